This design comes from an exercise in tuning for small area on the open sky130 flow, not from production work. The RTL was checked by simulation tests, not by an equivalence proof against the original design. The runs stand in the order in which they began. Some may have run side by side, so a run need not build on the results above it, and the first need not be the original design. Not every run is shown, and edits may drop behaviour that the tests do not exercise. Power figures rest on the tool's default switching activity, not on a simulated workload. No driver is modelled on the clock port, so clocking that relies on it looks cheaper here than on a real chip.

<file path="flow/config.mk">
export PLATFORM = sky130hd
export DESIGN_NAME = sd_encr_device
export DESIGN_NICKNAME = sd_encr_device
export VERILOG_FILES = /design/flow/design.v
export SDC_FILE = /design/flow/constraint.sdc
export NUM_CORES = 4
export LEC_CHECK = 0
export CAP_MARGIN = 20
export CORE_MARGIN = 2
export CORE_UTILIZATION = 45
export PLACE_DENSITY_LB_ADDON = 0.2
export SLEW_MARGIN = 20
</file>
<file path="flow/constraint.sdc">
create_clock -name core_clock -period 10.0 [get_ports {clk}]
set_input_delay 2.0000 -clock core_clock [delete_from_list [all_inputs] [get_ports {clk}]]
set_output_delay 2.0000 -clock core_clock [all_outputs]
set_load 0.01 [all_outputs]
</file>
<file path="flow/design.v">
module spi_transactor (
    input  wire       clk,
    input  wire       rst,
    input  wire       load,
    input  wire [7:0] load_data,
    output reg  [7:0] rx_byte,      
    output reg        done,
    output wire       active,       
    output reg        spi_clk,
    output wire       spi_mosi,
    input  wire       spi_miso
);
    reg       start;
    reg       busy;
    reg [2:0] div;
    reg       rise, fall;
    reg [3:0] bit_cnt;
    reg [7:0] tx_shift;
    reg [7:0] rx_shift;
    assign active   = start | busy | done;
    assign spi_mosi = ~busy | tx_shift[7];
    wire last = busy & fall & (bit_cnt == 4'd8);
    always @(posedge clk or posedge rst) begin
        if (rst) begin
            start   <= 1'b0;
            busy    <= 1'b0;
            done    <= 1'b0;
            spi_clk <= 1'b0;
        end else begin
            start <= load;
            done  <= last;
            if (!busy)
                spi_clk <= 1'b0;
            else if (div == 3'd4)
                spi_clk <= ~spi_clk;
            if (start && !busy)
                busy <= 1'b1;
            else if (last)
                busy <= 1'b0;
        end
    end
    always @(posedge clk) begin
        rise <= 1'b0;
        fall <= 1'b0;
        if (!busy)
            div <= 3'd0;
        else if (div == 3'd4) begin
            div  <= 3'd0;
            rise <= ~spi_clk;
            fall <= spi_clk;
        end else
            div <= div + 1'd1;
        if (start && !busy)
            bit_cnt <= 4'd0;
        else if (busy && rise) begin
            bit_cnt  <= bit_cnt + 1'd1;
            rx_shift <= {rx_shift[6:0], spi_miso};
        end
        if (load)
            tx_shift <= load_data;
        else if (busy && fall)
            tx_shift <= {tx_shift[6:0], 1'b0};
        if (done)
            rx_byte <= rx_shift;
    end
endmodule
module SD_Controller (
    input  wire         clk,
    input  wire         rst,
    input  wire         start,
    input  wire [511:0] key,
    output wire         done,
    output wire         spi_clk,
    output wire         spi_cs_n,
    output wire         spi_mosi,
    input  wire         spi_miso
);
localparam P_SETUP = 2'd0, P_SEND = 2'd1, P_WAIT = 2'd2, P_MISC = 2'd3;
localparam C_CMD0 = 4'd0, C_CMD8 = 4'd1, C_CMD59 = 4'd2, C_CMD55 = 4'd3,
           C_ACMD41 = 4'd4, C_CMD58 = 4'd5, C_CMD16 = 4'd6, C_READ = 4'd7,
           C_WRITE = 4'd8;
localparam M_IDLE = 4'd0, M_POWERUP = 4'd1, M_RTOKEN = 4'd2, M_RDATA = 4'd3,
           M_WWAIT = 4'd4, M_WTOKEN = 4'd5, M_WDATA = 4'd6, M_WRESP = 4'd7,
           M_WBUSY = 4'd8, M_ERROR = 4'd9;
reg  [3:0]  idx;
reg  [1:0]  ph;
reg         cs_n;
reg  [5:0]  cnt;        
reg  [10:0] tcnt;       
reg  [10:0] retry;
reg  [3:0]  rr;         
reg  [17:0] addr;       
wire       active;
wire       tx_done;
wire [7:0] rx_byte;
reg        load;
reg  [7:0] load_data;
assign spi_cs_n = cs_n;
assign done     = (ph == P_SETUP) && (idx == C_WRITE);
spi_transactor u_spi (
    .clk       (clk),
    .rst       (rst),
    .load      (load),
    .load_data (load_data),
    .rx_byte   (rx_byte),
    .done      (tx_done),
    .active    (active),
    .spi_clk   (spi_clk),
    .spi_mosi  (spi_mosi),
    .spi_miso  (spi_miso)
);
wire       in_misc = (ph == P_MISC);
wire       shift   = in_misc && ((idx == M_RDATA && tx_done) || (idx == M_WDATA && !active));
wire       xen     = in_misc && (idx == M_WWAIT) && (cnt == 6'd5);
wire [7:0] blk_byte;
xorEncr u_buf (
    .clk      (clk),
    .shift    (shift),
    .xen      (xen),
    .in_byte  (rx_byte),
    .key      (key),
    .out_byte (blk_byte)
);
reg [7:0] cmd_byte;
wire rw_cmd = (idx == C_READ) || (idx == C_WRITE);
always @(*) begin
    cmd_byte = 8'h00;
    case (cnt[2:0])
        3'd0: case (idx)
                C_CMD0:   cmd_byte = 8'h40;
                C_CMD8:   cmd_byte = 8'h48;
                C_CMD59:  cmd_byte = 8'h7B;
                C_CMD55:  cmd_byte = 8'h77;
                C_ACMD41: cmd_byte = 8'h69;
                C_CMD58:  cmd_byte = 8'h7A;
                C_CMD16:  cmd_byte = 8'h50;
                C_READ:   cmd_byte = 8'h51;
                default:  cmd_byte = 8'h58;
              endcase
        3'd1: cmd_byte = rw_cmd ? addr[17:10] : 8'h00;
        3'd2: cmd_byte = rw_cmd ? addr[9:2] : 8'h00;
        3'd3: cmd_byte = rw_cmd ? {addr[1:0], 6'd0} : (idx == C_CMD8) ? 8'h01 : 8'h00;
        3'd4: cmd_byte = (idx == C_CMD8) ? 8'hAA : (idx == C_CMD16) ? 8'h40 : 8'h00;
        default: case (idx)
                C_CMD0:   cmd_byte = 8'h95;
                C_CMD8:   cmd_byte = 8'h87;
                C_CMD59:  cmd_byte = 8'h01;
                C_CMD55:  cmd_byte = 8'h65;
                C_ACMD41: cmd_byte = 8'h01;
                C_CMD58:  cmd_byte = 8'hFF;
                C_CMD16:  cmd_byte = 8'hFF;
                default:  cmd_byte = 8'h01;
              endcase
    endcase
end
wire rx_ff  = (rx_byte == 8'hFF);
wire exp01  = (idx == C_CMD0) || (idx == C_CMD8) || (idx == C_CMD55);
wire rx_ok  = (rx_byte == {7'd0, exp01});
wire multi  = (idx == C_CMD8) || (idx == C_CMD58);
always @(*) begin
    load      = 1'b0;
    load_data = 8'hFF;
    if (!active) begin
        case (ph)
            P_SEND: begin load = 1'b1; load_data = cmd_byte; end
            P_WAIT: load = 1'b1;
            P_SETUP: ;
            default: case (idx)
                M_POWERUP: load = (tcnt < 11'd80);
                M_RTOKEN, M_RDATA, M_WRESP, M_WBUSY: load = 1'b1;
                M_WTOKEN: begin load = 1'b1; load_data = 8'hFE; end
                M_WDATA:  begin load = 1'b1; load_data = blk_byte; end
                default: ;
            endcase
        endcase
    end
end
always @(posedge clk or posedge rst) begin
    if (rst) begin
        ph    <= P_MISC;
        idx   <= M_IDLE;
        cs_n  <= 1'b1;
        retry <= 11'd0;
        addr  <= 18'd0;
    end else begin
        case (ph)
            P_SETUP: begin
                cs_n <= 1'b0;
                ph   <= P_SEND;
                if (idx == C_ACMD41) begin
                    retry <= retry + 1'd1;
                    if (retry > 11'd2000) begin ph <= P_MISC; idx <= M_ERROR; end
                end
            end
            P_SEND: begin
                if (tx_done && cnt == 6'd6) ph <= P_WAIT;
            end
            P_WAIT: begin
                if (tx_done) begin
                    if (!rx_ff && rx_ok && !(multi && cnt != 6'd4)) begin
                        if (idx == C_READ) begin
                            ph <= P_MISC; idx <= M_RTOKEN;
                        end else if (idx == C_WRITE) begin
                            ph <= P_MISC; idx <= M_WTOKEN;
                        end else begin
                            ph <= P_SETUP; idx <= idx + 1'd1;
                        end
                    end
                    if (rr >= 4'd10) begin
                        retry <= retry + 1'd1;
                        if (retry > 11'd2000) begin ph <= P_MISC; idx <= M_ERROR; end
                        else begin ph <= P_SETUP; idx <= C_CMD0; end
                    end
                end
            end
            default: case (idx)
                M_IDLE: begin
                    cs_n <= 1'b1;
                    idx  <= M_POWERUP;
                end
                M_POWERUP: begin
                    if (tcnt >= 11'd80) begin ph <= P_SETUP; idx <= C_CMD0; end
                end
                M_RTOKEN: begin
                    if (tx_done) begin
                        if (rx_byte == 8'hFE) idx <= M_RDATA;
                        else if (tcnt > 11'd1024) idx <= M_ERROR;
                    end
                end
                M_RDATA: begin
                    if (tx_done && cnt == 6'd63) idx <= M_WWAIT;
                end
                M_WWAIT: begin
                    if (cnt == 6'd9) begin ph <= P_SETUP; idx <= C_WRITE; end
                end
                M_WTOKEN: begin
                    if (tx_done) idx <= M_WDATA;
                end
                M_WDATA: begin
                    if (tx_done && cnt == 6'd63) idx <= M_WRESP;
                end
                M_WRESP: begin
                    if (tx_done && rx_byte[4:0] == 5'h05) idx <= M_WBUSY;
                end
                M_WBUSY: begin
                    if (tx_done && rx_ff) begin
                        addr <= addr + 1'd1;
                        cs_n <= 1'b1;
                        ph   <= P_SETUP;
                        idx  <= C_READ;
                    end
                end
                M_ERROR: begin
                    cs_n <= 1'b1;
                end
                default: ;
            endcase
        endcase
    end
end
always @(posedge clk) begin
    case (ph)
        P_SETUP: begin
            cnt <= 6'd0;
            if (idx == C_CMD0 || idx == C_CMD8) begin
                rr   <= 4'd0;
                tcnt <= 11'd0;
            end
        end
        P_SEND: begin
            if (!active) cnt <= cnt + 1'd1;
            else if (tx_done && cnt == 6'd6) cnt <= 6'd0;
        end
        P_WAIT: begin
            if (!active) tcnt <= tcnt + 1'd1;
            else if (tx_done) begin
                if (!rx_ff) begin
                    tcnt <= 11'd0;
                    if (rx_ok) begin
                        if (multi && cnt != 6'd4) cnt <= cnt + 1'd1;
                    end else
                        rr <= rr + 1'd1;
                end else if (tcnt > 11'd1000)
                    rr <= rr + 1'd1;
            end
        end
        default: case (idx)
            M_IDLE: tcnt <= 11'd0;
            M_POWERUP: if (tx_done) tcnt <= tcnt + 1'd1;
            M_RTOKEN: begin
                if (tx_done) begin
                    if (rx_byte == 8'hFE) begin cnt <= 6'd0; tcnt <= 11'd0; end
                    else tcnt <= tcnt + 1'd1;
                end
            end
            M_RDATA: if (tx_done && cnt != 6'd63) cnt <= cnt + 1'd1;
            M_WWAIT: begin
                if (cnt == 6'd63) cnt <= 6'd0;
                else if (cnt != 6'd0 || start) cnt <= cnt + 1'd1;
            end
            M_WDATA: if (tx_done && cnt != 6'd63) cnt <= cnt + 1'd1;
            default: ;
        endcase
    endcase
end
endmodule
module regfile_1024bit (
    input  wire         clk,        
    input  wire         rw,         
    input  wire         sel,        
    input  wire [511:0] data_in,    
    output reg  [511:0] data_out    
);
    reg [511:0] lo;
    reg [511:0] hi;
    always @(posedge clk) begin
        if (rw) begin
            if (sel) hi <= data_in;
            else     lo <= data_in;
        end else begin
            data_out <= sel ? hi : lo;
        end
    end
endmodule
module xorEncr (
    input  wire         clk,
    input  wire         shift,      
    input  wire         xen,        
    input  wire [7:0]   in_byte,
    input  wire [511:0] key,
    output wire [7:0]   out_byte
);
    reg [511:0] d;
    always @(posedge clk) begin
        if (shift)
            d <= {d[503:0], in_byte};
        else if (xen)
            d <= d ^ key;
    end
    assign out_byte = d[511:504];
endmodule
module sd_encr_device (
    input wire clk,                     
    input wire rst,                     
    input wire start,                   
    input wire rw_flag,                 
    output wire done,                   
    output wire sd_clk,
    output wire sd_cs_n,
    output wire sd_mosi,
    input  wire sd_miso,
    input wire key_rw,                  
    input wire key_sel,                 
    input wire [511:0] key_data_in,     
    output wire [511:0] key_data_out    
);
    regfile_1024bit u_regfile (
        .clk      (clk),
        .rw       (key_rw),
        .sel      (key_sel),
        .data_in  (key_data_in),
        .data_out (key_data_out)
    );
    SD_Controller u_sd_controller (
        .clk      (clk),
        .rst      (rst),
        .start    (start),
        .key      (key_data_out),
        .done     (done),
        .spi_clk  (sd_clk),
        .spi_cs_n (sd_cs_n),
        .spi_mosi (sd_mosi),
        .spi_miso (sd_miso)
    );
endmodule
</file>
<file path="flow/run.sh">
#!/bin/bash
# synth_recipe.tcl (not shown) runs the flow's synth.tcl, then flattens the netlist and writes it again
# the make line also repeats each setting of config.mk as NAME=value (left out here)
make -C /OpenROAD-flow-scripts/flow DESIGN_CONFIG=/design/flow/config.mk WORK_HOME=/design/flow/orfs CLKGATE_MAP_FILE= SYNTH_SCRIPT=/design/flow/synth_recipe.tcl finish
</file>
==> results of run 1 <==
==> power by group through the flow <==
stage | registers, mW | clock network, mW | logic [mW]
after floorplan | 10.9 | 0 | 0.499
after global placement | 10.8 | 0 | 1.33
after detailed placement | 10.8 | 0 | 1.35
after CTS | 10.6 | 8.21 | 1.36
after global routing | 10.6 | 8.53 | 1.43
final | 10.6 | 8.04 | 1.34
==> final cells by class <==
cell class | instances | area, µm²
Inverter | 32 | 124
Tap cell | 2385 | 2980
Fill cell | 14366 | 79900
Clock inverter | 121 | 1270
Timing Repair Buffer | 1076 | 10900
Antenna cell | 38 | 95.1
Multi-Input combinational cell | 2481 | 17700
Clock buffer | 271 | 5710
Sequential cell | 2142 | 64000
==> through the flow <==
step | cell area [µm²] | setup WS (ps)
after global routing | 103000 | 4540
after floorplan | 82600 | -33770
after detailed placement | 95700 | 4410
final | 103000 | 4830
after CTS | 103000 | 4740
after global placement | 95700 | 4430
==> kinds of logic (layout without fill, tap and decap cells) <==
family	after synthesis	in the layout	share of synthesized area
other cells	0	38	0
compound gates	643	643	0.0424
fa+ha+maj	26	26	0.00394
mux	524	524	0.0714
simple gates	732	732	0.0371
xor+xnor	556	556	0.0589
buf+inv	229	1500	0.0111
flops	2142	2142	0.775
==> metal layers <==
layer  GRT usage  up-vias  share of wire
met5           0        -         0.0013
met4       0.110       44          0.047
met3      0.0613      462          0.065
met2       0.397     1306           0.51
met1       0.278    22781           0.38
li1            -    20439              -
==> flip-flops by register name, indices dropped and copies added, names as in the netlist, 11 cells and up <==
name / flops
u_regfile.data_out: 512
u_regfile.hi: 512
u_regfile.lo: 512
u_sd_controller.u_buf.d: 512
u_sd_controller.addr: 18
u_sd_controller.retry: 11
u_sd_controller.tcnt: 11
==> worst max-delay path by stage <==
stage	from	end	slack (ps)	depth (start not counted)
2_1_floorplan	key_rw	u_regfile.lo[0]	-33770	2
3_3_place_gp	key_rw	u_regfile.data_out[150]	4430	5
3_5_place_dp	key_rw	u_regfile.data_out[150]	4410	5
4_1_cts	u_sd_controller.idx[1]	done	4740	5
5_1_grt	u_sd_controller.u_spi.done	u_sd_controller.u_buf.d[360]	4540	9
6_report	u_sd_controller.idx[1]	done	4830	5
==> worst max-delay path, delay by kind of cell, from the launching register on <==
| family | cells | cell delay (ps) |
|---|---|---|
| buf+inv | 2 | 740 |
| simple gates | 2 | 580 |
| flops | 1 | 490 |
| fa+ha+maj | 1 | 520 |
==> synth_stat cells (all sizes together), types with 12 or more instances <==
| library cell | count |
|---|---|
| ha | 26 |
| nand3 | 21 |
| nand4 | 12 |
| and3 | 14 |
| inv | 32 |
| nor2 | 575 |
| dfrtp | 37 |
| clkbuf | 147 |
| xor2 | 15 |
| buf | 50 |
| mux2 | 517 |
| edfxtp | 2093 |
| a21oi | 535 |
| o21ai | 27 |
| nor3 | 13 |
| nand2 | 50 |
| xnor2 | 541 |
==> flow_summary.json, run 1 <==
{
  "drv_slew": 0,
  "rsz0062_at_grt": "no",
  "cts_tree": "yes",
  "hold_violations": 0,
  "antenna_found_initial": 90,
  "synth_area_per_cell_um2": 17.0,
  "placed_cells": 8116,
  "ys_top_cells_by_area": "edfxtp_1 (76%), mux2_2 (7.0%), xnor2_1 (5.7%), a21oi_1 (3.2%), nor2_1 (2.6%)",
  "power.switching_mw": 4.25,
  "crit_arrival_ps": 3170,
  "internal-power_mw": 15.7,
  "combPwrFrac": 0.067,
  "fin_util": 0.563,
  "yosysUniqueCellTypes": 81,
  "leakage_nw": 34.2,
  "finalSetupTns_ps": 0,
  "setup_viol": 0,
  "cp_data_required_time_ps": 8000,
  "worstSkewPairLatency_ps": 860,
  "synth_top_flop_cell": "edfxtp_1",
  "finalCriticalPeriod_ps": 5170,
  "core.rowCount": 157,
  "gp_congestion": 0.858,
  "grt_max_degree": 209,
  "finClkSkew_ps": 25.9,
  "die_x_um": 432,
  "ir_worst_vdd_mv": 0.176,
  "synth-seq-cells": 2142,
  "routed_via_density": 5.27,
  "ys_async_sr_fraction": 0.0187,
  "clk_pin_slew_ps": 60,
  "yosysTopAreaCell": "edfxtp_1",
  "min_path_type": "reg -> reg",
  "drc": 0,
  "reg2reg_slack_ps": 5060,
  "holdPathStages": 0,
  "grt_pass1_vias": 45580,
  "most-common-layout-cells": "edfxtp_1 (2,093), clkdlybuf4s50_1 (1,032), nor2_1 (573), xnor2_1 (541), a21oi_1 (535)",
  "numCtsBuffers": 218,
  "antenna_left": 0,
  "holdPathEnd": "u_sd_controller.u_spi.rx_byte[7]",
  "outcome": "no timing/DRC/antenna violations",
  "dr.pass1.iters": 7,
  "synth_edf_count": 2093,
  "via_count": 45032,
  "gr-usage-all-layers": 0.234,
  "io_pins": 1035,
  "drt-initial-drc-count": 3674,
  "rr_startpoint": "u_sd_controller.u_spi.done",
  "yosysWarnings": 4,
  "postCtsResizedCells": 0,
  "start_util": 0.452,
  "synth_top_area_share": 0.761,
  "port_buffers": 1033,
  "cp_slowest_stage_delay_ps": 610,
  "whs_ps": 443,
  "crit_fanout": 13,
  "dp_hpwl_um": 153000,
  "crit_path_end_kind": "output pin",
  "worst_pin_slew_ps": 1110,
  "power.total_mw": 20.0,
  "syn_inst": 4852,
  "max_cap_viol_count": 0,
  "drive_gt1_frac": 0.144,
  "cts_setup_buffers": 0,
  "cts_max_level": 4,
  "die_y_um": 432,
  "start_kind": "flop",
  "reg2reg_depth": 8,
  "clk_path_buf_depth": 3,
  "max-slew-margin-rel": 0.263,
  "seq_area_frac_synth": 0.775,
  "clockRootBuffer": "clkbuf_16",
  "path_cells": "inv_1 > ha_1 > and3b_1 > and2_1 > clkdlybuf4s50_1",
  "overflow": 0,
  "grt_pass1_wl_um": 314000,
  "syn2layout_area_growth_pct": 24.4,
  "p_per_area_mw_per_mm2": 194,
  "p_seq_frac": 0.531,
  "switching_share": 0.213,
  "cp_slowest_cell": "clkdlybuf4s50_1",
  "clock-sinks": 2142,
  "crit_type": "reg -> out",
  "ctsHoldBuffers": 0,
  "layout_commonest_cell": "edfxtp_1",
  "avgRoutedWirePerCell_um": 26.2,
  "layout.nets": 6496,
  "p_clk_frac": 0.402,
  "synth_nets": 5397,
  "syn_area_mm2": 0.0826,
  "timing.final.crit_share": 0.517,
  "drt-total-wl_um": 224000,
  "r2r_end": "u_sd_controller.u_buf.d[336]",
  "dieArea_mm2": 0.187,
  "clock.fmax_mhz": 194,
  "instances_no_fill": 8546,
  "core_mm2": 0.183,
  "hold_start": "u_sd_controller.u_spi.rx_shift[7]"
}
==> inputs of run 2 (changes only) <==
--- a/flow/design.v
+++ b/flow/design.v
@@ -331,12 +331,8 @@
     output wire [7:0]   out_byte
 );
     reg [511:0] d;
-    always @(posedge clk) begin
-        if (shift)
-            d <= {d[503:0], in_byte};
-        else if (xen)
-            d <= d ^ key;
-    end
+    always @(posedge clk)
+        d <= shift ? {d[503:0], in_byte} : (d ^ (key & {512{xen}}));
     assign out_byte = d[511:504];
 endmodule
 module sd_encr_device (
==> run 2 against run 1 <==
- register-to-register slack better by 470 ps
- critical path depth stayed put
- critical path type unchanged
- via count is 2.8% higher
- clock skew is 15 ps higher
- non-clock buffer count is 1 higher
- first-iteration DRC count is 8.7% lower
==> flow_summary.json, run 2 <==
{
  "outcome": "no timing/DRC/antenna violations",
  "ys_async_sr_fraction": 0.0187,
  "synth_edf_count": 1581,
  "clk_path_buf_depth": 3,
  "drv_slew": 0,
  "grt_pass1_vias": 45759,
  "cp_data_required_time_ps": 8000,
  "hold_start": "u_sd_controller.u_spi.rx_shift[7]",
  "power.total_mw": 19.2,
  "gp_congestion": 0.854,
  "routed_via_density": 5.13,
  "synth_nets": 5957,
  "start_kind": "flop",
  "holdPathEnd": "u_sd_controller.u_spi.rx_byte[7]",
  "crit_type": "reg -> out",
  "grt_pass1_wl_um": 310000,
  "via_count": 46308,
  "avgRoutedWirePerCell_um": 24.3,
  "layout_commonest_cell": "edfxtp_1",
  "crit_arrival_ps": 3310,
  "overflow": 0,
  "setup_viol": 0,
  "ir_worst_vdd_mv": 0.165,
  "layout.nets": 6999,
  "p_per_area_mw_per_mm2": 194,
  "reg2reg_depth": 8,
  "grt_max_degree": 205,
  "ctsHoldBuffers": 0,
  "io_pins": 1035,
  "clock-sinks": 2142,
  "timing.final.crit_share": 0.531,
  "max_cap_viol_count": 0,
  "leakage_nw": 36.0,
  "clk_pin_slew_ps": 60,
  "dieArea_mm2": 0.180,
  "min_path_type": "reg -> reg",
  "synth_commonest_cells": "edfxtp_1 (1,581), nand2_1 (567), nor2_1 (565), a21oi_1 (534), xor2_1 (528)",
  "drt-total-wl_um": 219000,
  "cts_setup_buffers": 0,
  "finalCriticalPeriod_ps": 5310,
  "dp_hpwl_um": 149000,
  "die_x_um": 424,
  "fill_cells": 14216,
  "drt-initial-drc-count": 3353,
  "clock.fmax_mhz": 188,
  "rr_startpoint": "u_sd_controller.idx[3]",
  "fin_area_mm2": 0.0993,
  "crit_fanout": 13,
  "finClkSkew_ps": 40.7,
  "placed_area_mm2": 0.0923,
  "port_buffers": 1033,
  "synth_area_per_cell_um2": 14.7,
  "most-common-layout-cells": "edfxtp_1 (1,581), clkdlybuf4s50_1 (1,032), nand2_1 (566), nor2_1 (564), a21oi_1 (534)",
  "worstSkewPairLatency_ps": 870,
  "syn_inst": 5412,
  "synth_top_area_share": 0.597,
  "r2r_end": "u_sd_controller.u_buf.d[114]",
  "die_y_um": 424,
  "yosysTopAreaCell": "edfxtp_1",
  "drive_gt1_frac": 0.133,
  "holdPathStages": 0,
  "antenna_found_initial": 77,
  "finalSetupTns_ps": 0,
  "core_mm2": 0.176,
  "yosysUniqueCellTypes": 68,
  "clockRootBuffer": "clkbuf_16",
  "crit_path_end_kind": "output pin",
  "start_util": 0.452,
  "core.rowCount": 154,
  "synth_top_flop_cell": "edfxtp_1",
  "cts_tree": "yes",
  "numCtsBuffers": 214,
  "yosysWarnings": 4,
  "synth-seq-cells": 2142,
  "max-slew-margin-rel": 0.176,
  "cts_max_level": 4,
  "rsz0062_at_grt": "no",
  "ys_top_cells_by_area": "edfxtp_1 (60%), dfxtp_1 (13%), mux2_2 (7.3%), xor2_1 (5.8%), a21oi_1 (3.4%)",
  "drc": 0,
  "reg2reg_slack_ps": 5530,
  "hold_violations": 0,
  "syn_area_mm2": 0.0795,
  "seq_area_frac_synth": 0.741,
  "syn2layout_area_growth_pct": 24.9,
  "gr-usage-all-layers": 0.236,
  "worst_pin_slew_ps": 1240,
  "synth_most_common_cell": "edfxtp_1",
  "postCtsResizedCells": 0,
  "dr.pass1.iters": 5,
  "antenna_left": 0
}
run 2: cell type report:
class                           instances  area, µm²  area share
Antenna cell                           36       90.1    0.000907
Clock buffer                          298       5920      0.0596
Clock inverter                        110        995      0.0100
Inverter                               28        109     0.00110
Multi-Input combinational cell       2991      19500       0.196
Sequential cell                      2142      58900       0.593
Tap cell                             2340       2930      0.0295
Timing Repair Buffer                 1077      10900       0.109
run 2: critical path: stages (launching register included):
cell,delay (ps)
dfrtp_1,490
inv_1,130
ha_1,530
nand3b_1,460
nor2_1,270
clkdlybuf4s50_1,570
run 2: how the worst max path moves through the flow:
stage,depth (start not counted),to,start,slack [ps]
2_1_floorplan,2,u_regfile.lo[0],key_rw,-33770
3_3_place_gp,5,u_regfile.data_out[104],key_sel,4280
3_5_place_dp,5,u_regfile.data_out[112],key_sel,4260
4_1_cts,5,done,u_sd_controller.idx[1],4640
5_1_grt,5,done,u_sd_controller.idx[1],4460
6_report,5,done,u_sd_controller.idx[1],4690
run 2: per-stage QoR:
| stage | hold slack, ps | setup slack [ps] | util | instances |
|---|---|---|---|---|
| 5_1_grt | 437 | 4460 | 0.564 | 9016 |
| 6_report | 420 | 4690 | 0.565 | 9022 |
| 2_1_floorplan | 400 | -33770 | - | 5412 |
| 3_3_place_gp | 405 | 4280 | 0.525 | 8578 |
| 4_1_cts | 423 | 4640 | 0.564 | 8986 |
| 3_5_place_dp | 408 | 4260 | 0.525 | 8578 |
run 2: layer usage:
metal / up-vias / part of all wire / global-route usage
met4: 24 / 0.043 / 0.109
met5: - / 0.00083 / 0
met1: 23065 / 0.39 / 0.283
met3: 413 / 0.057 / 0.0509
met2: 1327 / 0.51 / 0.407
li1: 21479 / - / -
run 2: kinds of logic after synthesis:
logic type / synth area share
DFF: 0.741
muxes: 0.0737
AOI/OAI and AO/OA: 0.0432
xor gates and xnor gates: 0.0614
buffers and inverters: 0.0140
and+or+nand+nor: 0.0625
adders and majority gates: 0.00409
run 2: power by group:
part           internal (mW)  switching [mW]  leakage [nW]  total, mW
Clock                   4.40            3.46          3.37       7.86
Combinational          0.596           0.524          12.9       1.12
Sequential              10.1           0.186          19.7       10.3
Total                   15.1            4.17          36.0       19.2
==> inputs of run 3 (changes only) <==
==> flow/flow/run.sh (new file) <==
#!/bin/bash
# The standard layout (standard.sh: standard synthesis, floorplan, place,
# CTS, route, finish) with one change: the buffer on every input and output
# port is sky130_fd_sc_hd__buf_1 instead of the cell buffer_ports picks itself.
set -euo pipefail
cd "$(dirname "${BASH_SOURCE[0]}")/.."
bash standard.sh "BUFFER_PORTS_ARGS=-buffer_cell sky130_fd_sc_hd__buf_1" finish > standard_finish.log 2>&1
==> flow/standard.sh (new file) <==
#!/bin/bash
# synth_recipe.tcl (not shown) runs the flow's synth.tcl, then flattens the netlist and writes it again
# the make line also repeats each setting of config.mk as NAME=value (left out here)
make -C /OpenROAD-flow-scripts/flow DESIGN_CONFIG=/design/flow/config.mk WORK_HOME=/design/flow/orfs CLKGATE_MAP_FILE= SYNTH_SCRIPT=/design/flow/synth_recipe.tcl "${@:-finish}"
--- a/flow/config.mk
+++ b/flow/config.mk
@@ -8,5 +8,6 @@
 export CAP_MARGIN = 20
 export CORE_MARGIN = 2
 export CORE_UTILIZATION = 45
+export CTS_BUF_LIST = sky130_fd_sc_hd__clkbuf_4 sky130_fd_sc_hd__clkbuf_8
 export PLACE_DENSITY_LB_ADDON = 0.2
 export SLEW_MARGIN = 20
removed: flow/run.sh
==> run 3 against run 2 <==
- worst hold slack lost 4.7 ps
- synthesized cell count is the same
- non-clock buffer count increased by 4
- clock skew grew 65 ps
- maximum frequency is 5.7% higher
- design area fell by 6.2%
- largest cell class unchanged
==> flow_summary.json, run 3 <==
{
  "outcome": "no timing/DRC/antenna violations",
  "seq_area_mm2": 0.0589,
  "rsz0062_at_grt": "no",
  "synth_edf_count": 1581,
  "postCtsResizedCells": 0,
  "synth_area_per_cell_um2": 14.7,
  "whs_ps": 416,
  "multi_input_area_mm2": 0.0195,
  "finalCriticalPeriod_ps": 5030,
  "drt-total-wl_um": 218000,
  "grt_pass1_wl_um": 309000,
  "port_buffers": 1033,
  "clock.fmax_mhz": 199,
  "syn_area_mm2": 0.0795,
  "min_path_type": "reg -> reg",
  "clock-sinks": 2142,
  "most-common-layout-cells": "edfxtp_1 (1,581), buf_1 (1,032), nand2_1 (566), nor2_1 (564), a21oi_1 (534)",
  "timing.final.crit_share": 0.503,
  "die_x_um": 424,
  "max_cap_viol_count": 0,
  "hold_start": "u_sd_controller.u_spi.rx_shift[7]",
  "via_count": 47204,
  "drv_slew": 0,
  "dp_hpwl_um": 147000,
  "synth_fa_ha_area_frac": 0.00409,
  "layout.nets": 7153,
  "p_per_area_mw_per_mm2": 202,
  "antenna_left": 0,
  "core_mm2": 0.176,
  "fill_cells": 15160,
  "wl_met2_um": 110000,
  "worstSkewPairLatency_ps": 1110,
  "synthMuxAreaShare": 0.0737,
  "ys_top_cells_by_area": "edfxtp_1 (60%), dfxtp_1 (13%), mux2_2 (7.3%), xor2_1 (5.8%), a21oi_1 (3.4%)",
  "layout_commonest_cell": "edfxtp_1",
  "leakage_nw": 33.7,
  "rr_startpoint": "u_sd_controller.u_spi.done",
  "die_y_um": 424,
  "dr.pass1.iters": 5,
  "start_util": 0.452,
  "placed_area_mm2": 0.0859,
  "drc": 0,
  "synth-seq-cells": 2142,
  "finClkSkew_ps": 106,
  "crit_arrival_ps": 3030,
  "syn_inst": 5412,
  "drive_gt1_frac": 0.171,
  "io_pins": 1035,
  "routed_via_density": 5.09,
  "synth_commonest_cells": "edfxtp_1 (1,581), nand2_1 (567), nor2_1 (565), a21oi_1 (534), xor2_1 (528)",
  "ys_async_sr_fraction": 0.0187,
  "hold_violations": 0,
  "setup_viol": 0,
  "synth_top_family_by_area": "multiplexers",
  "start_kind": "flop",
  "grt_max_degree": 180,
  "synth_most_common_cell": "edfxtp_1",
  "yosysUniqueCellTypes": 68,
  "cp_data_required_time_ps": 8000,
  "drt-initial-drc-count": 3309,
  "crit_fanout": 13,
  "antenna_found_initial": 78,
  "dr.max_layer_used": "met5",
  "gp_congestion": 0.852,
  "crit_path_end_kind": "output pin",
  "cts_max_level": 5,
  "clk_pin_slew_ps": 60,
  "cts_setup_buffers": 0,
  "synth_top_area_share": 0.597,
  "clockRootBuffer": "clkbuf_8",
  "avgRoutedWirePerCell_um": 23.5,
  "overflow": 0,
  "synth-xor-area-share": 0.0614,
  "synth_compound_area_frac": 0.0432,
  "yosysTopAreaCell": "edfxtp_1",
  "power.total_mw": 18.8,
  "wl_met1_um": 83800,
  "ctsHoldBuffers": 0,
  "finalSetupTns_ps": 0,
  "worst_pin_slew_ps": 1060,
  "routed-wl-met3_um": 13400,
  "cts_tree": "yes",
  "dieArea_mm2": 0.180,
  "synth_top_flop_cell": "edfxtp_1",
  "fin_area_mm2": 0.0932,
  "synth_nets": 5957,
  "clk_path_buf_depth": 4,
  "max-slew-margin-rel": 0.295,
  "numCtsBuffers": 364,
  "crit_type": "reg -> out",
  "crit_start": "u_sd_controller.idx[1]",
  "grt_pass1_vias": 47356,
  "syn2layout_area_growth_pct": 17.2,
  "synth_simple_gate_area_frac": 0.0625,
  "ir_worst_vdd_mv": 0.201,
  "gr-usage-all-layers": 0.234,
  "yosysWarnings": 4,
  "seq_area_frac_synth": 0.741,
  "core.rowCount": 154
}
run 3: cell count changes in the layout (fill, tap and decap cells not counted), sizes merged:
cell           change
clkinv             -1
inv                -7
clkdlybuf4s50   -1032
diode             +10
buf             +1035
clkbuf           +262
bufinv             -8
run 3: kinds of logic after synthesis:
logic type | count (synthesis)
AOI/OAI and AO/OA | 640
DFF | 2142
adders and majority gates | 26
buffers and inverters | 279
xor gates and xnor gates | 557
muxes | 520
and+or+nand+nor | 1248
run 3: final cells by class:
| class | instances | share of cell area |
|---|---|---|
| Multi-Input combinational cell | 2991 | 0.209 |
| Antenna cell | 46 | 0.00124 |
| Inverter | 28 | 0.00117 |
| Timing Repair Buffer | 1081 | 0.0475 |
| Clock inverter | 94 | 0.00481 |
| Sequential cell | 2142 | 0.632 |
| Tap cell | 2340 | 0.0314 |
| Clock buffer | 559 | 0.0724 |
run 3: layer usage:
layer	vias up	track usage
met5	-	0
met1	23484	0.274
met2	1400	0.396
met4	24	0.126
li1	21822	-
met3	474	0.0590
run 3: per-stage QoR:
step	worst slack, ps	std cells	utilization
final	4970	9281	0.530
after global routing	4720	9277	0.530
after CTS	4910	9235	0.529
after detailed placement	4060	8582	0.488
after global placement	4080	8582	0.488
after floorplan	-33770	5412	-
run 3: worst paths after layout:
check                                                   endpoint  slack, ps  cells after the start
worst max-delay path                                        done       4970                      5
worst min-delay path            u_sd_controller.u_spi.rx_byte[7]        420                      0
worst max register to register      u_sd_controller.u_buf.d[262]       5970                      8
worst min register to register  u_sd_controller.u_spi.rx_byte[7]        420                      0
max in group asynchronous                  u_sd_controller.ph[1]       8550                      3
min in group asynchronous                u_sd_controller.addr[1]       1090                      3
run 3: power breakdown:
part / leakage, nW / internal, mW / switching (mW)
sequential: 19.7 / 10.1 / 0.190
combinational: 10.1 / 0.281 / 0.514
clock: 3.86 / 4.30 / 3.44
run 3: worst max-delay path: stages, from the launching register on:
cell and delay [ps]:
dfrtp_1 480, inv_1 120, ha_1 530, nand3b_1 450, nor2_1 250, buf_1 180
==> inputs of run 4 (changes only) <==
--- a/flow/design.v
+++ b/flow/design.v
@@ -304,6 +304,18 @@
     endcase
 end
 endmodule
+module rf_a2bb2oi (
+    input  wire a1_n, a2_n, b1, b2,
+    output wire y
+);
+    assign y = ~((~a1_n & ~a2_n) | (b1 & b2));
+endmodule
+module rf_a222oi (
+    input  wire a1, a2, b1, b2, c1, c2,
+    output wire y
+);
+    assign y = ~((a1 & a2) | (b1 & b2) | (c1 & c2));
+endmodule
 module regfile_1024bit (
     input  wire         clk,        
     input  wire         rw,         
@@ -311,17 +323,41 @@
     input  wire [511:0] data_in,    
     output reg  [511:0] data_out    
 );
-    reg [511:0] lo;
-    reg [511:0] hi;
-    always @(posedge clk) begin
-        if (rw) begin
-            if (sel) hi <= data_in;
-            else     lo <= data_in;
-        end else begin
-            data_out <= sel ? hi : lo;
+    reg  [511:0] lo_n;
+    reg  [511:0] hi_n;
+    wire [511:0] lo_n_next, hi_n_next, out_next;
+    wire [511:0] out_n = ~data_out;
+    wire we_lo = rw & ~sel;         
+    wire we_hi = rw & sel;          
+    wire rd_lo = ~rw & ~sel;        
+    wire rd_hi = ~rw & sel;         
+    genvar i;
+    generate
+        for (i = 0; i < 512; i = i + 1) begin : g_bit
+            rf_a2bb2oi u_lo (.a1_n(we_lo), .a2_n(lo_n[i]), .b1(we_lo), .b2(data_in[i]), .y(lo_n_next[i]));
+            rf_a2bb2oi u_hi (.a1_n(we_hi), .a2_n(hi_n[i]), .b1(we_hi), .b2(data_in[i]), .y(hi_n_next[i]));
+            rf_a222oi  u_out (.a1(rw), .a2(out_n[i]), .b1(rd_hi), .b2(hi_n[i]), .c1(rd_lo), .c2(lo_n[i]),
+                              .y(out_next[i]));
         end
+    endgenerate
+    always @(posedge clk) begin
+        lo_n     <= lo_n_next;
+        hi_n     <= hi_n_next;
+        data_out <= out_next;
     end
 endmodule
+module xe_nand2 (input wire a, b, output wire y);
+    assign y = ~(a & b);
+endmodule
+module xe_nor2 (input wire a, b, output wire y);
+    assign y = ~(a | b);
+endmodule
+module xe_xnor2 (input wire a, b, output wire y);
+    assign y = ~(a ^ b);
+endmodule
+module xe_a21oi (input wire a1, a2, b1, output wire y);
+    assign y = ~((a1 & a2) | b1);
+endmodule
 module xorEncr (
     input  wire         clk,
     input  wire         shift,      
@@ -330,10 +366,22 @@
     input  wire [511:0] key,
     output wire [7:0]   out_byte
 );
-    reg [511:0] d;
+    reg  [511:0] s;
+    wire [511:0] s_next;
+    wire [511:0] below = {s[503:0], in_byte};
+    genvar i;
+    generate
+        for (i = 0; i < 512; i = i + 1) begin : g_bit
+            wire g_n, x, h;
+            xe_nand2 u_g (.a(xen), .b(key[i]), .y(g_n));         
+            xe_xnor2 u_x (.a(s[i]), .b(g_n), .y(x));             
+            xe_nor2  u_h (.a(shift), .b(x), .y(h));
+            xe_a21oi u_y (.a1(shift), .a2(below[i]), .b1(h), .y(s_next[i]));   
+        end
+    endgenerate
     always @(posedge clk)
-        d <= shift ? {d[503:0], in_byte} : (d ^ (key & {512{xen}}));
-    assign out_byte = d[511:504];
+        s <= s_next;
+    assign out_byte = s[511:504];
 endmodule
 module sd_encr_device (
     input wire clk,                     
==> flow/flow/run.sh (replaced) <==
#!/bin/bash
# The standard layout (standard.sh) with two changes:
#  - flow/downsize.tcl runs before floorplanning (PRE_FLOORPLAN_TCL): each
#    combinational cell of the synthesized netlist gets the smallest drive
#    strength of its type; repair_design/repair_timing size up what needs it.
#  - the buffer on every input and output port is sky130_fd_sc_hd__buf_1
#    instead of the cell buffer_ports picks itself.
# Synthesis is standard.sh's, unchanged. make's full output goes to
# standard_finish.log here; ORFS's per-step logs are under orfs/logs.
set -euo pipefail
cd "$(dirname "${BASH_SOURCE[0]}")/.."
bash standard.sh \
  "PRE_FLOORPLAN_TCL=$PWD/flow/downsize.tcl" \
  "BUFFER_PORTS_ARGS=-buffer_cell sky130_fd_sc_hd__buf_1" \
  finish > standard_finish.log 2>&1
==> flow/flow/downsize.tcl (new file) <==
# PRE_FLOORPLAN hook: give every combinational cell of the synthesized
# netlist the smallest-area drive strength of its own type (same function and
# pins). Registers, clock cells and anything else are left as they are.
# repair_design and repair_timing later size up whatever needs it.
set db [ord::get_db]
set block [ord::get_db_block]
set skip {^(df|edf|sdf|sedf|dl|sdl|clk|tap|fill|decap|conb|lpflow|probe|diode|ebuf|einv)}
set swapped 0
foreach inst [$block getInsts] {
  set m [$inst getMaster]
  set name [$m getName]
  if {![regexp {^sky130_fd_sc_hd__([a-z0-9]+)_([0-9]+)$} $name -> base size]} { continue }
  if {[regexp $skip $base]} { continue }
  set best $m
  set best_area [expr {[$m getWidth] * [$m getHeight]}]
  foreach s {0 1 2 4} {
    set c [$db findMaster sky130_fd_sc_hd__${base}_$s]
    if {$c == "NULL" || $c == ""} { continue }
    set a [expr {[$c getWidth] * [$c getHeight]}]
    if {$a < $best_area} { set best $c; set best_area $a }
  }
  if {$best != $m} {
    $inst swapMaster $best
    incr swapped
  }
}
puts "downsize.tcl: swapped $swapped instances to smaller drive strengths"
--- a/flow/config.mk
+++ b/flow/config.mk
@@ -11,3 +11,5 @@
 export CTS_BUF_LIST = sky130_fd_sc_hd__clkbuf_4 sky130_fd_sc_hd__clkbuf_8
 export PLACE_DENSITY_LB_ADDON = 0.2
 export SLEW_MARGIN = 20
+export SYNTH_HIERARCHICAL = 1
+export SYNTH_MINIMUM_KEEP_SIZE = 0
==> run 4 against run 3 <==
- worst hold slack got worse by 34 ps
- routed wire length is 4.1% higher
- non-clock buffer count increased by 12
- critical endpoint unchanged
- highest routed layer unchanged
- global-route usage increased by 2.7 points
==> flow_summary.json, run 4 <==
{
  "outcome": "no timing/DRC/antenna violations",
  "fin_area_mm2": 0.0882,
  "synth_nets": 7263,
  "numCtsBuffers": 359,
  "die_x_um": 408,
  "core_mm2": 0.162,
  "reg2reg_slack_ps": 6130,
  "crit_arrival_ps": 2710,
  "ir_worst_vdd_mv": 0.196,
  "worstSetupEndpoint": "done",
  "antenna_found_initial": 82,
  "setup_viol": 0,
  "yosysWarnings": 10,
  "grt_pass1_wl_um": 340000,
  "clockRootBuffer": "clkbuf_8",
  "max-slew-margin-rel": 0.223,
  "io_pins": 1035,
  "rsz0062_at_grt": "no",
  "placed_cells": 9963,
  "drive_gt1_frac": 0.0833,
  "die_y_um": 408,
  "rr_startpoint": "u_sd_controller.idx[2]",
  "gr-usage-all-layers": 0.261,
  "port_buffers": 1033,
  "start_kind": "flop",
  "gp_congestion": 0.860,
  "core.rowCount": 148,
  "ctsHoldBuffers": 0,
  "drt-total-wl_um": 227000,
  "clk_path_buf_depth": 4,
  "fin_util": 0.543,
  "r2r_end": "u_sd_controller.u_buf.s[117]",
  "grt_max_degree": 235,
  "hold_violations": 0,
  "worstSkewPairLatency_ps": 1060,
  "whs_ps": 382,
  "routed_via_density": 5.47,
  "clock-sinks": 2142,
  "crit_start": "u_sd_controller.ph[0]",
  "reg2reg_depth": 8,
  "start_util": 0.452,
  "drt-initial-drc-count": 5665,
  "finClkSkew_ps": 95.6,
  "avgRoutedWirePerCell_um": 21.4,
  "dieArea_mm2": 0.166,
  "max_cap_viol_count": 0,
  "finalCriticalPeriod_ps": 4710,
  "dr.pass1.iters": 9,
  "syn_inst": 6718,
  "postCtsResizedCells": 0,
  "crit_fanout": 15,
  "via_count": 58011,
  "cts_tree": "yes",
  "layout_commonest_cell": "dfxtp_1",
  "fill_cells": 14694,
  "crit_path_end_kind": "output pin",
  "timing.final.crit_share": 0.471,
  "grt_pass1_vias": 55640,
  "clk_pin_slew_ps": 70,
  "overflow": 0,
  "cts_max_level": 5,
  "most-common-layout-cells": "dfxtp_1 (2,057), buf_1 (1,032), a2bb2oi_1 (1,025), nor2_1 (573), nand2_1 (559)",
  "cts_setup_buffers": 0,
  "drv_slew": 0,
  "clock.fmax_mhz": 212,
  "dp_hpwl_um": 150000,
  "drc": 0,
  "layout.nets": 8695,
  "placed_area_mm2": 0.0807,
  "crit_type": "reg -> out",
  "cp_data_required_time_ps": 8000,
  "min_path_type": "reg -> reg",
  "antenna_left": 0,
  "worst_pin_slew_ps": 1160,
  "leakage_nw": 35.3,
  "instances_no_fill": 10613,
  "p_per_area_mw_per_mm2": 227
}
-- run 4: cell type report --
type / instances / area (µm²) / area share
Sequential cell: 2142 / 43500 / 0.494
Clock buffer: 569 / 7010 / 0.0795
Multi-Input combinational cell: 4010 / 27800 / 0.316
Inverter: 544 / 2040 / 0.0232
Clock inverter: 42 / 355 / 0.00403
Antenna cell: 38 / 95.1 / 0.00108
Tap cell: 2175 / 2720 / 0.0309
Timing Repair Buffer: 1093 / 4580 / 0.0519
-- run 4: power breakdown --
group | internal (mW) | switching, mW | leakage, nW
registers | 9.48 | 0.632 | 18.0
logic | 0.926 | 1.07 | 13.3
clock network | 4.55 | 3.40 | 3.95
total | 14.9 | 5.10 | 35.3
-- run 4: worst min-delay path by stage --
stage	start	end	slack [ps]	depth (start not counted)
2_1_floorplan	u_sd_controller.u_spi.rx_shift[7]	u_sd_controller.u_spi.rx_byte[7]	400	0
3_3_place_gp	u_sd_controller.u_spi.rx_shift[7]	u_sd_controller.u_spi.rx_byte[7]	410	0
3_5_place_dp	u_sd_controller.u_spi.rx_shift[7]	u_sd_controller.u_spi.rx_byte[7]	410	0
4_1_cts	u_sd_controller.u_buf.s[153]	u_sd_controller.u_buf.s[161]	390	1
5_1_grt	u_sd_controller.u_buf.s[395]	u_sd_controller.u_buf.s[403]	410	1
6_report	u_sd_controller.u_buf.s[153]	u_sd_controller.u_buf.s[161]	380	1
-- run 4: critical path, cell delays in order (launching register included) --
cell and delay (ps):
dfstp_2 390, inv_1 80, ha_1 560, inv_1 270, nor2_1 170, buf_1 260
-- run 4: stage by stage --
step / setup TNS (ps) / worst slack [ps] / total power [mW]
6_report: 0 / 5290 / 20.0
5_1_grt: 0 / 5140 / 20.8
4_1_cts: 0 / 5210 / 20.2
3_5_place_dp: 0 / 4430 / 12.2
3_3_place_gp: 0 / 4450 / 12.2
2_1_floorplan: -4410960 / -3630 / 11.6
-- run 4: metal layers --
layer	GRT usage	up-vias	part of all wire
met5	0	-	0.0024
met4	0.129	84	0.046
met3	0.0786	509	0.080
met2	0.411	2004	0.46
met1	0.324	27438	0.41
li1	-	27976	-
==> inputs of run 5 (changes only) <==
--- a/flow/design.v
+++ b/flow/design.v
@@ -3,7 +3,7 @@
     input  wire       rst,
     input  wire       load,
     input  wire [7:0] load_data,
-    output reg  [7:0] rx_byte,      
+    output reg  [7:0] sr,           
     output reg        done,
     output wire       active,       
     output reg        spi_clk,
@@ -13,13 +13,14 @@
     reg       start;
     reg       busy;
     reg [2:0] div;
-    reg       rise, fall;
     reg [3:0] bit_cnt;
-    reg [7:0] tx_shift;
-    reg [7:0] rx_shift;
+    reg       sbit;
     assign active   = start | busy | done;
-    assign spi_mosi = ~busy | tx_shift[7];
-    wire last = busy & fall & (bit_cnt == 4'd8);
+    assign spi_mosi = ~busy | sr[7];
+    wire div0 = (div == 3'd0);
+    wire rise = spi_clk & div0;
+    wire fall = busy & ~spi_clk & div0 & (bit_cnt != 4'd0);
+    wire last = fall & (bit_cnt == 4'd8);
     always @(posedge clk or posedge rst) begin
         if (rst) begin
             start   <= 1'b0;
@@ -33,35 +34,27 @@
                 spi_clk <= 1'b0;
             else if (div == 3'd4)
                 spi_clk <= ~spi_clk;
-            if (start && !busy)
+            if (start)
                 busy <= 1'b1;
             else if (last)
                 busy <= 1'b0;
         end
     end
     always @(posedge clk) begin
-        rise <= 1'b0;
-        fall <= 1'b0;
-        if (!busy)
+        if (!busy || div == 3'd4)
             div <= 3'd0;
-        else if (div == 3'd4) begin
-            div  <= 3'd0;
-            rise <= ~spi_clk;
-            fall <= spi_clk;
-        end else
+        else
             div <= div + 1'd1;
-        if (start && !busy)
+        if (start)
             bit_cnt <= 4'd0;
-        else if (busy && rise) begin
-            bit_cnt  <= bit_cnt + 1'd1;
-            rx_shift <= {rx_shift[6:0], spi_miso};
-        end
+        else if (rise)
+            bit_cnt <= bit_cnt + 1'd1;
+        if (rise)
+            sbit <= spi_miso;
         if (load)
-            tx_shift <= load_data;
-        else if (busy && fall)
-            tx_shift <= {tx_shift[6:0], 1'b0};
-        if (done)
-            rx_byte <= rx_shift;
+            sr <= load_data;
+        else if (fall)
+            sr <= {sr[6:0], sbit};
     end
 endmodule
 module SD_Controller (
@@ -92,7 +85,7 @@
 reg  [17:0] addr;       
 wire       active;
 wire       tx_done;
-wire [7:0] rx_byte;
+wire [7:0] rx_cur;     
 reg        load;
 reg  [7:0] load_data;
 assign spi_cs_n = cs_n;
@@ -102,7 +95,7 @@
     .rst       (rst),
     .load      (load),
     .load_data (load_data),
-    .rx_byte   (rx_byte),
+    .sr        (rx_cur),
     .done      (tx_done),
     .active    (active),
     .spi_clk   (spi_clk),
@@ -110,14 +103,15 @@
     .spi_miso  (spi_miso)
 );
 wire       in_misc = (ph == P_MISC);
-wire       shift   = in_misc && ((idx == M_RDATA && tx_done) || (idx == M_WDATA && !active));
+wire       shift   = in_misc && (((idx == M_RTOKEN || (idx == M_RDATA && cnt != 6'd63)) && tx_done) ||
+                                 (idx == M_WDATA && !active));
 wire       xen     = in_misc && (idx == M_WWAIT) && (cnt == 6'd5);
 wire [7:0] blk_byte;
 xorEncr u_buf (
     .clk      (clk),
     .shift    (shift),
     .xen      (xen),
-    .in_byte  (rx_byte),
+    .in_byte  (rx_cur),
     .key      (key),
     .out_byte (blk_byte)
 );
@@ -153,9 +147,18 @@
               endcase
     endcase
 end
-wire rx_ff  = (rx_byte == 8'hFF);
+reg rx_ff, rx_00, rx_01, rx_fe, rx_x5;
+always @(posedge clk) begin
+    if (tx_done) begin
+        rx_ff <= (rx_cur == 8'hFF);
+        rx_00 <= (rx_cur == 8'h00);
+        rx_01 <= (rx_cur == 8'h01);
+        rx_fe <= (rx_cur == 8'hFE);
+        rx_x5 <= (rx_cur[4:0] == 5'h05);
+    end
+end
 wire exp01  = (idx == C_CMD0) || (idx == C_CMD8) || (idx == C_CMD55);
-wire rx_ok  = (rx_byte == {7'd0, exp01});
+wire rx_ok  = exp01 ? rx_01 : rx_00;
 wire multi  = (idx == C_CMD8) || (idx == C_CMD58);
 always @(*) begin
     load      = 1'b0;
@@ -223,7 +226,7 @@
                 end
                 M_RTOKEN: begin
                     if (tx_done) begin
-                        if (rx_byte == 8'hFE) idx <= M_RDATA;
+                        if (rx_fe) idx <= M_RDATA;
                         else if (tcnt > 11'd1024) idx <= M_ERROR;
                     end
                 end
@@ -240,7 +243,7 @@
                     if (tx_done && cnt == 6'd63) idx <= M_WRESP;
                 end
                 M_WRESP: begin
-                    if (tx_done && rx_byte[4:0] == 5'h05) idx <= M_WBUSY;
+                    if (tx_done && rx_x5) idx <= M_WBUSY;
                 end
                 M_WBUSY: begin
                     if (tx_done && rx_ff) begin
@@ -289,7 +292,7 @@
             M_POWERUP: if (tx_done) tcnt <= tcnt + 1'd1;
             M_RTOKEN: begin
                 if (tx_done) begin
-                    if (rx_byte == 8'hFE) begin cnt <= 6'd0; tcnt <= 11'd0; end
+                    if (rx_fe) begin cnt <= 6'd0; tcnt <= 11'd0; end
                     else tcnt <= tcnt + 1'd1;
                 end
             end
--- a/flow/config.mk
+++ b/flow/config.mk
@@ -8,7 +8,9 @@
 export CAP_MARGIN = 20
 export CORE_MARGIN = 2
 export CORE_UTILIZATION = 45
-export CTS_BUF_LIST = sky130_fd_sc_hd__clkbuf_4 sky130_fd_sc_hd__clkbuf_8
+export CTS_BUF_LIST = sky130_fd_sc_hd__clkbuf_16
+export CTS_CLUSTER_DIAMETER = 100
+export CTS_CLUSTER_SIZE = 30
 export PLACE_DENSITY_LB_ADDON = 0.2
 export SLEW_MARGIN = 20
 export SYNTH_HIERARCHICAL = 1
==> run 5 against run 4 <==
- still clean on timing, DRC and antenna
- die area is 0.31% lower
- global-route usage is 1.4 points lower
- sequential share of layout area grew 2.8 points
- clock power is 47% lower
- worst hold slack gained 50 ps
- register-to-register slack worse by 810 ps
- non-clock buffer count is 6 lower
- combinational power about the same
- sequential power hardly changed
- first-iteration DRC count is 8.0% higher
- total power is 19% lower
- largest power group unchanged
- highest routed layer unchanged
==> flow_summary.json, run 5 <==
{
  "overflow": 0,
  "min_path_type": "reg -> reg",
  "crit_fanout": 164,
  "cts_tree": "yes",
  "power.total_mw": 16.2,
  "clock-sinks": 2130,
  "drc": 0,
  "drv_slew": 0,
  "antenna_left": 0,
  "numCtsBuffers": 83,
  "leakage_nw": 32.4,
  "crit_arrival_ps": 5340,
  "setup_viol": 0,
  "gp_congestion": 0.852,
  "p_clk_frac": 0.260,
  "clk_pin_slew_ps": 110,
  "antenna_found_initial": 79,
  "clockRootBuffer": "clkbuf_16",
  "grt_pass1_wl_um": 324000,
  "synth_nets": 7269,
  "grt_max_degree": 231,
  "port_buffers": 1033,
  "cp_data_required_time_ps": 10660,
  "grt_pass1_vias": 52531,
  "finalCriticalPeriod_ps": 4680,
  "via_count": 55919,
  "syn_inst": 6724,
  "drt-total-wl_um": 216000,
  "dieArea_mm2": 0.166,
  "ir_worst_vdd_mv": 0.160,
  "yosysWarnings": 10,
  "dp_hpwl_um": 143000,
  "start_kind": "flop",
  "postCtsResizedCells": 0,
  "die_y_um": 407,
  "crit_path_end_kind": "flop",
  "max_cap_viol_count": 0,
  "avgRoutedWirePerCell_um": 21.3,
  "outcome": "no timing/DRC/antenna violations",
  "reg2reg_slack_ps": 5320,
  "most-common-layout-cells": "dfxtp_1 (2,055), buf_1 (1,032), a2bb2oi_1 (1,024), nor2_1 (575), nand2_1 (555)",
  "p_per_area_mw_per_mm2": 196,
  "crit_type": "reg -> reg",
  "timing.final.crit_share": 0.468,
  "combPwrFrac": 0.121,
  "drt-initial-drc-count": 6119,
  "fill_cells": 15059,
  "worstSkewPairLatency_ps": 740,
  "layout.nets": 8415,
  "clk_path_buf_depth": 3,
  "core.rowCount": 148,
  "gr-usage-all-layers": 0.246,
  "ctsHoldBuffers": 0,
  "io_pins": 1035,
  "fin_util": 0.511,
  "max-slew-margin-rel": 0.146,
  "die_x_um": 407,
  "drive_gt1_frac": 0.0231,
  "clock.fmax_mhz": 214,
  "finClkSkew_ps": 49.8,
  "cts_max_level": 3,
  "start_util": 0.451,
  "hold_violations": 0,
  "layout_commonest_cell": "dfxtp_1",
  "internal-power_mw": 11.9,
  "path_cells": "inv_1 > ha_1 > nand2_1 > nor2_1 > and4_4 > buf_12 > buf_12 > nand2_1 > xnor2_1 > nor2_1 > a21oi_1",
  "cts_setup_buffers": 0,
  "cp_slowest_stage_delay_ps": 730,
  "switching_share": 0.267,
  "worst_pin_slew_ps": 1280,
  "routed_via_density": 5.53,
  "p_seq_frac": 0.619,
  "core_mm2": 0.162,
  "dr.pass1.iters": 7,
  "power.switching_mw": 4.33,
  "cp_slowest_cell": "and4_4",
  "rsz0062_at_grt": "no"
}
-- run 5: final timing paths --
| check | from | endpoint | cells past startpoint |
|---|---|---|---|
| setup / recovery | u_sd_controller.idx[1] | u_sd_controller.u_buf.s[158] | 11 |
| hold / removal | u_regfile.hi_n[511] | u_regfile.data_out[511] | 1 |
| setup reg to reg | u_sd_controller.idx[1] | u_sd_controller.u_buf.s[158] | 11 |
| hold reg to reg | u_regfile.hi_n[511] | u_regfile.data_out[511] | 1 |
| max in group asynchronous | rst | u_sd_controller.addr[2] | 3 |
| min in group asynchronous | rst | u_sd_controller.u_spi.spi_clk | 2 |
-- run 5: power groups by stage --
stage / combinational, mW / sequential [mW] / clock [mW]
floorplan: 1.26 / 10.2 / 0
detailed placement: 1.96 / 10.2 / 0
global route: 2.12 / 10.1 / 4.61
CTS: 1.97 / 10.0 / 4.33
finish: 1.97 / 10.0 / 4.21
global placement: 1.92 / 10.2 / 0
-- run 5: final cells by class --
cell class / instances / area (µm²) / share of cell area
Sequential cell: 2130 / 43200 / 0.522
Inverter: 547 / 2050 / 0.0248
Multi-Input combinational cell: 4021 / 27900 / 0.337
Clock inverter: 16 / 186 / 0.00225
Clock buffer: 84 / 2100 / 0.0254
Tap cell: 2175 / 2720 / 0.0329
Antenna cell: 45 / 113 / 0.00136
Timing Repair Buffer: 1087 / 4570 / 0.0552
-- run 5: routing by layer --
layer,vias to the layer above,part of all wire,wire (µm),global-route usage
met5,-,0.0019,419,0
met4,60,0.043,9300,0.103
met3,368,0.067,14400,0.0539
met2,1634,0.46,99600,0.395
met1,26642,0.43,91900,0.321
li1,27215,-,-,-
-- run 5: critical path: cells and delay by family (launching register included) --
| kind | cells | cell delay [ps] |
|---|---|---|
| adders and majority gates | 1 | 480 |
| xor gates and xnor gates | 1 | 190 |
| and+or+nand+nor | 5 | 1670 |
| AOI/OAI and AO/OA | 1 | 190 |
| buffers and inverters | 3 | 1150 |
| DFF | 1 | 470 |
-- run 5: per-stage QoR --
| stage | area (µm²) | setup WS, ps | instances | hold WS [ps] | TNS (ps) |
|---|---|---|---|---|---|
| 2_1_floorplan | 73200 | -3630 | 6724 | 418 | -3690760 |
| 3_3_place_gp | 80400 | 5010 | 9959 | 421 | 0 |
| 3_5_place_dp | 80400 | 4990 | 9959 | 426 | 0 |
| 4_1_cts | 82700 | 5310 | 10059 | 433 | 0 |
| 5_1_grt | 82800 | 5020 | 10096 | 445 | 0 |
| 6_report | 82800 | 5320 | 10105 | 432 | 0 |
==> inputs of run 6 (changes only) <==
--- a/flow/design.v
+++ b/flow/design.v
@@ -82,6 +82,14 @@
 reg  [10:0] tcnt;       
 reg  [10:0] retry;
 reg  [3:0]  rr;         
+wire [10:0] tcnt_inc  = {tcnt[9:0], ~(tcnt[10] ^ tcnt[8])};
+wire [10:0] retry_inc = {retry[9:0], ~(retry[10] ^ retry[8])};
+wire [3:0]  rr_inc    = {rr[2:0], ~(rr[3] ^ rr[2])};
+wire t80    = (tcnt  == 11'd1688);    
+wire t1001  = (tcnt  == 11'd433);     
+wire t1025  = (tcnt  == 11'd1407);    
+wire r2001  = (retry == 11'd1870);    
+wire rr10   = (rr    == 4'd2);        
 reg  [17:0] addr;       
 wire       active;
 wire       tx_done;
@@ -115,38 +123,34 @@
     .key      (key),
     .out_byte (blk_byte)
 );
-reg [7:0] cmd_byte;
 wire rw_cmd = (idx == C_READ) || (idx == C_WRITE);
-always @(*) begin
-    cmd_byte = 8'h00;
-    case (cnt[2:0])
-        3'd0: case (idx)
-                C_CMD0:   cmd_byte = 8'h40;
-                C_CMD8:   cmd_byte = 8'h48;
-                C_CMD59:  cmd_byte = 8'h7B;
-                C_CMD55:  cmd_byte = 8'h77;
-                C_ACMD41: cmd_byte = 8'h69;
-                C_CMD58:  cmd_byte = 8'h7A;
-                C_CMD16:  cmd_byte = 8'h50;
-                C_READ:   cmd_byte = 8'h51;
-                default:  cmd_byte = 8'h58;
-              endcase
-        3'd1: cmd_byte = rw_cmd ? addr[17:10] : 8'h00;
-        3'd2: cmd_byte = rw_cmd ? addr[9:2] : 8'h00;
-        3'd3: cmd_byte = rw_cmd ? {addr[1:0], 6'd0} : (idx == C_CMD8) ? 8'h01 : 8'h00;
-        3'd4: cmd_byte = (idx == C_CMD8) ? 8'hAA : (idx == C_CMD16) ? 8'h40 : 8'h00;
-        default: case (idx)
-                C_CMD0:   cmd_byte = 8'h95;
-                C_CMD8:   cmd_byte = 8'h87;
-                C_CMD59:  cmd_byte = 8'h01;
-                C_CMD55:  cmd_byte = 8'h65;
-                C_ACMD41: cmd_byte = 8'h01;
-                C_CMD58:  cmd_byte = 8'hFF;
-                C_CMD16:  cmd_byte = 8'hFF;
-                default:  cmd_byte = 8'h01;
-              endcase
-    endcase
-end
+wire i0 = (idx == C_CMD0),   i1 = (idx == C_CMD8),  i2 = (idx == C_CMD59), i3 = (idx == C_CMD55);
+wire i4 = (idx == C_ACMD41), i5 = (idx == C_CMD58), i6 = (idx == C_CMD16), i7 = (idx == C_READ);
+wire i8 = (idx == C_WRITE);
+wire c0 = (cnt[2:0] == 3'd0), c1 = (cnt[2:0] == 3'd1), c2 = (cnt[2:0] == 3'd2);
+wire c3 = (cnt[2:0] == 3'd3), c4 = (cnt[2:0] == 3'd4), c5 = (cnt[2:0] == 3'd5);
+wire [7:0] b0 = {1'b0, 1'b1,
+                 i2 | i3 | i4 | i5,                
+                 i2 | i3 | i5 | i6 | i7 | i8,      
+                 i1 | i2 | i4 | i5 | i8,           
+                 i3,                               
+                 i2 | i3 | i5,                     
+                 i2 | i3 | i4 | i7};               
+wire [7:0] b5 = {i0 | i1 | i5 | i6,                
+                 i3 | i5 | i6,                     
+                 i3 | i5 | i6,                     
+                 i0 | i5 | i6,                     
+                 i5 | i6,
+                 i0 | i1 | i3 | i5 | i6,           
+                 i1 | i5 | i6,                     
+                 1'b1};
+wire [7:0] cmd_byte = ({8{c0}} & b0) | ({8{c5}} & b5) |
+                      ({8{c1 & rw_cmd}} & addr[17:10]) |
+                      ({8{c2 & rw_cmd}} & addr[9:2]) |
+                      ({8{c3 & rw_cmd}} & {addr[1:0], 6'd0}) |
+                      ({8{c3 & i1}} & 8'h01) |
+                      ({8{c4 & i1}} & 8'hAA) |
+                      ({8{c4 & i6}} & 8'h40);
 reg rx_ff, rx_00, rx_01, rx_fe, rx_x5;
 always @(posedge clk) begin
     if (tx_done) begin
@@ -169,7 +173,7 @@
             P_WAIT: load = 1'b1;
             P_SETUP: ;
             default: case (idx)
-                M_POWERUP: load = (tcnt < 11'd80);
+                M_POWERUP: load = !t80;
                 M_RTOKEN, M_RDATA, M_WRESP, M_WBUSY: load = 1'b1;
                 M_WTOKEN: begin load = 1'b1; load_data = 8'hFE; end
                 M_WDATA:  begin load = 1'b1; load_data = blk_byte; end
@@ -191,8 +195,8 @@
                 cs_n <= 1'b0;
                 ph   <= P_SEND;
                 if (idx == C_ACMD41) begin
-                    retry <= retry + 1'd1;
-                    if (retry > 11'd2000) begin ph <= P_MISC; idx <= M_ERROR; end
+                    retry <= retry_inc;
+                    if (r2001) begin ph <= P_MISC; idx <= M_ERROR; end
                 end
             end
             P_SEND: begin
@@ -209,9 +213,9 @@
                             ph <= P_SETUP; idx <= idx + 1'd1;
                         end
                     end
-                    if (rr >= 4'd10) begin
-                        retry <= retry + 1'd1;
-                        if (retry > 11'd2000) begin ph <= P_MISC; idx <= M_ERROR; end
+                    if (rr10) begin
+                        retry <= retry_inc;
+                        if (r2001) begin ph <= P_MISC; idx <= M_ERROR; end
                         else begin ph <= P_SETUP; idx <= C_CMD0; end
                     end
                 end
@@ -222,12 +226,12 @@
                     idx  <= M_POWERUP;
                 end
                 M_POWERUP: begin
-                    if (tcnt >= 11'd80) begin ph <= P_SETUP; idx <= C_CMD0; end
+                    if (t80) begin ph <= P_SETUP; idx <= C_CMD0; end
                 end
                 M_RTOKEN: begin
                     if (tx_done) begin
                         if (rx_fe) idx <= M_RDATA;
-                        else if (tcnt > 11'd1024) idx <= M_ERROR;
+                        else if (t1025) idx <= M_ERROR;
                     end
                 end
                 M_RDATA: begin
@@ -275,25 +279,27 @@
             else if (tx_done && cnt == 6'd6) cnt <= 6'd0;
         end
         P_WAIT: begin
-            if (!active) tcnt <= tcnt + 1'd1;
+            if (!active) begin
+                if (!t1001) tcnt <= tcnt_inc;
+            end
             else if (tx_done) begin
                 if (!rx_ff) begin
                     tcnt <= 11'd0;
                     if (rx_ok) begin
                         if (multi && cnt != 6'd4) cnt <= cnt + 1'd1;
                     end else
-                        rr <= rr + 1'd1;
-                end else if (tcnt > 11'd1000)
-                    rr <= rr + 1'd1;
+                        rr <= rr_inc;
+                end else if (t1001)
+                    rr <= rr_inc;
             end
         end
         default: case (idx)
             M_IDLE: tcnt <= 11'd0;
-            M_POWERUP: if (tx_done) tcnt <= tcnt + 1'd1;
+            M_POWERUP: if (tx_done) tcnt <= tcnt_inc;
             M_RTOKEN: begin
                 if (tx_done) begin
                     if (rx_fe) begin cnt <= 6'd0; tcnt <= 11'd0; end
-                    else tcnt <= tcnt + 1'd1;
+                    else tcnt <= tcnt_inc;
                 end
             end
             M_RDATA: if (tx_done && cnt != 6'd63) cnt <= cnt + 1'd1;
==> run 6 against run 5 <==
- cell count down 0.92%
- clock power up 1%
- design area decreased by 0.40%
- total power up 0.28%
- clock skew decreased by 7.6 ps
- register-to-register slack better by 430 ps
- non-clock buffer count decreased by 3
- critical endpoint is now u_regfile.lo_n[100]
- highest routed layer unchanged
==> flow_summary.json, run 6 <==
{
  "outcome": "no timing/DRC/antenna violations",
  "drt-initial-drc-count": 5606,
  "max_cap_viol_count": 0,
  "rr_startpoint": "u_sd_controller.u_spi.done",
  "drv_slew": 0,
  "clk_path_buf_depth": 3,
  "syn_inst": 6659,
  "grt_max_degree": 225,
  "reg2reg_depth": 6,
  "crit_type": "in -> reg",
  "p_per_area_mw_per_mm2": 197,
  "numCtsBuffers": 83,
  "pre_cts_ws_ps": 4140,
  "clockRootBuffer": "clkbuf_16",
  "via_count": 55532,
  "clk_pin_slew_ps": 110,
  "setup_viol": 0,
  "gp_congestion": 0.869,
  "holdPathStages": 1,
  "drc": 0,
  "grt_pass1_vias": 51753,
  "clock-sinks": 2130,
  "ir_worst_vdd_mv": 0.163,
  "cts_setup_buffers": 0,
  "layout_commonest_cell": "dfxtp_1",
  "hold_violations": 0,
  "cts_max_level": 3,
  "rsz0062_at_grt": "no",
  "dieArea_mm2": 0.165,
  "ctsHoldBuffers": 0,
  "cts_tree": "yes",
  "clock.fmax_mhz": 198,
  "power.total_mw": 16.3,
  "crit_start": "key_rw",
  "antenna_left": 0,
  "crit_fanout": 81,
  "worst_pin_slew_ps": 1160,
  "max-slew-margin-rel": 0.228,
  "avgRoutedWirePerCell_um": 21.4,
  "die_y_um": 406,
  "worstSkewPairLatency_ps": 760,
  "io_pins": 1035,
  "yosysWarnings": 10,
  "dr.pass1.iters": 8,
  "start_util": 0.453,
  "dp_hpwl_um": 141000,
  "drive_gt1_frac": 0.0247,
  "min_path_type": "reg -> reg",
  "layout.nets": 8342,
  "routed_via_density": 5.55,
  "drt-total-wl_um": 214000,
  "overflow": 0,
  "worst_slack_ps": 4950,
  "most-common-layout-cells": "dfxtp_1 (2,055), buf_1 (1,032), a2bb2oi_1 (1,024), nor2_1 (560), nand2_1 (555)",
  "hold_start": "u_regfile.hi_n[440]",
  "timing.final.crit_share": 0.505,
  "finClkSkew_ps": 42.2,
  "fin_util": 0.513,
  "core_mm2": 0.161,
  "grt_pass1_wl_um": 318000,
  "instances_no_fill": 10012,
  "postCtsResizedCells": 0,
  "leakage_nw": 32.3,
  "antenna_found_initial": 77,
  "finalCriticalPeriod_ps": 5050,
  "cp_data_required_time_ps": 10600,
  "port_buffers": 1033,
  "synth_nets": 7197,
  "finalSetupTns_ps": 0,
  "gr-usage-all-layers": 0.245,
  "crit_path_end_kind": "flop",
  "crit_arrival_ps": 5650,
  "placed_cells": 9878,
  "start_kind": "input port",
  "core.rowCount": 147,
  "die_x_um": 406
}
## run 6: final cells by class
class	count	area, µm²
diodes	31	77.6
clock buffers	83	2080
clock inverters	19	307
fillers	14919	78300
inverters	540	2030
multi-input cells	3965	27600
flip-flops and latches	2130	43200
well taps	2160	2700
repair buffers	1084	4500
## run 6: report_power, final
part	total [mW]	leakage, nW	internal, mW	switching [mW]
clock	4.26	1.17	1.61	2.66
sequential	10.0	17.9	9.41	0.636
combinational	1.96	13.2	0.926	1.03
## run 6: final timing paths
path	slack, ps	to
worst max-delay path	4950	u_regfile.lo_n[100]
worst min-delay path	420	u_regfile.data_out[440]
worst max register to register	5750	u_sd_controller.u_buf.s[369]
worst min register to register	420	u_regfile.data_out[440]
max in group asynchronous	8260	u_sd_controller.ph[1]
min in group asynchronous	1130	u_sd_controller.u_spi.start
## run 6: per-stage QoR
step | hold slack [ps] | cell area (µm²)
global placement | 424 | 80000
floorplan | 418 | 72900
CTS | 424 | 82400
global route | 444 | 82500
detailed placement | 427 | 80000
finish | 420 | 82500
## run 6: worst max-delay path, stage by stage
cell       delay (ps)
clkbuf_4          320
buf_4             730
nor2b_4           770
buf_4             780
buf_4             780
a2bb2oi_1         150
## run 6: per-layer routing
metal | routed length (µm) | GRT usage | up-vias
li1 | - | - | 26977
met1 | 89100 | 0.315 | 26443
met2 | 99700 | 0.392 | 1686
met3 | 16800 | 0.0654 | 350
met4 | 8130 | 0.0956 | 76
met5 | 491 | 0 | -
==> inputs of run 7 (changes only) <==
==> flow/flow/run.sh (replaced) <==
#!/bin/bash
# The standard layout (standard.sh) with three changes:
#  - flow/downsize.tcl runs before floorplanning (PRE_FLOORPLAN_TCL): each
#    combinational cell of the synthesized netlist gets the smallest drive
#    strength of its type; repair_design/repair_timing size up what needs it.
#  - the buffer on every input and output port is sky130_fd_sc_hd__buf_1
#    instead of the cell buffer_ports picks itself.
#  - clock tree synthesis gets the same arguments ORFS builds from the
#    CTS_* settings in config.mk, plus -dont_use_dummy_load (no balancing
#    load cells on the clock tree).
# Synthesis is standard.sh's, unchanged. make's full output goes to
# standard_finish.log here; ORFS's per-step logs are under orfs/logs.
set -euo pipefail
cd "$(dirname "${BASH_SOURCE[0]}")/.."
bash standard.sh \
  "PRE_FLOORPLAN_TCL=$PWD/flow/downsize.tcl" \
  "BUFFER_PORTS_ARGS=-buffer_cell sky130_fd_sc_hd__buf_1" \
  "CTS_ARGS=-sink_clustering_enable -repair_clock_nets -sink_clustering_size 30 -sink_clustering_max_diameter 100 -buf_list sky130_fd_sc_hd__clkbuf_16 -dont_use_dummy_load" \
  finish > standard_finish.log 2>&1
==> run 7 against run 6 <==
- still clean on timing, DRC and antenna
- combinational power about the same
- synthesized cell count stayed put
- global-route usage about the same
- largest power group unchanged
==> flow_summary.json, run 7 <==
{
  "drt-initial-drc-count": 5566,
  "crit_start": "key_rw",
  "ctsHoldBuffers": 0,
  "worst_pin_slew_ps": 1190,
  "crit_type": "in -> reg",
  "core_mm2": 0.161,
  "die_y_um": 406,
  "hold_violations": 0,
  "worstSkewPairLatency_ps": 750,
  "most-common-layout-cells": "dfxtp_1 (2,055), buf_1 (1,032), a2bb2oi_1 (1,024), nor2_1 (560), nand2_1 (555)",
  "setup_viol": 0,
  "clock-sinks": 2130,
  "synth_nets": 7197,
  "min_path_type": "reg -> reg",
  "start_kind": "input port",
  "r2r_end": "u_sd_controller.u_buf.s[407]",
  "start_util": 0.453,
  "layout_commonest_cell": "dfxtp_1",
  "dr.pass1.iters": 8,
  "postCtsResizedCells": 0,
  "antenna_found_initial": 77,
  "drive_gt1_frac": 0.0228,
  "instances_no_fill": 9992,
  "avgRoutedWirePerCell_um": 21.4,
  "crit_path_end_kind": "flop",
  "clock.fmax_mhz": 196,
  "placed_cells": 9878,
  "clk_pin_slew_ps": 110,
  "die_x_um": 406,
  "grt_pass1_vias": 51646,
  "crit_fanout": 81,
  "max_cap_viol_count": 0,
  "clk_path_buf_depth": 3,
  "gp_congestion": 0.869,
  "finalSetupTns_ps": 0,
  "p_per_area_mw_per_mm2": 195,
  "grt_pass1_wl_um": 317000,
  "whs_ps": 383,
  "drv_slew": 0,
  "clockRootBuffer": "clkbuf_16",
  "routed_via_density": 5.55,
  "cts_max_level": 3,
  "yosysWarnings": 10,
  "reg2reg_depth": 7,
  "antenna_left": 0,
  "cts_tree": "yes",
  "fill_cells": 14961,
  "crit_arrival_ps": 5650,
  "syn_inst": 6659,
  "drc": 0,
  "fin_util": 0.511,
  "layout.nets": 8341,
  "grt_max_degree": 225,
  "port_buffers": 1033,
  "reg2reg_slack_ps": 5700,
  "leakage_nw": 32.1,
  "finClkSkew_ps": 89.6,
  "rr_startpoint": "u_sd_controller.u_spi.done",
  "cts_setup_buffers": 0,
  "timing.final.crit_share": 0.509,
  "gr-usage-all-layers": 0.245,
  "max-slew-margin-rel": 0.209,
  "rsz0062_at_grt": "no",
  "finalCriticalPeriod_ps": 5090,
  "holdPathStages": 1,
  "cp_data_required_time_ps": 10550,
  "worstSetupEndpoint": "u_regfile.lo_n[96]",
  "dp_hpwl_um": 141000,
  "ir_worst_vdd_mv": 0.154,
  "via_count": 55473,
  "overflow": 0,
  "outcome": "no timing/DRC/antenna violations",
  "drt-total-wl_um": 214000,
  "io_pins": 1035,
  "core.rowCount": 147,
  "numCtsBuffers": 83,
  "dieArea_mm2": 0.165
}
==> run 7: power by group <==
group	internal [mW]	switching [mW]	total, mW
Combinational	0.925	1.03	1.96
Sequential	9.41	0.637	10.0
Clock	1.50	2.53	4.04
==> run 7: worst min path at each step <==
stage	start	endpoint	slack [ps]
floorplan	u_regfile.hi_n[0]	u_regfile.data_out[0]	420
global route	u_regfile.hi_n[440]	u_regfile.data_out[440]	400
finish	u_regfile.hi_n[440]	u_regfile.data_out[440]	380
CTS	u_regfile.hi_n[440]	u_regfile.data_out[440]	380
global placement	u_regfile.hi_n[430]	u_regfile.data_out[430]	420
detailed placement	u_regfile.hi_n[453]	u_regfile.data_out[453]	430
==> run 7: cell type report <==
type                            instances  area, µm²  share of cell area
Sequential cell                      2130      43200               0.526
Inverter                              540       2030              0.0247
Tap cell                             2160       2700              0.0329
Antenna cell                           31       77.6            0.000944
Multi-Input combinational cell       3965      27600               0.336
Timing Repair Buffer                 1083       4470              0.0544
Clock buffer                           83       2080              0.0253
==> run 7: per-stage QoR <==
stage	instance area (µm²)	worst slack, ps	power (mW)
CTS	82100	4930	16.1
floorplan	72900	-3630	11.5
global route	82100	4660	16.7
global placement	80000	4160	12.1
detailed placement	80000	4140	12.2
finish	82200	4910	16.0
==> run 7: routing by layer <==
layer / global-route usage / wire length, µm / vias up
li1: - / - / 26956
met1: 0.315 / 90100 / 26544
met2: 0.392 / 99700 / 1557
met3: 0.0658 / 15700 / 336
met4: 0.0927 / 7990 / 80
met5: 0 / 511 / -
==> run 7: critical path, cell delays in order <==
cell and delay, ps:
clkbuf_4 330, buf_4 750, nor2b_4 770, buf_4 770, buf_4 780, a2bb2oi_1 140
==> inputs of run 8 (changes only) <==
--- a/flow/config.mk
+++ b/flow/config.mk
@@ -5,13 +5,13 @@
 export SDC_FILE = /design/flow/constraint.sdc
 export NUM_CORES = 4
 export LEC_CHECK = 0
-export CAP_MARGIN = 20
+export CAP_MARGIN = 0
 export CORE_MARGIN = 2
 export CORE_UTILIZATION = 45
 export CTS_BUF_LIST = sky130_fd_sc_hd__clkbuf_16
 export CTS_CLUSTER_DIAMETER = 100
 export CTS_CLUSTER_SIZE = 30
 export PLACE_DENSITY_LB_ADDON = 0.2
-export SLEW_MARGIN = 20
+export SLEW_MARGIN = 0
 export SYNTH_HIERARCHICAL = 1
 export SYNTH_MINIMUM_KEEP_SIZE = 0
==> run 8 against run 7 <==
- design area unchanged
- clock skew unchanged
- flip-flop and latch count unchanged
- critical endpoint unchanged
- die area stayed put
- core utilization is the same
- via count is the same
==> flow_summary.json, run 8 <==
{
  "rsz0062_at_grt": "no",
  "port_buffers": 1033,
  "worstSkewPairLatency_ps": 750,
  "placed_area_mm2": 0.0800,
  "instances_no_fill": 9992,
  "holdPathStages": 1,
  "combPwrFrac": 0.122,
  "leakage_nw": 32.1,
  "most-common-layout-cells": "dfxtp_1 (2,055), buf_1 (1,032), a2bb2oi_1 (1,024), nor2_1 (560), nand2_1 (555)",
  "layout_commonest_cell": "dfxtp_1",
  "clk_pin_slew_ps": 110,
  "clockRootBuffer": "clkbuf_16",
  "gr-usage-all-layers": 0.245,
  "hold_violations": 0,
  "ir_worst_vdd_mv": 0.154,
  "via_count": 55473,
  "setup_viol": 0,
  "reg2reg_depth": 7,
  "die_y_um": 406,
  "core.rowCount": 147,
  "hold_start": "u_regfile.hi_n[440]",
  "dr.pass1.iters": 8,
  "holdPathEnd": "u_regfile.data_out[440]",
  "gp_congestion": 0.869,
  "clock.fmax_mhz": 196,
  "fin_area_mm2": 0.0822,
  "dieArea_mm2": 0.165,
  "pre_cts_ws_ps": 4140,
  "worst_pin_slew_ps": 1190,
  "clock-sinks": 2130,
  "cts_tree": "yes",
  "timing.final.crit_share": 0.509,
  "antenna_left": 0,
  "reg2reg_slack_ps": 5700,
  "cts_max_level": 3,
  "internal-power_mw": 11.8,
  "overflow": 0,
  "cp_data_required_time_ps": 10550,
  "die_x_um": 406,
  "yosysWarnings": 10,
  "finClkSkew_ps": 89.6,
  "switching_share": 0.262,
  "io_pins": 1035,
  "p_seq_frac": 0.626,
  "p_clk_frac": 0.252,
  "drive_gt1_frac": 0.0228,
  "r2r_end": "u_sd_controller.u_buf.s[407]",
  "crit_fanout": 81,
  "whs_ps": 383,
  "grt_pass1_wl_um": 317000,
  "syn_inst": 6659,
  "avgRoutedWirePerCell_um": 21.4,
  "start_kind": "input port",
  "start_util": 0.453,
  "drt-initial-drc-count": 5566,
  "clk_path_buf_depth": 3,
  "crit_arrival_ps": 5650,
  "worst_slack_ps": 4910,
  "grt_max_degree": 225,
  "numCtsBuffers": 83,
  "drc": 0,
  "postCtsResizedCells": 0,
  "dp_hpwl_um": 141000,
  "rr_startpoint": "u_sd_controller.u_spi.done",
  "synth_nets": 7197,
  "drv_slew": 0,
  "finalCriticalPeriod_ps": 5090,
  "ctsHoldBuffers": 0,
  "grt_pass1_vias": 51646,
  "layout.nets": 8341,
  "crit_type": "in -> reg",
  "routed_via_density": 5.55,
  "max_cap_viol_count": 0,
  "min_path_type": "reg -> reg",
  "power.switching_mw": 4.20,
  "cts_setup_buffers": 0,
  "crit_path_end_kind": "flop",
  "p_per_area_mw_per_mm2": 195,
  "core_mm2": 0.161,
  "max-slew-margin-rel": 0.209,
  "antenna_found_initial": 77,
  "drt-total-wl_um": 214000,
  "fin_util": 0.511,
  "placed_cells": 9878,
  "outcome": "no timing/DRC/antenna violations"
}
run 8: cell counts in the layout (fill, tap and decap cells not counted):
Identical to the previous run, type by type.
run 8: how the worst max path moves through the flow:
stage	startpoint	end	slack, ps	depth (start not counted)
3_3_place_gp	key_rw	u_regfile.lo_n[251]	4160	6
4_1_cts	key_rw	u_regfile.lo_n[339]	4930	6
6_report	key_rw	u_regfile.lo_n[96]	4910	6
5_1_grt	key_rw	u_regfile.lo_n[170]	4660	6
3_5_place_dp	key_rw	u_regfile.lo_n[100]	4140	6
2_1_floorplan	key_rw	u_regfile.lo_n[0]	-3630	2
run 8: area by class of cell:
cell class / count / area, µm²
antenna: 31 / 77.6
clock buffer: 83 / 2080
fill: 14961 / 78600
inverter: 540 / 2030
multi-input combinational: 3965 / 27600
sequential: 2130 / 43200
tap: 2160 / 2700
timing repair buffer: 1083 / 4470
run 8: per-layer routing:
metal | vias up | part of all wire | track usage
met5 | - | 0.0024 | 0
met4 | 80 | 0.037 | 0.0927
met3 | 336 | 0.073 | 0.0658
met2 | 1557 | 0.47 | 0.392
met1 | 26544 | 0.42 | 0.315
li1 | 26956 | - | -
run 8: through the flow:
stage | setup TNS (ps) | total power, mW
final | 0 | 16.0
after global routing | 0 | 16.7
after CTS | 0 | 16.1
after detailed placement | 0 | 12.2
after global placement | 0 | 12.1
after floorplan | -4341250 | 11.5
run 8: worst max-delay path: stages:
cell and delay [ps]:
clkbuf_4 330, buf_4 750, nor2b_4 770, buf_4 770, buf_4 780, a2bb2oi_1 140
run 8: power groups by stage:
stage	Sequential (mW)	Combinational (mW)	Clock [mW]
2_1_floorplan	10.2	1.32	0
3_3_place_gp	10.2	1.91	0
3_5_place_dp	10.2	1.96	0
4_1_cts	10.0	1.96	4.15
5_1_grt	10.1	2.12	4.42
6_report	10.0	1.96	4.04
==> inputs of run 9 (changes only) <==
--- a/flow/flow/run.sh
+++ b/flow/flow/run.sh
@@ -15,5 +15,5 @@
 bash standard.sh \
   "PRE_FLOORPLAN_TCL=$PWD/flow/downsize.tcl" \
   "BUFFER_PORTS_ARGS=-buffer_cell sky130_fd_sc_hd__buf_1" \
-  "CTS_ARGS=-sink_clustering_enable -repair_clock_nets -sink_clustering_size 30 -sink_clustering_max_diameter 100 -buf_list sky130_fd_sc_hd__clkbuf_16 -dont_use_dummy_load" \
+  "CTS_ARGS=-sink_clustering_enable -repair_clock_nets -sink_clustering_size 40 -sink_clustering_max_diameter 60 -buf_list sky130_fd_sc_hd__clkbuf_16 -dont_use_dummy_load" \
   finish > standard_finish.log 2>&1
==> flow/config.mk (replaced) <==
export PLATFORM = sky130hd
export DESIGN_NAME = sd_encr_device
export DESIGN_NICKNAME = sd_encr_device
export VERILOG_FILES = /design/flow/design.v
export SDC_FILE = /design/flow/constraint.sdc
export NUM_CORES = 4
export LEC_CHECK = 0
export CAP_MARGIN = 20
export CORE_MARGIN = 2
export CORE_UTILIZATION = 45
export CTS_BUF_LIST = sky130_fd_sc_hd__clkbuf_16
export CTS_CLUSTER_DIAMETER = 60
export CTS_CLUSTER_SIZE = 40
export PLACE_DENSITY_LB_ADDON = 0.2
export SLEW_MARGIN = 20
export SYNTH_HIERARCHICAL = 1
export SYNTH_MINIMUM_KEEP_SIZE = 0
==> run 9 against run 8 <==
- still clean on timing, DRC and antenna
- maximum frequency grew 1.0%
- clock-buffer cell count grew 56
- sequential power is essentially flat
- critical path type unchanged
- largest cell class unchanged
==> flow_summary.json, run 9 <==
{
  "holdPathStages": 1,
  "ctsHoldBuffers": 0,
  "grt_max_degree": 225,
  "internal-power_mw": 12.8,
  "fin_area_mm2": 0.0836,
  "leakage_nw": 32.8,
  "syn_inst": 6659,
  "ir_worst_vdd_mv": 0.152,
  "antenna_left": 0,
  "cp_slowest_stage_delay_ps": 790,
  "p_clk_frac": 0.301,
  "reg2reg_depth": 7,
  "finalSetupTns_ps": 0,
  "p_per_area_mw_per_mm2": 206,
  "worst_pin_slew_ps": 1300,
  "hold_start": "u_sd_controller.u_buf.s[86]",
  "pre_cts_ws_ps": 4140,
  "grt_pass1_wl_um": 319000,
  "worst_slack_ps": 4960,
  "via_count": 55948,
  "synth_nets": 7197,
  "crit_type": "in -> reg",
  "max_cap_viol_count": 0,
  "placed_area_mm2": 0.0800,
  "gp_congestion": 0.869,
  "cts_tree": "yes",
  "clock-sinks": 2130,
  "rr_startpoint": "u_sd_controller.u_spi.done",
  "holdPathEnd": "u_sd_controller.u_buf.s[94]",
  "crit_path_end_kind": "flop",
  "cp_data_required_time_ps": 10620,
  "yosysWarnings": 10,
  "max-slew-margin-rel": 0.133,
  "setup_viol": 0,
  "min_path_type": "reg -> reg",
  "timing.final.crit_share": 0.504,
  "drive_gt1_frac": 0.0298,
  "drv_slew": 0,
  "postCtsResizedCells": 0,
  "drt-initial-drc-count": 5458,
  "cts_setup_buffers": 0,
  "power.total_mw": 17.2,
  "drc": 0,
  "die_x_um": 406,
  "clockRootBuffer": "clkbuf_16",
  "io_pins": 1035,
  "finalCriticalPeriod_ps": 5040,
  "core_mm2": 0.161,
  "outcome": "no timing/DRC/antenna violations",
  "p_seq_frac": 0.585,
  "crit_arrival_ps": 5660,
  "combPwrFrac": 0.114,
  "clk_pin_slew_ps": 80,
  "cp_slowest_cell": "buf_4",
  "routed_via_density": 5.57,
  "worstSkewPairLatency_ps": 780,
  "layout_commonest_cell": "dfxtp_1",
  "dieArea_mm2": 0.165,
  "core.rowCount": 147,
  "start_util": 0.453,
  "overflow": 0,
  "grt_pass1_vias": 52253,
  "avgRoutedWirePerCell_um": 21.4,
  "layout.nets": 8397,
  "switching_share": 0.255,
  "r2r_end": "u_sd_controller.u_buf.s[407]",
  "rsz0062_at_grt": "no",
  "gr-usage-all-layers": 0.247,
  "path_cells": "clkbuf_4 > buf_4 > nor2b_4 > buf_4 > buf_4 > a2bb2oi_1",
  "cts_max_level": 4,
  "crit_top_cell": "buf_4",
  "die_y_um": 406,
  "dp_hpwl_um": 141000,
  "drt-total-wl_um": 215000,
  "start_kind": "input port",
  "reg2reg_slack_ps": 5770,
  "antenna_found_initial": 76,
  "finClkSkew_ps": 105,
  "crit_fanout": 81,
  "numCtsBuffers": 139,
  "port_buffers": 1033,
  "dr.pass1.iters": 8,
  "most-common-layout-cells": "dfxtp_1 (2,055), buf_1 (1,032), a2bb2oi_1 (1,024), nor2_1 (560), nand2_1 (555)",
  "power.switching_mw": 4.39,
  "clk_path_buf_depth": 3,
  "hold_violations": 0,
  "clock.fmax_mhz": 198
}
## run 9: worst max path at each step
| stage | slack (ps) | end | start | cells past startpoint |
|---|---|---|---|---|
| after global routing | 4680 | u_regfile.lo_n[339] | key_rw | 6 |
| after floorplan | -3630 | u_regfile.lo_n[0] | key_rw | 2 |
| after global placement | 4160 | u_regfile.lo_n[251] | key_rw | 6 |
| after detailed placement | 4140 | u_regfile.lo_n[100] | key_rw | 6 |
| after CTS | 4970 | u_regfile.lo_n[339] | key_rw | 6 |
| final | 4960 | u_regfile.lo_n[212] | key_rw | 6 |
## run 9: worst max-delay path: cells and delay by family
family          cells  cell delay (ps)
buf+inv             4             2620
simple gates        1              760
compound gates      1              160
## run 9: through the flow
stage	utilization	std cells	hold WS (ps)
final	0.520	10047	389
after CTS	0.519	10017	392
after floorplan	-	6659	418
after detailed placement	0.498	9878	427
after global placement	0.498	9878	424
after global routing	0.520	10041	417
## run 9: routing by layer
| metal | vias to the layer above | track usage | wire, µm |
|---|---|---|---|
| met1 | 26632 | 0.312 | 89300 |
| met5 | - | 0 | 484 |
| li1 | 27103 | - | - |
| met3 | 420 | 0.0709 | 16800 |
| met2 | 1719 | 0.393 | 99500 |
| met4 | 74 | 0.102 | 8890 |
## run 9: cell type report
type                            count  area (µm²)
Timing Repair Buffer             1083        4470
Multi-Input combinational cell   3965       27600
Antenna cell                       30        75.1
Tap cell                         2160        2700
Fill cell                       14805       77200
Sequential cell                  2130       43200
Clock buffer                      139        3480
Inverter                          540        2030
## run 9: power by group through the flow
stage	combinational (mW)	sequential, mW	clock [mW]
global route	2.12	10.1	5.61
detailed placement	1.96	10.2	0
floorplan	1.32	10.2	0
CTS	1.96	10.0	5.31
global placement	1.91	10.2	0
finish	1.96	10.0	5.18
==> inputs of run 10 (changes only) <==
--- a/flow/flow/run.sh
+++ b/flow/flow/run.sh
@@ -15,5 +15,5 @@
 bash standard.sh \
   "PRE_FLOORPLAN_TCL=$PWD/flow/downsize.tcl" \
   "BUFFER_PORTS_ARGS=-buffer_cell sky130_fd_sc_hd__buf_1" \
-  "CTS_ARGS=-sink_clustering_enable -repair_clock_nets -sink_clustering_size 40 -sink_clustering_max_diameter 60 -buf_list sky130_fd_sc_hd__clkbuf_16 -dont_use_dummy_load" \
+  "CTS_ARGS=-sink_clustering_enable -repair_clock_nets -sink_clustering_size 30 -sink_clustering_max_diameter 100 -buf_list sky130_fd_sc_hd__clkbuf_16 -dont_use_dummy_load" \
   finish > standard_finish.log 2>&1
--- a/flow/config.mk
+++ b/flow/config.mk
@@ -9,8 +9,9 @@
 export CORE_MARGIN = 2
 export CORE_UTILIZATION = 45
 export CTS_BUF_LIST = sky130_fd_sc_hd__clkbuf_16
-export CTS_CLUSTER_DIAMETER = 60
-export CTS_CLUSTER_SIZE = 40
+export CTS_CLUSTER_DIAMETER = 100
+export CTS_CLUSTER_SIZE = 30
+export GPL_TIMING_DRIVEN = 0
 export PLACE_DENSITY_LB_ADDON = 0.2
 export SLEW_MARGIN = 20
 export SYNTH_HIERARCHICAL = 1
==> run 10 against run 9 <==
- combinational power up 6%
- largest power group unchanged
- global-route usage is 0.45 points higher
- routed wire length up 1.1%
- highest routed layer unchanged
- sequential share of layout area fell by 1.0 points
- clock skew rose by 1.6 ps
- worst hold slack worse by 8.8 ps
- die area unchanged
- cell count is 0.96% higher
- still clean
- critical path type unchanged
==> flow_summary.json, run 10 <==
{
  "dp_hpwl_um": 159000,
  "most-common-layout-cells": "dfxtp_1 (2,055), buf_1 (1,035), a2bb2oi_1 (1,024), nor2_1 (560), nand2_1 (555)",
  "max-slew-margin-rel": 0.388,
  "setup_viol": 0,
  "timing.final.crit_share": 0.556,
  "avgRoutedWirePerCell_um": 21.4,
  "clock-sinks": 2130,
  "antenna_found_initial": 96,
  "fin_area_mm2": 0.0852,
  "dieArea_mm2": 0.165,
  "internal-power_mw": 11.9,
  "die_x_um": 406,
  "worst_pin_slew_ps": 916,
  "dr.pass1.iters": 8,
  "outcome": "no timing/DRC/antenna violations",
  "synth_nets": 7197,
  "grt_pass1_wl_um": 324000,
  "hold_violations": 0,
  "overflow": 0,
  "cts_max_level": 3,
  "grt_max_degree": 82,
  "clock.fmax_mhz": 180,
  "max_cap_viol_count": 0,
  "ctsHoldBuffers": 0,
  "syn_inst": 6659,
  "combPwrFrac": 0.129,
  "cp_data_required_time_ps": 10650,
  "p_seq_frac": 0.619,
  "crit_path_end_kind": "flop",
  "cts_tree": "yes",
  "clockRootBuffer": "clkbuf_16",
  "layout_commonest_cell": "dfxtp_1",
  "drv_slew": 0,
  "numCtsBuffers": 84,
  "ir_worst_vdd_mv": 0.185,
  "switching_share": 0.262,
  "p_clk_frac": 0.252,
  "min_path_type": "reg -> reg",
  "yosysWarnings": 10,
  "core.rowCount": 147,
  "die_y_um": 406,
  "leakage_nw": 33.4,
  "finalCriticalPeriod_ps": 5560,
  "rsz0062_at_grt": "no",
  "layout.nets": 8475,
  "placed_area_mm2": 0.0830,
  "core_mm2": 0.161,
  "postCtsResizedCells": 0,
  "multi_input_area_mm2": 0.0276,
  "gp_congestion": 0.862,
  "port_buffers": 1033,
  "seq_area_mm2": 0.0432,
  "drive_gt1_frac": 0.0368,
  "antenna_left": 0,
  "start_kind": "input port",
  "clk_pin_slew_ps": 110,
  "cts_setup_buffers": 0,
  "io_pins": 1035,
  "instances_no_fill": 10143,
  "fill_cells": 14675,
  "fin_util": 0.530,
  "crit_arrival_ps": 6200,
  "crit_fanout": 34,
  "routed_via_density": 5.50,
  "clk_path_buf_depth": 3,
  "whs_ps": 380,
  "grt_pass1_vias": 53011,
  "finClkSkew_ps": 107,
  "drt-total-wl_um": 217000,
  "crit_type": "in -> reg",
  "drt-initial-drc-count": 5577,
  "p_per_area_mw_per_mm2": 190,
  "worstSkewPairLatency_ps": 720,
  "start_util": 0.453,
  "gr-usage-all-layers": 0.251,
  "power.total_mw": 16.2,
  "drc": 0,
  "power.switching_mw": 4.23,
  "via_count": 55837,
  "placed_cells": 10010
}
[run 10: final timing paths]
check,from,endpoint,slack [ps],depth (start not counted)
hold reg to reg,u_regfile.lo_n[384],u_regfile.data_out[384],380,1
max in group asynchronous,rst,u_sd_controller.ph[1],8090,3
setup / recovery,key_rw,u_regfile.lo_n[18],4440,16
min in group asynchronous,rst,u_sd_controller.u_spi.start,1160,2
hold / removal,u_regfile.lo_n[384],u_regfile.data_out[384],380,1
setup reg to reg,u_sd_controller.idx[0],u_sd_controller.u_buf.s[331],5900,14
[run 10: power by group through the flow]
| stage | sequential (mW) | combinational, mW | clock [mW] |
|---|---|---|---|
| after global placement | 10.2 | 2.41 | 0 |
| after global routing | 10.1 | 2.25 | 4.45 |
| after CTS | 9.99 | 2.09 | 4.19 |
| after floorplan | 10.2 | 1.32 | 0 |
| final | 10.0 | 2.08 | 4.07 |
| after detailed placement | 10.2 | 2.08 | 0 |
[run 10: per-stage QoR]
step | setup WS, ps | TNS (ps)
2_1_floorplan | -3630 | -4341250
3_3_place_gp | -136420 | -
3_5_place_dp | 3730 | 0
4_1_cts | 4550 | 0
5_1_grt | 4280 | 0
6_report | 4440 | 0
[run 10: worst max-delay path, cell delays in order]
cell and delay, ps:
buf_2 420, buf_12 270, buf_12 220, buf_12 240, buf_12 240, nor2b_4 590
buf_12 280, buf_12 210, buf_12 210, buf_16 170, buf_16 180, buf_16 180
buf_12 200, buf_12 210, buf_12 210, a2bb2oi_1 180
[run 10: cell type report]
type | instances | area share
plain buffers | 24 | 0.00120
clock buffers | 84 | 0.0247
inverters | 540 | 0.0238
repair buffers | 1192 | 0.0864
multi-input cells | 3965 | 0.324
diodes | 48 | 0.00141
well taps | 2160 | 0.0317
flip-flops and latches | 2130 | 0.507
[run 10: layer usage]
| layer | track usage | vias up | part of all wire |
|---|---|---|---|
| met4 | 0.112 | 86 | 0.046 |
| met5 | 0 | - | 0.0026 |
| li1 | - | 27290 | - |
| met3 | 0.0724 | 403 | 0.078 |
| met2 | 0.406 | 1558 | 0.47 |
| met1 | 0.310 | 26500 | 0.41 |
==> inputs of run 11 (changes only) <==
--- a/flow/config.mk
+++ b/flow/config.mk
@@ -7,12 +7,11 @@
 export LEC_CHECK = 0
 export CAP_MARGIN = 20
 export CORE_MARGIN = 2
-export CORE_UTILIZATION = 45
+export CORE_UTILIZATION = 50
 export CTS_BUF_LIST = sky130_fd_sc_hd__clkbuf_16
 export CTS_CLUSTER_DIAMETER = 100
 export CTS_CLUSTER_SIZE = 30
-export GPL_TIMING_DRIVEN = 0
-export PLACE_DENSITY_LB_ADDON = 0.2
+export PLACE_DENSITY_LB_ADDON = 0.1
 export SLEW_MARGIN = 20
 export SYNTH_HIERARCHICAL = 1
 export SYNTH_MINIMUM_KEEP_SIZE = 0
==> run 11 against run 10 <==
- routed wire length fell by 1.3%
- die area is 9.9% lower
- flip-flop and latch count is the same
- via count shrank 1.0%
- critical path type unchanged
- largest cell class unchanged
- largest power group unchanged
==> flow_summary.json, run 11 <==
{
  "outcome": "no timing/DRC/antenna violations",
  "fin_area_mm2": 0.0818,
  "reg2reg_depth": 6,
  "drt-total-wl_um": 214000,
  "clockRootBuffer": "clkbuf_16",
  "min_path_type": "reg -> reg",
  "drt-initial-drc-count": 5068,
  "gr-usage-all-layers": 0.274,
  "start_kind": "input port",
  "finalSetupTns_ps": 0,
  "ctsHoldBuffers": 0,
  "drv_slew": 0,
  "finClkSkew_ps": 79.4,
  "cp_data_required_time_ps": 10610,
  "grt_pass1_wl_um": 318000,
  "leakage_nw": 32.1,
  "rr_startpoint": "u_sd_controller.u_spi.done",
  "grt_max_degree": 242,
  "die_y_um": 386,
  "crit_type": "in -> reg",
  "antenna_found_initial": 91,
  "dp_hpwl_um": 145000,
  "cts_setup_buffers": 0,
  "worstSkewPairLatency_ps": 730,
  "layout_commonest_cell": "dfxtp_1",
  "via_count": 55252,
  "dieArea_mm2": 0.149,
  "yosysWarnings": 10,
  "clk_pin_slew_ps": 110,
  "syn_inst": 6659,
  "crit_fanout": 82,
  "crit_arrival_ps": 5550,
  "max_cap_viol_count": 0,
  "reg2reg_slack_ps": 5560,
  "gp_congestion": 0.878,
  "worstSetupEndpoint": "u_regfile.lo_n[479]",
  "synth_nets": 7197,
  "top_usage_layer": "met2",
  "max-slew-margin-rel": 0.218,
  "numCtsBuffers": 82,
  "worst_pin_slew_ps": 1170,
  "io_pins": 1035,
  "core.rowCount": 140,
  "placed_area_mm2": 0.0797,
  "grt.met3_usage": 0.0803,
  "crit_path_end_kind": "flop",
  "die_x_um": 386,
  "crit_start": "key_rw",
  "layout.nets": 8352,
  "cts_tree": "yes",
  "postCtsResizedCells": 0,
  "clock-sinks": 2130,
  "rsz0062_at_grt": "no",
  "cts_max_level": 3,
  "met1_usage": 0.344,
  "met2_usage": 0.437,
  "drive_gt1_frac": 0.0242,
  "most-common-layout-cells": "dfxtp_1 (2,055), buf_1 (1,032), a2bb2oi_1 (1,024), nor2_1 (560), nand2_1 (555)",
  "drc": 0,
  "timing.final.crit_share": 0.494,
  "clock.fmax_mhz": 202,
  "overflow": 0,
  "ir_worst_vdd_mv": 0.171,
  "start_util": 0.502,
  "avgRoutedWirePerCell_um": 22.0,
  "p_per_area_mw_per_mm2": 196,
  "port_buffers": 1033,
  "clk_path_buf_depth": 3,
  "finalCriticalPeriod_ps": 4940,
  "core_mm2": 0.145,
  "hold_violations": 0,
  "dr.pass1.iters": 9,
  "routed_via_density": 5.66,
  "r2r_end": "u_sd_controller.u_buf.s[285]",
  "grt_pass1_vias": 51701,
  "antenna_left": 0,
  "setup_viol": 0
}
## run 11: per-layer routing
| layer | vias up | routed length (µm) |
|---|---|---|
| met5 | - | 523 |
| met4 | 82 | 9920 |
| met3 | 411 | 17000 |
| met2 | 1549 | 99000 |
| met1 | 26208 | 88000 |
| li1 | 27002 | - |
## run 11: worst max-delay path, cell delays in order
cell and delay, ps:
clkbuf_4 230, buf_4 800, nor2b_4 780, buf_4 710, buf_4 670, a2bb2oi_1 240
## run 11: worst min-delay path by stage
stage	slack, ps	endpoint	cells past startpoint	startpoint
floorplan	420	u_regfile.data_out[0]	1	u_regfile.hi_n[0]
global placement	420	u_regfile.data_out[458]	1	u_regfile.hi_n[458]
detailed placement	430	u_regfile.data_out[428]	1	u_regfile.hi_n[428]
CTS	380	u_regfile.data_out[50]	1	u_regfile.hi_n[50]
global route	400	u_regfile.data_out[50]	1	u_regfile.hi_n[50]
finish	400	u_regfile.data_out[259]	1	u_regfile.hi_n[259]
## run 11: where the power goes
group | internal (mW) | switching, mW
Sequential | 9.41 | 0.624
Combinational | 0.924 | 1.06
Clock | 1.49 | 2.53
Total | 11.8 | 4.21
## run 11: area by class of cell
| class | count | area (µm²) |
|---|---|---|
| Antenna cell | 33 | 82.6 |
| Multi-Input combinational cell | 3965 | 27600 |
| Inverter | 540 | 2030 |
| Sequential cell | 2130 | 43200 |
| Fill cell | 12963 | 63400 |
| Clock buffer | 82 | 2050 |
| Timing Repair Buffer | 1095 | 4480 |
| Tap cell | 1917 | 2400 |
## run 11: stage by stage
stage / power (mW) / cells / hold slack (ps) / worst slack (ps) / utilization
after floorplan: 11.5 / 6659 / 418 / -3630 / -
after global placement: 12.1 / 9647 / 422 / 4350 / 0.549
after detailed placement: 12.2 / 9647 / 427 / 4290 / 0.549
after CTS: 16.1 / 9729 / 383 / 5060 / 0.563
after global routing: 16.7 / 9753 / 397 / 4870 / 0.563
final: 16.0 / 9762 / 399 / 5060 / 0.564

afterwards: timing with drivers on the ports:
No port has a modelled driver above. Below, the same layouts with a new extraction and two added sets of constraints. Step 1: set_driving_cell puts a clkbuf_16 on clk and a buf_2 on each other input, an assumption about the parent block. Step 2 times the ports against the registers' clock, not the clock port: input delays grow and output delays shrink by t, the midpoint of the rising clock arrivals with the driver on. Three values: no drivers, after step 1, after step 2; two values: the first two.
| run | shift t [ns] | slack for setup (ns) | latest minus earliest clock arrival (ns) | pins driven straight from the clock port |
|---|---|---|---|---|
| run 1 | 0.931 | 4.834 / 4.750 / 4.365 | 0.032 / 0.032 | 1 |
| run 2 | 0.930 | 4.687 / 4.601 / 4.118 | 0.049 / 0.049 | 1 |
| run 3 | 1.129 | 4.971 / 4.894 / 4.087 | 0.109 / 0.109 | 1 |
| run 4 | 1.094 | 5.287 / 5.200 / 4.291 | 0.099 / 0.099 | 1 |
| run 5 | 0.800 | 5.317 / 5.300 / 4.881 | 0.058 / 0.058 | 1 |
| run 6 | 0.818 | 4.953 / 5.017 / 4.199 | 0.059 / 0.059 | 1 |
| run 7 | 0.775 | 4.907 / 4.969 / 4.194 | 0.134 / 0.134 | 1 |
| run 8 | 0.775 | 4.907 / 4.969 / 4.194 | 0.134 / 0.134 | 1 |
| run 9 | 0.814 | 4.957 / 5.020 / 4.206 | 0.119 / 0.119 | 1 |
| run 10 | 0.761 | 4.445 / 4.508 / 3.747 | 0.132 / 0.132 | 1 |
| run 11 | 0.779 | 5.059 / 5.108 / 4.328 | 0.087 / 0.087 | 1 |
After both steps setup and hold are still met in every run listed. For run 4, which loses most, drivers alone change the setup slack by -0.087 ns; drivers and shift together by -0.996 ns.
